Context: an optimization exercise on an open-source flow, tuned for small area, a short achievable clock period and few clock cycles. The choices shown serve that exercise and are no tape-out recipe.
The RTL was checked by simulation tests, not by an equivalence proof against the original design.
Order is by start time. A run may have started before the one above it ended, and the first run may already hold edits.
Not every run is shown, and edits may drop behaviour that the tests do not exercise.
Power and IR drop assume default switching activity.

==> flow/design.v <==
`timescale 1ns / 1ps
module adder(S,Cout,A,B,Cin);
parameter WIDTH=31;
output	[WIDTH-1:0]	S;
output				Cout;
input	[WIDTH-1:0]	A;
input	[WIDTH-1:0]	B;
input				Cin;
assign {Cout,S}=A+B+Cin;
endmodule
`timescale 1ns / 1ps
module mux2_1(out,in0,in1,sel);
parameter WIDTH=32;
output	[WIDTH-1:0]	out;
input	[WIDTH-1:0]	in0;
input	[WIDTH-1:0]	in1;
input				sel;
assign out=sel?in1:in0;
endmodule
`timescale 1ns / 1ps
module extender(data32, data16,ext_ops);
output reg [31:0] data32;
input [15:0] data16;
input [1:0] ext_ops;
always @(*)
begin
    case(ext_ops)
    2'b01: data32 = {{16{data16[15]}},data16};
    2'b10: data32 = {data16,{16{1'b0}}};
    default: data32 = {{16{1'b0}},data16};
    endcase
end
endmodule
`timescale 1ns / 1ps
module alu(
    output reg [31:0] S,
    output wire z,
    output reg Cout,
    input wire [31:0] A,
    input wire [31:0] B,
    input wire Cin,
    input wire [2:0] alu_ops
    );
assign z=~|S;
always @(*)
begin
	case (alu_ops)
	3'b000: begin {Cout,S}=A+B+Cin; end
	3'b001: begin {Cout,S}=A-B; end
	3'b010: begin S=A|B; Cout=0; end
	3'b011: begin S=A&B; Cout=0; end
	3'b100: begin S=A^B; Cout=0; end
	3'b101: begin S=-A; Cout=0; end
	3'b110: begin S=~A; Cout=0; end
	default: begin S=~B; Cout=0; end	
	endcase
end
endmodule
`timescale 1ns / 1ps
module regfile(A, B, data, ra, rb, rw, we, clock);
output	[31:0]	A;
output	[31:0]	B;
input 	[31:0]	data;
input 	[4:0]	ra, rb, rw;
input			we;
input			clock;
reg		[31:0] regs[31:0];
assign A = regs[ra];
assign B = regs[rb];
always @(posedge clock)
begin
	if (we)
		regs[rw] <= data;
end
endmodule
`timescale 1ns / 1ps
module control(	
	sel_pc,
	sel_addpc,
	sel_wr,
	sel_b,
	sel_data,
	reg_wr,
	mem_wr,
	ext_ops,
	alu_ops,
	opcode,
	reserved,
	z_flag
	);
output reg sel_pc;
output reg sel_addpc;
output reg sel_wr;
output reg sel_b;
output reg sel_data;
output reg reg_wr;
output reg mem_wr;
output reg [1:0] ext_ops;
output reg [2:0] alu_ops;
input [5:0] opcode;
input [2:0] reserved;
input z_flag;
localparam ORI=6'b010000;
localparam ORUI=6'b010001;
localparam ADD=6'b000001;
localparam LW=6'b011000;
localparam SW=6'b011100;
localparam BEQ=6'b100100;
localparam JMP=6'b110000;
always @(*)
begin
	case (opcode)
		JMP : sel_pc=1;
		default : sel_pc=0;
	endcase
end
always @(*)
begin
	case (opcode)
		BEQ : sel_addpc=z_flag;
		default : sel_addpc=0;
	endcase
end
always @(*)
begin
	case (opcode)
		ORI : sel_wr=1;
		ORUI : sel_wr=1;
		LW : sel_wr=1;
		default : sel_wr=0;
	endcase
end
always @(*)
begin
	case (opcode)
		ORI : sel_b=1;
		ORUI : sel_b=1;
		LW : sel_b=1;
		SW : sel_b=1;
		default : sel_b=0;
	endcase
end
always @(*)
begin
	case (opcode)
		LW : sel_data=1;
		default : sel_data=0;
	endcase
end
always @(*)
begin
	case (opcode)
		ORI : reg_wr=1;
		ORUI : reg_wr=1;
		ADD : reg_wr=1;
		LW : reg_wr=1;
		default : reg_wr=0;
	endcase
end
always @(*)
begin
	case (opcode)
		SW : mem_wr=1;
		default : mem_wr=0;
	endcase
end
always @(*)
begin
	case (opcode)
		ORUI : ext_ops=2'b10;
		LW : ext_ops=2'b01;
		SW : ext_ops=2'b01;
		BEQ : ext_ops=2'b01;
		default : ext_ops=2'b00;
	endcase
end
always @(*)
begin
	case (opcode)
		ORI : alu_ops=3'b010;
		ORUI : alu_ops=3'b010;
		BEQ : alu_ops=3'b001;
		ADD : alu_ops=reserved;
		default : alu_ops=3'b000;
	endcase
end
endmodule
`timescale 1ns / 1ps
module nanocpu(p_address,p_data,d_address,d_wdata,d_rdata,mem_wr,clock,nreset);
output 	[31:0]	p_address;
input 	[31:0]	p_data;
output	[31:0]	d_address;
output			mem_wr;
output	[31:0]	d_wdata;
input	[31:0]	d_rdata;
input			clock;
input			nreset;
localparam ORI=6'b010000;
localparam ORUI=6'b010001;
localparam ADD=6'b000001;
localparam LW=6'b011000;
localparam SW=6'b011100;
localparam BEQ=6'b100100;
localparam JMP=6'b110000;
localparam R_SUM=3'd0, R_OR=3'd1, R_AND=3'd2, R_XOR=3'd3, R_Y=3'd4, R_MEM=3'd5;
reg	[29:0]	pc;
assign p_address = {pc, 2'b00};
wire	[5:0]	op = p_data[31:26];
wire	[4:0]	rs = p_data[25:21];
wire	[4:0]	rt = p_data[20:16];
wire	[4:0]	rd = p_data[15:11];
wire	[2:0]	fn = p_data[2:0];
wire	[15:0]	imm = p_data[15:0];
wire	d_ori  = (op == ORI);
wire	d_orui = (op == ORUI);
wire	d_add  = (op == ADD);
wire	d_lw   = (op == LW);
wire	d_sw   = (op == SW);
wire	d_beq  = (op == BEQ);
wire	d_jmp  = (op == JMP);
reg		v_q;
reg	[31:0]	a_q, y_q, b_q;
reg		cin_c_q, cin_k_q, c_inv_q, c_en_q;
reg	[2:0]	rsel_q;
reg		we_q, sw_q, beq_q;
reg	[4:0]	rw_q;
reg		c_q;
wire	[31:0]	ex_res;
wire		ex_we = v_q & we_q;
wire	[31:0]	rf_a, rf_b;
regfile	REGFILE(rf_a, rf_b, ex_res, rs, rt, rw_q, ex_we, clock);
wire	[31:0]	A = (ex_we && rw_q == rs) ? ex_res : rf_a;
wire	[31:0]	B = (ex_we && rw_q == rt) ? ex_res : rf_b;
reg	[31:0]	a_d, y_d;
reg		cin_c_d, cin_k_d, c_inv_d, c_en_d, we_d;
reg	[2:0]	rsel_d;
reg	[4:0]	rw_d;
always @(*)
begin
	a_d = A;
	y_d = B;
	cin_c_d = 1'b1; cin_k_d = 1'b0; c_inv_d = 1'b0; c_en_d = 1'b1;
	rsel_d = R_SUM; we_d = 1'b0; rw_d = rd;
	case (op)
	ORI:  begin y_d = {16'b0, imm}; rsel_d = R_OR; c_en_d = 1'b0; we_d = 1'b1; rw_d = rt; end
	ORUI: begin y_d = {imm, 16'b0}; rsel_d = R_OR; c_en_d = 1'b0; we_d = 1'b1; rw_d = rt; end
	LW:   begin y_d = {{16{imm[15]}}, imm}; rsel_d = R_MEM; we_d = 1'b1; rw_d = rt; end
	SW:   begin y_d = {{16{imm[15]}}, imm}; end
	BEQ:  begin y_d = ~B; cin_c_d = 1'b0; cin_k_d = 1'b1; c_inv_d = 1'b1; end
	ADD:  begin
		we_d = 1'b1;
		case (fn)
		3'b000: ;
		3'b001: begin y_d = ~B; cin_c_d = 1'b0; cin_k_d = 1'b1; c_inv_d = 1'b1; end
		3'b010: begin rsel_d = R_OR;  c_en_d = 1'b0; end
		3'b011: begin rsel_d = R_AND; c_en_d = 1'b0; end
		3'b100: begin rsel_d = R_XOR; c_en_d = 1'b0; end
		3'b101: begin a_d = 32'b0; y_d = ~A; cin_c_d = 1'b0; cin_k_d = 1'b1; c_en_d = 1'b0; end
		3'b110: begin y_d = ~A; rsel_d = R_Y; c_en_d = 1'b0; end
		default: begin y_d = ~B; rsel_d = R_Y; c_en_d = 1'b0; end
		endcase
		end
	default: ;
	endcase
end
wire	[32:0]	sum = {1'b0, a_q} + {1'b0, y_q} + {32'b0, cin_c_q ? c_q : cin_k_q};
wire		carry = sum[32];
reg	[31:0]	res;
always @(*)
begin
	case (rsel_q)
	R_SUM:	res = sum[31:0];
	R_OR:	res = a_q | y_q;
	R_AND:	res = a_q & y_q;
	R_XOR:	res = a_q ^ y_q;
	R_Y:	res = y_q;
	default: res = d_rdata;
	endcase
end
assign ex_res = res;
assign d_address = sum[31:0];
assign d_wdata = b_q;
assign mem_wr = v_q & sw_q;
wire	br_taken = v_q & beq_q & (&(a_q ^ y_q));
wire	[29:0]	pc_inc = pc + 30'd1;
wire	[29:0]	pc_br = pc + {{14{b_q[15]}}, b_q[15:0]};
wire	[29:0]	pc_jmp = {4'b0000, p_data[25:0]};
always @(posedge clock)
begin
	if (!nreset) begin
		pc <= 30'd0;
		v_q <= 1'b0;
		c_q <= 1'b0;
	end else begin
		pc <= br_taken ? pc_br : (d_jmp ? pc_jmp : pc_inc);
		v_q <= ~br_taken;
		if (v_q)
			c_q <= (carry ^ c_inv_q) & c_en_q;
	end
end
always @(posedge clock)
begin
	a_q <= a_d;
	y_q <= y_d;
	b_q <= d_beq ? {B[31:16], imm} : B;
	cin_c_q <= cin_c_d;
	cin_k_q <= cin_k_d;
	c_inv_q <= c_inv_d;
	c_en_q <= c_en_d;
	rsel_q <= rsel_d;
	we_q <= we_d;
	sw_q <= d_sw;
	beq_q <= d_beq;
	rw_q <= rw_d;
end
endmodule
==> flow/run.sh <==
#!/bin/bash
# synth_recipe.tcl (not shown) runs the flow's synth.tcl, then flattens the netlist and writes it again
# the make line also repeats each setting of config.mk as NAME=value (left out here)
make -C /OpenROAD-flow-scripts/flow DESIGN_CONFIG=/design/flow/config.mk WORK_HOME=/design/flow/orfs CLKGATE_MAP_FILE= SYNTH_SCRIPT=/design/flow/synth_recipe.tcl finish
==> flow/config.mk <==
export PLATFORM = sky130hd
export DESIGN_NAME = nanocpu
export DESIGN_NICKNAME = nanocpu
export VERILOG_FILES = /design/flow/design.v
export SDC_FILE = /design/flow/constraint.sdc
export NUM_CORES = 4
export LEC_CHECK = 0
export CAP_MARGIN = 20
export CORE_MARGIN = 2
export CORE_UTILIZATION = 40
export SLEW_MARGIN = 20
==> flow/constraint.sdc <==
create_clock -name core_clock -period 11.5 [get_ports {clock}]
set_input_delay 2.3000 -clock core_clock [delete_from_list [all_inputs] [get_ports {clock}]]
set_output_delay 2.3000 -clock core_clock [all_outputs]
set_load 0.01 [all_outputs]
==> summary.txt, run 1 <==
STA
  • Worst-case hold slack: about 460 ps
  • Max-slew violation count: 0
  • Fin Setup TNS: 0 ps
  • Clock Skew: 68.0 ps
  • Final number of hold-violating endpoints: 0
  • Post-route fraction of the period consumed by the critical path: between 50 and 60%
  • Relative slew margins: roughly 22%
  • Final Critical Period: around 6900 ps
  • Final number of setup-violating endpoints: 0
  • Fmax: around 150 MHz
  • Post-route worst setup slack: ~4600 ps
  • Pin slew with the least headroom to its limit: roughly 1200 ps
  • Unrepaired setup endpoints after global routing: false

Hold path
  • Hold Crit Endpoint: c_q
  • Hold Crit Class: reg -> reg
  • Min-delay src: c_en_q
  • Worst Hold Depth: 2

Floorplanning
  • DIE AREA: roughly 150000 um2
  • Top-Level Pins: between 150 and 200
  • Initial core utilization: 40.4%
  • Die W: slightly below 400 um
  • Core region area: about 150000 um2
  • Die extent in y: 391 um
  • Total number of placement rows: between 100 and 150

Logic synthesis
  • Leading cell type by number of instances after synthesis: edfxtp_1
  • Total of warnings raised by yosys: 2
  • Post-synthesis average cell area: roughly 16 um2
  • Top cells by area in the synthesized netlist: edfxtp_1 (51%), mux4_2 (24%), dfxtp_1 (4.8%)
  • Number of flops mapped to enable cells by yosys: 1024
  • Proportion of synthesized flip-flops having asynchronous set or reset: 0%
  • Share of the synthesized area in the top cell type: ~50%
  • Flip-flop and latch count after synthesis: 1167
  • Cells after synthesis: between 3000 and 4000
  • Number of distinct library cell variants in the gate-level netlist after synthesis: 87
  • Top cell type by total area after synthesis: edfxtp_1
  • Ys flop type: edfxtp_1
  • Post-synthesis instance area: roughly 60000 um2
  • Most frequent cells after synthesis: edfxtp_1 (1024), mux4_2 (643), nand2_1 (212)
  • Sequential fraction of the synthesis area: roughly 56%

Finish
  • Finished Cell Area: 68000 um2
  • Non-filler instance count after layout: 5908
  • Post-layout nets: between 4000 and 5000
  • Total area of multi-input combinational cells: between 20000 and 25000 um2
  • Area Overhead vs Synth: 13.7%
  • Register area: between 30000 and 40000 um2
  • Count of filler cells inserted in the layout: 12600
  • Layout cells sized above 1: between 20% and 30%
  • Final core utilization: 45.9%

CTS
  • Clock sink count: approximately 1200
  • Clock Root Buffer: clkbuf_16
  • H-Tree Level Count: 3
  • Number of gates resized after CTS: 0
  • Number of buffers inserted by hold repair at cts: 0
  • Insertion delay to the later sink of the worst-skew pair: 760 ps
  • Number of buffers inserted during clock tree synthesis: 116
  • Number of post-CTS setup repair buffers: 0
  • Clock slew seen by the registers of the worst setup and hold paths: about 60 ps
  • Clock tree buffer depth: 3
  • CTS tree: built

Worst setup path
  • Worst reg2reg setup slack: ~6800 ps
  • Crit Path Class: reg -> out
  • Critical Path Start Type: flip-flop
  • Capture instance of the worst register-to-register path: y_q[13]
  • Maximum fanout count along the critical path: 4
  • Data required time of the worst path: between 9000 and 10000 ps
  • Worst endpoint data arrival time: roughly 4600 ps
  • Worst reg2reg path depth: 13
  • Worst reg2reg startpoint: cin_c_q
  • Endpoint kind of the worst setup timing path: output port

Placement
  • Placer's final routability congestion estimate: between 0.9 and 1
  • Worst slack after detailed placement: just over 5000 ps
  • Area after detailed placement: between 60000 and 70000 um2
  • HPWL after detailed placement: between 100000 and 150000 um
  • Number of placed instances with taps included: roughly 5700
  • Port Buffer Count: 160

Routing
  • Number of detailed-route iterations in the first pass: 7
  • Routed wire length: slightly below 200000 um
  • DRT iter0 DRCs: approximately 4700
  • Number of nets still failing antenna checks after routing: 0
  • Number of design rule violations left after detail routing: 0
  • Via count: roughly 38000
  • Avg WL per Cell: about 33 um
  • Detailed-route vias per instance: 6.41

Power
  • Total power draw: about 12 mW
  • Leakage power of the design: ~23 nW
  • Power density over the cells: between 150 and 200 nW/um2
  • VDD IR max: ~0.00013 V

Global routing
  • Initial antenna violation count: 7
  • Global route total overflow: 0
  • Aggregate global-route resource usage: around 25%
  • Wire length of the first global-routing pass: between 200000 and 300000 um
  • Vias in the first global route: between 30000 and 40000
  • Pin count of the biggest net entering global routing: 120

Job
  • Count of maximum capacitance violations: 0

Status
  • Result of the run: complete, no violations
==> sequential cells by signal (all words and copies together), names as in the netlist, 3 cells and up <==
register,count
REGFILE.regs,1024
a_q,32
b_q,32
pc,30
rsel_q,3
rw_q,5
y_q,32
==> logic make-up (layout without fill, tap and decap cells) <==
family / after synthesis / count (layout) / synth area share (%)
flops: 1167 / 1167 / 56.2
mux: 755 / 755 / 26.1
simple gates: 638 / 638 / 4.88
compound gates: 624 / 624 / 6.62
buf+inv: 392 / 609 / 2.85
fa+ha+maj: 97 / 97 / 2.07
xor+xnor: 84 / 84 / 1.23
other cells: 1 / 4 / 0.00627
==> layout by cell type (no fill, tap or decap), types with 97 or more instances in the layout <==
cell type        instances
nand2_1                212
dfxtp_1                141
mux4_2                 643
clkdlybuf4s50_1        150
inv_1                  123
o21ai_0                119
clkbuf_16              118
a21oi_1                180
buf_4                   97
edfxtp_1              1024
nor2_1                 155
==> metal layers <==
metal,GRT usage (%),part of all wire [%],vias up
met1,35.0,40,19900
met4,9.10,3.6,4
met5,0,0.011,-
met3,3.71,8.9,330
li1,-,-,15500
met2,40.3,48,2049
==> critical path, stage by stage, from the launching register on <==
cell	delay, ps
dfxtp_1	310
mux2_2	230
fa_1	240
inv_1	70
fa_1	400
nand2b_1	210
a211oi_4	320
o21ai_1	180
a31o_1	290
o221a_2	290
o31a_1	360
xnor2_1	280
clkdlybuf4s50_1	620
==> report_power, final <==
part	total, mW	internal [mW]	switching (mW)
registers	5.34	5.27	0.0699
logic	2.33	0.776	1.56
clock network	4.11	2.40	1.72
==> worst max-delay path by stage <==
stage,cells past startpoint,endpoint,startpoint,slack (ps)
floorplan,11,d_address[30],cin_c_q,6380
global placement,10,y_q[6],p_data[21],5090
detailed placement,10,y_q[6],p_data[21],5080
CTS,12,d_address[30],cin_c_q,4570
global route,12,d_address[26],cin_c_q,4470
finish,12,d_address[30],cin_c_q,4630
==> layout make-up <==
class | count | share of cell area [%]
antenna | 2 | 0.00736
clock buffer | 141 | 4.55
clock inverter | 80 | 1.55
inverter | 129 | 0.712
multi-input combinational | 2200 | 36.6
sequential | 1167 | 49.5
tap | 1930 | 3.55
timing repair buffer | 259 | 3.58
Testbench counts, summed over its fixed seeds: cycles 109,667.
==> run 2, diff against run 1 <==
--- a/flow/design.v
+++ b/flow/design.v
@@ -206,10 +206,13 @@
 reg	[29:0]	pc;
 assign p_address = {pc, 2'b00};
-wire	[5:0]	op = p_data[31:26];
-wire	[4:0]	rs = p_data[25:21];
-wire	[4:0]	rt = p_data[20:16];
-wire	[4:0]	rd = p_data[15:11];
-wire	[2:0]	fn = p_data[2:0];
-wire	[15:0]	imm = p_data[15:0];
+wire	f_jmp = (p_data[31:26] == JMP);
+reg	[31:0]	ir;
+reg		vd_q;
+wire	[5:0]	op = ir[31:26];
+wire	[4:0]	rs = ir[25:21];
+wire	[4:0]	rt = ir[20:16];
+wire	[4:0]	rd = ir[15:11];
+wire	[2:0]	fn = ir[2:0];
+wire	[15:0]	imm = ir[15:0];
 wire	d_ori  = (op == ORI);
 wire	d_orui = (op == ORUI);
@@ -218,5 +221,4 @@
 wire	d_sw   = (op == SW);
 wire	d_beq  = (op == BEQ);
-wire	d_jmp  = (op == JMP);
 reg		v_q;
 reg	[31:0]	a_q, y_q, b_q;
@@ -226,10 +228,19 @@
 reg	[4:0]	rw_q;
 reg		c_q;
+reg		v3_q, we3_q, ld3_q, sw3_q;
+reg	[4:0]	rw3_q;
+reg	[31:0]	res3_q, wd3_q;
 wire	[31:0]	ex_res;
-wire		ex_we = v_q & we_q;
+wire		ex_fw = v_q & we_q & (rsel_q != R_MEM);
+wire		ld2 = v_q & (rsel_q == R_MEM);
+wire		wb_we = v3_q & we3_q;
+wire	[31:0]	wb_data = ld3_q ? d_rdata : res3_q;
 wire	[31:0]	rf_a, rf_b;
-regfile	REGFILE(rf_a, rf_b, ex_res, rs, rt, rw_q, ex_we, clock);
-wire	[31:0]	A = (ex_we && rw_q == rs) ? ex_res : rf_a;
-wire	[31:0]	B = (ex_we && rw_q == rt) ? ex_res : rf_b;
+regfile	REGFILE(rf_a, rf_b, wb_data, rs, rt, rw3_q, wb_we, clock);
+wire	[31:0]	A = (ex_fw && rw_q == rs) ? ex_res : (wb_we && rw3_q == rs) ? wb_data : rf_a;
+wire	[31:0]	B = (ex_fw && rw_q == rt) ? ex_res : (wb_we && rw3_q == rt) ? wb_data : rf_b;
+wire	uses_rt = ~(d_ori | d_orui | d_lw);
+wire	stall = ld2 & ((rw_q == rs) | (uses_rt & (rw_q == rt)));
+wire	[29:0]	pc_br = pc + {{14{imm[15]}}, imm};
 reg	[31:0]	a_d, y_d;
 reg		cin_c_d, cin_k_d, c_inv_d, c_en_d, we_d;
@@ -270,29 +281,34 @@
 begin
 	case (rsel_q)
-	R_SUM:	res = sum[31:0];
 	R_OR:	res = a_q | y_q;
 	R_AND:	res = a_q & y_q;
 	R_XOR:	res = a_q ^ y_q;
 	R_Y:	res = y_q;
-	default: res = d_rdata;
+	default: res = sum[31:0];
 	endcase
 end
 assign ex_res = res;
-assign d_address = sum[31:0];
-assign d_wdata = b_q;
-assign mem_wr = v_q & sw_q;
 wire	br_taken = v_q & beq_q & (&(a_q ^ y_q));
-wire	[29:0]	pc_inc = pc + 30'd1;
-wire	[29:0]	pc_br = pc + {{14{b_q[15]}}, b_q[15:0]};
-wire	[29:0]	pc_jmp = {4'b0000, p_data[25:0]};
+assign d_address = res3_q;
+assign d_wdata = wd3_q;
+assign mem_wr = v3_q & sw3_q;
 always @(posedge clock)
 begin
 	if (!nreset) begin
 		pc <= 30'd0;
+		vd_q <= 1'b0;
 		v_q <= 1'b0;
+		v3_q <= 1'b0;
 		c_q <= 1'b0;
 	end else begin
-		pc <= br_taken ? pc_br : (d_jmp ? pc_jmp : pc_inc);
-		v_q <= ~br_taken;
+		if (br_taken) begin
+			pc <= b_q[29:0];
+			vd_q <= 1'b0;
+		end else if (!stall) begin
+			pc <= f_jmp ? {4'b0000, p_data[25:0]} : pc + 30'd1;
+			vd_q <= 1'b1;
+		end
+		v_q <= vd_q & ~br_taken & ~stall;
+		v3_q <= v_q;
 		if (v_q)
 			c_q <= (carry ^ c_inv_q) & c_en_q;
@@ -301,7 +317,9 @@
 always @(posedge clock)
 begin
+	if (!stall)
+		ir <= p_data;
 	a_q <= a_d;
 	y_q <= y_d;
-	b_q <= d_beq ? {B[31:16], imm} : B;
+	b_q <= d_beq ? {2'b00, pc_br} : B;
 	cin_c_q <= cin_c_d;
 	cin_k_q <= cin_k_d;
@@ -313,4 +331,10 @@
 	beq_q <= d_beq;
 	rw_q <= rw_d;
+	we3_q <= we_q;
+	ld3_q <= (rsel_q == R_MEM);
+	sw3_q <= sw_q;
+	rw3_q <= rw_q;
+	res3_q <= res;
+	wd3_q <= b_q;
 end
 endmodule
==> summary.txt, run 2 <==
Logic synthesis
  • Number of flops mapped to enable cells by yosys: 1056
  • Flip-flop and latch count after synthesis: around 1300
  • Proportion of synthesized flip-flops having asynchronous set or reset: 0%
  • Ys flop type: edfxtp_1
  • Cells after synthesis: about 4000
  • Total of warnings raised by yosys: 2
  • Top cells by area in the synthesized netlist: edfxtp_1 (50%), mux4_2 (22%), dfxtp_1 (7.2%)
  • Number of distinct library cell variants in the gate-level netlist after synthesis: between 80 and 90
  • Post-synthesis instance area: 62900 um2
  • Top cell type by total area after synthesis: edfxtp_1
  • Post-synthesis average cell area: ~16 um2
  • Sequential fraction of the synthesis area: a little under 60%
  • Share of the synthesized area in the top cell type: 50.4%
  • Leading cell type by number of instances after synthesis: edfxtp_1
  • Most frequent cells after synthesis: edfxtp_1 (1056), mux4_2 (606), nor2_1 (257)

Job
  • Count of maximum capacitance violations: 0

CTS
  • Number of buffers inserted by hold repair at cts: 0
  • CTS tree: built
  • Number of gates resized after CTS: 0
  • Insertion delay to the later sink of the worst-skew pair: 790 ps
  • Number of buffers inserted during clock tree synthesis: ~140
  • H-Tree Level Count: 4
  • Clock tree buffer depth: 3
  • Clock slew seen by the registers of the worst setup and hold paths: 70 ps
  • Clock sink count: roughly 1300
  • Number of post-CTS setup repair buffers: 0
  • Clock Root Buffer: clkbuf_16

Routing
  • Detailed-route vias per instance: 6.46
  • Avg WL per Cell: approximately 33 um
  • DRT iter0 DRCs: 5242
  • Number of nets still failing antenna checks after routing: 0
  • Via count: ~40000
  • Routed wire length: ~210000 um
  • Number of design rule violations left after detail routing: 0
  • Number of detailed-route iterations in the first pass: 6

STA
  • Clock Skew: between 20 and 25 ps
  • Pin slew with the least headroom to its limit: between 1000 and 1500 ps
  • Relative slew margins: a little under a quarter
  • Post-route fraction of the period consumed by the critical path: 42.9%
  • Final number of hold-violating endpoints: 0
  • Final Critical Period: between 4000 and 5000 ps
  • Fin Setup TNS: 0 ps
  • Fmax: slightly above 200 MHz
  • Final number of setup-violating endpoints: 0
  • Max-slew violation count: 0
  • Unrepaired setup endpoints after global routing: false

Finish
  • Largest Register: REGFILE.regs
  • Most frequent cells in the layout: edfxtp_1 (1056), mux4_2 (606), a21oi_1 (241)
  • Most frequent standard cell in the layout excluding fill and tap cells: edfxtp_1
  • Post-layout nets: between 4000 and 5000
  • Final core utilization: 45.6%
  • Layout cells sized above 1: 24.7%
  • Max reg flops: around 1000
  • Area Overhead vs Synth: 13.1%
  • Finished Cell Area: between 70000 and 80000 um2

Placement
  • Area after detailed placement: 66900 um2
  • HPWL after detailed placement: 125000 um
  • Placer's final routability congestion estimate: between 0.9 and 1
  • Port Buffer Count: 160

Floorplanning
  • Top-Level Pins: between 150 and 200
  • Core region area: about 160000 um2
  • Total number of placement rows: roughly 150
  • DIE AREA: 160000 um2
  • Die extent in y: between 400 and 500 um
  • Die W: 401 um
  • Initial core utilization: 40.3%

Global routing
  • Initial antenna violation count: 7
  • Vias in the first global route: ~40000
  • Aggregate global-route resource usage: around a quarter
  • Wire length of the first global-routing pass: around 300000 um
  • Pin count of the biggest net entering global routing: 87
  • Global route total overflow: 0

Worst setup path
  • Worst reg2reg path depth: 9
  • Largest delay share family, worst path: multiplexers
  • CP max stage cell: dfxtp_4
  • Endpoint kind of the worst setup timing path: flip-flop
  • Worst endpoint data arrival time: 5630 ps
  • Peak per-stage delay on the critical path: ~870 ps
  • Capture instance of the worst register-to-register path: y_q[20]
  • Maximum fanout count along the critical path: 35
  • Sum of buffers and inverters on the critical path: 2
  • Worst reg2reg setup slack: approximately 6600 ps
  • Cells along the critical path: buf_4 > buf_4 > mux4_2 > mux4_2 > mux2i_1 > a21oi_1 > a21oi_1 > nor2_1 > a22oi_1
  • Data required time of the worst path: ~12000 ps
  • Crit Path Class: reg -> reg
  • Critical Path Start Type: flip-flop

Power
  • Power spent charging and discharging nets: approximately 3.4 mW
  • Cell internal pwr: a little under 9 mW
  • Sequential cell fraction of total power: about 48%
  • Total power draw: 12.1 mW
  • VDD IR max: about 0.00013 V
  • Leakage power of the design: around 23 nW
  • Switching Fraction: approximately 28%
  • Logic pwr share: between 10% and 20%
  • Power density over the cells: 170 nW/um2
  • Clock network power share: roughly a third

Hold path
  • Min-delay src: b_q[31]
  • Worst Hold Depth: 0
  • Hold Crit Class: reg -> reg
  • Hold Crit Endpoint: wd3_q[31]

Status
  • Result of the run: complete, no violations
-- run 2: kinds of logic after synthesis --
| group | count (synthesis) | share of synthesized area (%) |
|---|---|---|
| DFF | 1283 | 57.6 |
| AOI/OAI and AO/OA | 747 | 7.75 |
| muxes | 737 | 23.9 |
| and+or+nand+nor | 688 | 5.04 |
| buffers and inverters | 396 | 2.85 |
| adders and majority gates | 97 | 1.96 |
| xor gates and xnor gates | 59 | 0.821 |
| other | 1 | 0.00596 |
-- run 2: worst max-delay path by stage --
stage	startpoint	to	slack, ps	cells past startpoint
after CTS	flip-flop	y_q[21]	6540	9
after detailed placement	flip-flop	y_q[21]	6570	9
after floorplan	p_data[27]	pc[17]	7850	6
final	flip-flop	y_q[20]	6560	9
after global placement	d_rdata[16]	y_q[16]	6300	6
after global routing	flip-flop	y_q[21]	6390	9
-- run 2: per-layer routing --
layer	vias up	GRT usage, %	share of wire, %
met3	460	4.69	9.1
met1	21400	34.8	39
li1	16600	-	-
met5	-	0	0.013
met2	2229	41.2	47
met4	4	10.8	4.5
-- run 2: power by group through the flow --
stage / clock network [mW] / registers, mW / logic [mW]
3_3_place_gp: 0 / 5.89 / 2.00
5_1_grt: 4.51 / 5.81 / 2.18
2_1_floorplan: 0 / 5.84 / 1.17
6_report: 4.29 / 5.80 / 2.04
3_5_place_dp: 0 / 5.90 / 2.02
4_1_cts: 4.33 / 5.80 / 2.02
-- run 2: worst register-to-register path, stage by stage (launching register included) --
cell	delay (ps)
dfxtp_4	870
buf_4	590
buf_4	610
mux4_2	640
mux4_2	500
mux2i_1	350
a21oi_1	140
a21oi_1	860
nor2_1	80
a22oi_1	210
-- run 2: final cells by class --
| class | instances | area [um2] |
|---|---|---|
| fillers | 13300 | 85100 |
| flip-flops and latches | 1283 | 36300 |
| multi-input cells | 2330 | 25200 |
| clock buffers | 182 | 3710 |
| well taps | 2058 | 2570 |
| repair buffers | 264 | 2420 |
| clock inverters | 64 | 551 |
| inverters | 106 | 399 |
| diodes | 5 | 12.5 |
-- run 2: per-stage QoR --
stage,setup WS [ps],hold slack [ps],cells
finish,6560,325,6292
global placement,6300,313,6041
floorplan,7850,310,4009
detailed placement,6570,312,6041
global route,6390,330,6288
CTS,6540,326,6287
Testbench counts for the RTL of run 2, summed over its fixed seeds: cycles 119,108.
==> run 3, diff against run 2 <==
--- a/flow/design.v
+++ b/flow/design.v
@@ -58,14 +58,26 @@
 endmodule
 `timescale 1ns / 1ps
-module regfile(A, B, data, ra, rb, rw, we, clock);
+module regfile(A, B, data, sa, sb, rw, we, clock);
 output	[31:0]	A;
 output	[31:0]	B;
 input 	[31:0]	data;
-input 	[4:0]	ra, rb, rw;
+input 	[31:0]	sa, sb;
+input 	[4:0]	rw;
 input			we;
 input			clock;
 reg		[31:0] regs[31:0];
-assign A = regs[ra];
-assign B = regs[rb];
+reg	[31:0]	ra_out, rb_out;
+integer i;
+always @(*)
+begin
+	ra_out = 32'b0;
+	rb_out = 32'b0;
+	for (i = 0; i < 32; i = i + 1) begin
+		ra_out = ra_out | (regs[i] & {32{sa[i]}});
+		rb_out = rb_out | (regs[i] & {32{sb[i]}});
+	end
+end
+assign A = ra_out;
+assign B = rb_out;
 always @(posedge clock)
 begin
@@ -209,4 +221,12 @@
 reg	[31:0]	ir;
 reg		vd_q;
+reg	[31:0]	sa_q, sb_q;
+reg	[31:0]	sa_d, sb_d;
+integer k;
+always @(*)
+	for (k = 0; k < 32; k = k + 1) begin
+		sa_d[k] = (p_data[25:21] == k);
+		sb_d[k] = (p_data[20:16] == k);
+	end
 wire	[5:0]	op = ir[31:26];
 wire	[4:0]	rs = ir[25:21];
@@ -228,5 +248,5 @@
 reg	[4:0]	rw_q;
 reg		c_q;
-reg		v3_q, we3_q, ld3_q, sw3_q;
+reg		v3_q, we3_q, ld3_q, mw3_q;
 reg	[4:0]	rw3_q;
 reg	[31:0]	res3_q, wd3_q;
@@ -237,5 +257,5 @@
 wire	[31:0]	wb_data = ld3_q ? d_rdata : res3_q;
 wire	[31:0]	rf_a, rf_b;
-regfile	REGFILE(rf_a, rf_b, wb_data, rs, rt, rw3_q, wb_we, clock);
+regfile	REGFILE(rf_a, rf_b, wb_data, sa_q, sb_q, rw3_q, wb_we, clock);
 wire	[31:0]	A = (ex_fw && rw_q == rs) ? ex_res : (wb_we && rw3_q == rs) ? wb_data : rf_a;
 wire	[31:0]	B = (ex_fw && rw_q == rt) ? ex_res : (wb_we && rw3_q == rt) ? wb_data : rf_b;
@@ -292,5 +312,5 @@
 assign d_address = res3_q;
 assign d_wdata = wd3_q;
-assign mem_wr = v3_q & sw3_q;
+assign mem_wr = mw3_q;
 always @(posedge clock)
 begin
@@ -300,4 +320,5 @@
 		v_q <= 1'b0;
 		v3_q <= 1'b0;
+		mw3_q <= 1'b0;
 		c_q <= 1'b0;
 	end else begin
@@ -311,4 +332,5 @@
 		v_q <= vd_q & ~br_taken & ~stall;
 		v3_q <= v_q;
+		mw3_q <= v_q & sw_q;
 		if (v_q)
 			c_q <= (carry ^ c_inv_q) & c_en_q;
@@ -317,6 +339,9 @@
 always @(posedge clock)
 begin
-	if (!stall)
+	if (!stall) begin
 		ir <= p_data;
+		sa_q <= sa_d;
+		sb_q <= sb_d;
+	end
 	a_q <= a_d;
 	y_q <= y_d;
@@ -333,5 +358,4 @@
 	we3_q <= we_q;
 	ld3_q <= (rsel_q == R_MEM);
-	sw3_q <= sw_q;
 	rw3_q <= rw_q;
 	res3_q <= res;
==> flow/flow/run.sh (new file) <==
#!/bin/bash
# The standard layout, with timing repair aimed at a tighter setup margin.
set -euo pipefail
bash standard.sh SETUP_SLACK_MARGIN=7.5 finish > standard_flow.log 2>&1
==> flow/standard.sh (new file) <==
#!/bin/bash
# synth_recipe.tcl (not shown) runs the flow's synth.tcl, then flattens the netlist and writes it again
# the make line also repeats each setting of config.mk as NAME=value (left out here)
make -C /OpenROAD-flow-scripts/flow DESIGN_CONFIG=/design/flow/config.mk WORK_HOME=/design/flow/orfs CLKGATE_MAP_FILE= SYNTH_SCRIPT=/design/flow/synth_recipe.tcl "${@:-finish}"
removed: flow/run.sh
==> summary.txt, run 3 <==
Status
  • Result of the run: complete, no violations

Routing
  • Avg WL per Cell: roughly 43 um
  • Routed wire length: around 300000 um
  • DRT iter0 DRCs: about 11000
  • Number of nets still failing antenna checks after routing: 0
  • Number of detailed-route iterations in the first pass: 7
  • Number of design rule violations left after detail routing: 0
  • Via count: between 50000 and 60000
  • Detailed-route vias per instance: approximately 7.5

Placement
  • Area after detailed placement: 64700 um2
  • Placer's final routability congestion estimate: 0.970
  • Worst slack after detailed placement: 6800 ps
  • Port Buffer Count: 160
  • HPWL after detailed placement: roughly 170000 um

Floorplanning
  • Die extent in y: roughly 400 um
  • Top-Level Pins: 163
  • Die W: 391 um
  • Core region area: between 100000 and 150000 um2
  • Total number of placement rows: ~140
  • Initial core utilization: roughly two fifths
  • DIE AREA: ~150000 um2

Power
  • Sequential cell fraction of total power: about 48%
  • Clock network power share: between 30% and 40%
  • Switching Fraction: between 20 and 30%
  • Leakage power of the design: ~24 nW
  • Power spent charging and discharging nets: about 3.7 mW
  • Power density over the cells: roughly 190 nW/um2
  • Logic pwr share: between 15 and 20%
  • VDD IR max: 0.000180 V
  • Total power draw: 12.9 mW
  • Cell internal pwr: between 9 and 10 mW

Logic synthesis
  • Number of flops mapped to enable cells by yosys: approximately 1100
  • Flip-flop and latch count after synthesis: approximately 1300
  • Cells after synthesis: roughly 4700
  • Top cell type by total area after synthesis: edfxtp_1
  • Post-synthesis average cell area: around 13 um2
  • Post-synthesis instance area: around 60000 um2
  • Proportion of synthesized flip-flops having asynchronous set or reset: 0%
  • Leading cell type by number of instances after synthesis: edfxtp_1
  • Ys flop type: edfxtp_1
  • Sequential fraction of the synthesis area: between 60 and 70%
  • Most frequent cells after synthesis: edfxtp_1 (1120), a22oi_1 (649), nor2_1 (304)
  • Share of the synthesized area in the top cell type: approximately 56%
  • Total of warnings raised by yosys: 2
  • Number of distinct library cell variants in the gate-level netlist after synthesis: 88
  • Top cells by area in the synthesized netlist: edfxtp_1 (56%), a22oi_1 (8.1%), dfxtp_1 (7.2%)

STA
  • Max-slew violation count: 0
  • Fin Setup TNS: 0 ps
  • Clock Skew: a little over 40 ps
  • Final number of setup-violating endpoints: 0
  • Post-route worst setup slack: between 7000 and 8000 ps
  • Final number of hold-violating endpoints: 0
  • Pin slew with the least headroom to its limit: around 1300 ps
  • Final Critical Period: about 4200 ps
  • Relative slew margins: roughly an eighth
  • Fmax: 241 MHz
  • Post-route fraction of the period consumed by the critical path: around 36%
  • Unrepaired setup endpoints after global routing: true

Finish
  • Post-layout nets: between 5000 and 6000
  • Area Overhead vs Synth: 15.7%
  • Max reg flops: 1024
  • Finished Cell Area: between 60000 and 70000 um2
  • Largest Register: REGFILE.regs
  • Layout cells sized above 1: between 10% and 20%
  • Count of filler cells inserted in the layout: ~13000
  • Most frequent standard cell in the layout excluding fill and tap cells: edfxtp_1
  • Most frequent cells in the layout: edfxtp_1 (1120), a22oi_1 (649), nor2_1 (271)

Worst setup path
  • Worst reg2reg startpoint: sa_q[0]
  • Worst endpoint data arrival time: approximately 4900 ps
  • Worst reg2reg path depth: 9
  • Critical Path Start Type: flip-flop
  • Endpoint kind of the worst setup timing path: flip-flop
  • Worst reg2reg setup slack: ~7300 ps
  • Data required time of the worst path: approximately 12000 ps
  • Critical path origin: sa_q[0]
  • Capture instance of the worst register-to-register path: y_q[19]
  • Maximum fanout count along the critical path: 22
  • Crit Path Class: reg -> reg

CTS
  • Clock Root Buffer: clkbuf_16
  • Number of buffers inserted by hold repair at cts: 0
  • Clock slew seen by the registers of the worst setup and hold paths: about 60 ps
  • H-Tree Level Count: 4
  • Number of buffers inserted during clock tree synthesis: 141
  • CTS tree: built
  • Insertion delay to the later sink of the worst-skew pair: a little over 800 ps
  • Clock tree buffer depth: 3
  • Number of post-CTS setup repair buffers: 0
  • Clock sink count: 1337

Global routing
  • Vias in the first global route: just under 50000
  • Aggregate global-route resource usage: between 30% and 40%
  • Pin count of the biggest net entering global routing: between 70 and 80
  • Initial antenna violation count: 20
  • Wire length of the first global-routing pass: around 400000 um
  • Global route total overflow: 0

Hold path
  • Worst Hold Depth: 0
  • Min-delay src: b_q[31]
  • Hold Crit Endpoint: wd3_q[31]
  • Hold Crit Class: reg -> reg

Job
  • Count of maximum capacitance violations: 0
run 3: cell count changes in the layout (fill, tap and decap cells not counted), moves of 83 or more:
cell,change
mux4_2,-606
buf_4,+83
a22oi_1,+579
a221oi_1,+199
nand4_1,+161
a22o_1,+195
run 3: area by class of cell:
type | count | area, um2 | share of cell area (%)
clock buffers | 178 | 3790 | 5.46
inverters | 113 | 429 | 0.618
multi-input cells | 2938 | 20800 | 29.9
flip-flops and latches | 1337 | 38000 | 54.8
diodes | 13 | 32.5 | 0.0468
repair buffers | 350 | 3040 | 4.37
well taps | 2016 | 2520 | 3.63
clock inverters | 77 | 818 | 1.18
run 3: through the flow:
| step | hold WS [ps] | util [%] | std cells |
|---|---|---|---|
| 2_1_floorplan | 310 | - | 4718 |
| 3_3_place_gp | 311 | 43.2 | 6749 |
| 3_5_place_dp | 314 | 43.3 | 6751 |
| 4_1_cts | 328 | 46.4 | 7006 |
| 5_1_grt | 336 | 46.5 | 7009 |
| 6_report | 328 | 46.5 | 7022 |
run 3: metal layers:
metal / vias to the layer above / routed length, um / share of wire (%) / global-route usage (%)
met2: 5566 / 120000 / 40 / 53.9
met5: - / 277 / 0.093 / 0.287
met4: 30 / 32300 / 11 / 30.1
met1: 25300 / 96000 / 32 / 44.5
met3: 1856 / 49900 / 17 / 16.7
li1: 19600 / - / - / -
run 3: power by group through the flow:
stage                     clock network, mW  logic [mW]  registers, mW
after floorplan                           0        1.02           6.15
after global placement                    0        1.96           6.21
after detailed placement                  0        1.99           6.21
after CTS                              4.64        1.96           6.11
after global routing                   4.83        2.16           6.11
final                                  4.67        2.07           6.11
run 3: kinds of logic after synthesis:
| kind of cell | after synthesis | share of synthesized area [%] |
|---|---|---|
| muxes | 83 | 1.46 |
| AOI/OAI and AO/OA | 1683 | 20.9 |
| xor gates and xnor gates | 58 | 0.847 |
| other | 1 | 0.00625 |
| adders and majority gates | 97 | 2.06 |
| DFF | 1337 | 63.3 |
| buffers and inverters | 443 | 2.82 |
| and+or+nand+nor | 1015 | 8.59 |
run 3: timing repair:
item	CTS	global route
endpoints found under the setup margin	68	17
pin swaps	0	1
resized for setup	105	13
run 3: worst max-delay path, stage by stage (launching register included):
cell and delay (ps):
edfxtp_1 900, buf_4 580, a22o_1 310, a221oi_1 210, nand3_1 140, nor4_2 1000, a21oi_1 210, o31ai_1 380
o31ai_1 120, mux2i_1 190
run 3: worst max path at each step:
stage	end	slack [ps]	cells past startpoint
CTS	p_address[22]	7290	1
finish	y_q[19]	7340	9
detailed placement	y_q[17]	6800	8
global route	y_q[30]	7430	13
global placement	y_q[16]	6800	7
floorplan	y_q[17]	7720	7
Testbench counts for the RTL of run 3, summed over its fixed seeds: cycles 119,108.
==> run 4, diff against run 3 <==
==> flow/design.v (replaced) <==
`timescale 1ns / 1ps
module prefix32(gg, pp, p0, A, B);
output	[31:0]	gg;
output	[31:0]	pp;
output	[31:0]	p0;
input	[31:0]	A;
input	[31:0]	B;
localparam N = 32;
localparam L = 5;
assign p0 = A ^ B;
wire	[(L+1)*N-1:0]	g;
wire	[(L+1)*N-1:0]	p;
assign g[N-1:0] = A & B;
assign p[N-1:0] = p0;
genvar l, i;
generate
for (l = 0; l < L; l = l + 1) begin : lvl
	for (i = 0; i < N; i = i + 1) begin : pos
		if (((i >> l) & 1) == 1) begin : comb
			localparam integer J = ((i >> l) << l) - 1;
			assign g[(l+1)*N+i] = g[l*N+i] | (p[l*N+i] & g[l*N+J]);
			assign p[(l+1)*N+i] = p[l*N+i] & p[l*N+J];
		end else begin : pass
			assign g[(l+1)*N+i] = g[l*N+i];
			assign p[(l+1)*N+i] = p[l*N+i];
		end
	end
end
endgenerate
assign gg = g[L*N +: N];
assign pp = p[L*N +: N];
endmodule
module addfold32(S, Cout, gg, pp, p0, Cin);
output	[31:0]	S;
output			Cout;
input	[31:0]	gg;
input	[31:0]	pp;
input	[31:0]	p0;
input			Cin;
wire	[32:0]	c = {gg | (pp & {32{Cin}}), Cin};
assign S = p0 ^ c[31:0];
assign Cout = c[32];
endmodule
`timescale 1ns / 1ps
module mux2_1(out,in0,in1,sel);
parameter WIDTH=32;
output	[WIDTH-1:0]	out;
input	[WIDTH-1:0]	in0;
input	[WIDTH-1:0]	in1;
input				sel;
assign out=sel?in1:in0;
endmodule
`timescale 1ns / 1ps
module agu(S, A, imm, Cin);
output	[31:0]	S;
input	[31:0]	A;
input	[15:0]	imm;
input			Cin;
wire	[15:0]	gg, pp, p0;
prefix16	PRE(gg, pp, p0, A[15:0], imm);
wire	[15:0]	hi = A[31:16];
wire	[15:0]	inc, dec;
incdec16	INCDEC(inc, dec, hi);
agu_sel	SEL(S, gg, pp, p0, hi, inc, dec, imm[15], Cin);
endmodule
module incdec16(inc, dec, A);
output	[15:0]	inc;
output	[15:0]	dec;
input	[15:0]	A;
reg	[15:0]	all1, all0;
integer i;
always @(*)
begin
	all1[0] = 1'b1;
	all0[0] = 1'b1;
	for (i = 1; i < 16; i = i + 1) begin
		all1[i] = all1[i-1] & A[i-1];
		all0[i] = all0[i-1] & ~A[i-1];
	end
end
assign inc = A ^ all1;
assign dec = A ^ all0;
endmodule
module agu_sel(S, gg, pp, p0, hi, inc, dec, s, Cin);
output	[31:0]	S;
input	[15:0]	gg, pp, p0;
input	[15:0]	hi, inc, dec;
input			s;
input			Cin;
wire	[16:0]	c = {gg | (pp & {16{Cin}}), Cin};
assign S[15:0] = p0 ^ c[15:0];
assign S[31:16] = (s ^ c[16]) ? (s ? dec : inc) : hi;
endmodule
module prefix16(gg, pp, p0, A, B);
output	[15:0]	gg;
output	[15:0]	pp;
output	[15:0]	p0;
input	[15:0]	A;
input	[15:0]	B;
localparam N = 16;
localparam L = 4;
assign p0 = A ^ B;
wire	[(L+1)*N-1:0]	g;
wire	[(L+1)*N-1:0]	p;
assign g[N-1:0] = A & B;
assign p[N-1:0] = p0;
genvar l, i;
generate
for (l = 0; l < L; l = l + 1) begin : lvl
	for (i = 0; i < N; i = i + 1) begin : pos
		if (((i >> l) & 1) == 1) begin : comb
			localparam integer J = ((i >> l) << l) - 1;
			assign g[(l+1)*N+i] = g[l*N+i] | (p[l*N+i] & g[l*N+J]);
			assign p[(l+1)*N+i] = p[l*N+i] & p[l*N+J];
		end else begin : pass
			assign g[(l+1)*N+i] = g[l*N+i];
			assign p[(l+1)*N+i] = p[l*N+i];
		end
	end
end
endgenerate
assign gg = g[L*N +: N];
assign pp = p[L*N +: N];
endmodule
`timescale 1ns / 1ps
module adder32(S, Cout, A, B, Cin);
output	[31:0]	S;
output			Cout;
input	[31:0]	A;
input	[31:0]	B;
input			Cin;
wire	[31:0]	gg, pp, p0;
prefix32	PRE(gg, pp, p0, A, B);
addfold32	FOLD(S, Cout, gg, pp, p0, Cin);
endmodule
`timescale 1ns / 1ps
module regfile(A, B, data, sa, sb, rw, we, clock);
output	[31:0]	A;
output	[31:0]	B;
input 	[31:0]	data;
input 	[31:0]	sa, sb;
input 	[4:0]	rw;
input			we;
input			clock;
reg		[31:0] regs[31:0];
reg	[31:0]	ra_out, rb_out;
integer i;
always @(*)
begin
	ra_out = 32'b0;
	rb_out = 32'b0;
	for (i = 0; i < 32; i = i + 1) begin
		ra_out = ra_out | (regs[i] & {32{sa[i]}});
		rb_out = rb_out | (regs[i] & {32{sb[i]}});
	end
end
assign A = ra_out;
assign B = rb_out;
always @(posedge clock)
begin
	if (we)
		regs[rw] <= data;
end
endmodule
`timescale 1ns / 1ps
module control(	
	sel_pc,
	sel_addpc,
	sel_wr,
	sel_b,
	sel_data,
	reg_wr,
	mem_wr,
	ext_ops,
	alu_ops,
	opcode,
	reserved,
	z_flag
	);
output reg sel_pc;
output reg sel_addpc;
output reg sel_wr;
output reg sel_b;
output reg sel_data;
output reg reg_wr;
output reg mem_wr;
output reg [1:0] ext_ops;
output reg [2:0] alu_ops;
input [5:0] opcode;
input [2:0] reserved;
input z_flag;
localparam ORI=6'b010000;
localparam ORUI=6'b010001;
localparam ADD=6'b000001;
localparam LW=6'b011000;
localparam SW=6'b011100;
localparam BEQ=6'b100100;
localparam JMP=6'b110000;
always @(*)
begin
	case (opcode)
		JMP : sel_pc=1;
		default : sel_pc=0;
	endcase
end
always @(*)
begin
	case (opcode)
		BEQ : sel_addpc=z_flag;
		default : sel_addpc=0;
	endcase
end
always @(*)
begin
	case (opcode)
		ORI : sel_wr=1;
		ORUI : sel_wr=1;
		LW : sel_wr=1;
		default : sel_wr=0;
	endcase
end
always @(*)
begin
	case (opcode)
		ORI : sel_b=1;
		ORUI : sel_b=1;
		LW : sel_b=1;
		SW : sel_b=1;
		default : sel_b=0;
	endcase
end
always @(*)
begin
	case (opcode)
		LW : sel_data=1;
		default : sel_data=0;
	endcase
end
always @(*)
begin
	case (opcode)
		ORI : reg_wr=1;
		ORUI : reg_wr=1;
		ADD : reg_wr=1;
		LW : reg_wr=1;
		default : reg_wr=0;
	endcase
end
always @(*)
begin
	case (opcode)
		SW : mem_wr=1;
		default : mem_wr=0;
	endcase
end
always @(*)
begin
	case (opcode)
		ORUI : ext_ops=2'b10;
		LW : ext_ops=2'b01;
		SW : ext_ops=2'b01;
		BEQ : ext_ops=2'b01;
		default : ext_ops=2'b00;
	endcase
end
always @(*)
begin
	case (opcode)
		ORI : alu_ops=3'b010;
		ORUI : alu_ops=3'b010;
		BEQ : alu_ops=3'b001;
		ADD : alu_ops=reserved;
		default : alu_ops=3'b000;
	endcase
end
endmodule
`timescale 1ns / 1ps
module nanocpu(p_address,p_data,d_address,d_wdata,d_rdata,mem_wr,clock,nreset);
output 	[31:0]	p_address;
input 	[31:0]	p_data;
output	[31:0]	d_address;
output			mem_wr;
output	[31:0]	d_wdata;
input	[31:0]	d_rdata;
input			clock;
input			nreset;
localparam ORI=6'b010000;
localparam ORUI=6'b010001;
localparam ADD=6'b000001;
localparam LW=6'b011000;
localparam SW=6'b011100;
localparam BEQ=6'b100100;
localparam JMP=6'b110000;
localparam R_SUM=3'd0, R_OR=3'd1, R_AND=3'd2, R_XOR=3'd3, R_Y=3'd4, R_MEM=3'd5;
reg	[29:0]	pc;
assign p_address = {pc, 2'b00};
wire	[5:0]	f_op = p_data[31:26];
wire	f_jmp = (f_op == JMP);
wire	f_mem = (f_op == LW) | (f_op == SW);
reg	[31:0]	ir;
reg		vd_q;
reg	[31:0]	sa_q, sb_q;
reg	[31:0]	sa_d, sb_d;
integer k;
always @(*)
	for (k = 0; k < 32; k = k + 1) begin
		sa_d[k] = (p_data[25:21] == k);
		sb_d[k] = (p_data[20:16] == k);
	end
wire	[5:0]	op = ir[31:26];
wire	[4:0]	rs = ir[25:21];
wire	[4:0]	rt = ir[20:16];
wire	[4:0]	rd = ir[15:11];
wire	[2:0]	fn = ir[2:0];
wire	[15:0]	imm = ir[15:0];
wire	d_ori  = (op == ORI);
wire	d_orui = (op == ORUI);
wire	d_add  = (op == ADD);
wire	d_lw   = (op == LW);
wire	d_sw   = (op == SW);
wire	d_beq  = (op == BEQ);
reg		v_q;
reg	[31:0]	a_q, y_q;
reg	[29:0]	bt_q;
reg		cin_q, c_inv_q, c_en_q;
reg	[2:0]	rsel_q;
reg		we_q, beq_q;
reg	[4:0]	rw_q;
reg		c_q;
reg	[31:0]	da_q, wd_q;
reg		mw_q;
wire	[31:0]	ex_res;
wire		ex_we = v_q & we_q;
wire	[31:0]	rf_a, rf_b;
regfile	REGFILE(rf_a, rf_b, ex_res, sa_q, sb_q, rw_q, ex_we, clock);
wire	byp_a = ex_we & (rw_q == rs);
wire	byp_b = ex_we & (rw_q == rt);
wire	[31:0]	A = rf_a;
wire	[31:0]	B = rf_b;
reg	stall;
reg	we_d;
wire	stall_d = vd_q & we_d & f_mem & (rw_d == p_data[25:21]);
wire	[29:0]	pc_br = pc + {{14{imm[15]}}, imm};
reg	[31:0]	a_d, y_d;
reg		ya_d, yb_d, yinv_d, a0_d;
reg		cin_c_d, cin_k_d, c_inv_d, c_en_d;
reg	[2:0]	rsel_d;
reg	[4:0]	rw_d;
always @(*)
begin
	a_d = A;
	y_d = B;
	ya_d = 1'b0; yb_d = 1'b1; yinv_d = 1'b0; a0_d = 1'b0;
	cin_c_d = 1'b1; cin_k_d = 1'b0; c_inv_d = 1'b0; c_en_d = 1'b1;
	rsel_d = R_SUM; we_d = 1'b0; rw_d = rd;
	case (op)
	ORI:  begin y_d = {16'b0, imm}; yb_d = 1'b0; rsel_d = R_OR; c_en_d = 1'b0; we_d = 1'b1; rw_d = rt; end
	ORUI: begin y_d = {imm, 16'b0}; yb_d = 1'b0; rsel_d = R_OR; c_en_d = 1'b0; we_d = 1'b1; rw_d = rt; end
	LW:   begin y_d = {{16{imm[15]}}, imm}; yb_d = 1'b0; rsel_d = R_MEM; we_d = 1'b1; rw_d = rt; end
	SW:   begin y_d = {{16{imm[15]}}, imm}; yb_d = 1'b0; end
	BEQ:  begin y_d = ~B; yinv_d = 1'b1; cin_c_d = 1'b0; cin_k_d = 1'b1; c_inv_d = 1'b1; end
	ADD:  begin
		we_d = 1'b1;
		case (fn)
		3'b000: ;
		3'b001: begin y_d = ~B; yinv_d = 1'b1; cin_c_d = 1'b0; cin_k_d = 1'b1; c_inv_d = 1'b1; end
		3'b010: begin rsel_d = R_OR;  c_en_d = 1'b0; end
		3'b011: begin rsel_d = R_AND; c_en_d = 1'b0; end
		3'b100: begin rsel_d = R_XOR; c_en_d = 1'b0; end
		3'b101: begin a_d = 32'b0; a0_d = 1'b1; y_d = ~A; ya_d = 1'b1; yb_d = 1'b0; yinv_d = 1'b1; cin_c_d = 1'b0; cin_k_d = 1'b1; c_en_d = 1'b0; end
		3'b110: begin y_d = ~A; ya_d = 1'b1; yb_d = 1'b0; yinv_d = 1'b1; rsel_d = R_Y; c_en_d = 1'b0; end
		default: begin y_d = ~B; yinv_d = 1'b1; rsel_d = R_Y; c_en_d = 1'b0; end
		endcase
		end
	default: ;
	endcase
end
wire	use_ex_y = (ya_d & byp_a) | (yb_d & byp_b);
wire	use_ex_a = byp_a & ~a0_d;
wire	[31:0]	sum;
wire		carry;
adder32	ALUADD(sum, carry, a_q, y_q, cin_q);
wire		c_new = v_q ? ((carry ^ c_inv_q) & c_en_q) : c_q;
reg	[31:0]	res_o;
always @(*)
begin
	case (rsel_q)
	R_OR:	res_o = a_q | y_q;
	R_AND:	res_o = a_q & y_q;
	R_XOR:	res_o = a_q ^ y_q;
	R_Y:	res_o = y_q;
	default: res_o = d_rdata;
	endcase
end
assign ex_res = (rsel_q == R_SUM) ? sum : res_o;
wire	br_taken = v_q & beq_q & (&(a_q ^ y_q));
wire	[31:0]	ag_sum;
agu	AGU(ag_sum, rf_a, imm, c_new);
assign d_address = da_q;
assign d_wdata = wd_q;
assign mem_wr = mw_q;
always @(posedge clock)
begin
	if (!nreset) begin
		pc <= 30'd0;
		vd_q <= 1'b0;
		v_q <= 1'b0;
		mw_q <= 1'b0;
		c_q <= 1'b0;
		stall <= 1'b0;
	end else begin
		if (br_taken) begin
			pc <= bt_q;
			vd_q <= 1'b0;
		end else if (!stall) begin
			pc <= f_jmp ? {4'b0000, p_data[25:0]} : pc + 30'd1;
			vd_q <= 1'b1;
		end
		v_q <= vd_q & ~br_taken & ~stall;
		mw_q <= vd_q & ~br_taken & ~stall & d_sw;
		c_q <= c_new;
		stall <= ~stall & ~br_taken & stall_d;
	end
end
always @(posedge clock)
begin
	if (!stall) begin
		ir <= p_data;
		sa_q <= sa_d;
		sb_q <= sb_d;
	end
	a_q <= use_ex_a ? ex_res : a_d;
	y_q <= use_ex_y ? (ex_res ^ {32{yinv_d}}) : y_d;
	bt_q <= pc_br;
	cin_q <= cin_c_d ? c_new : cin_k_d;
	c_inv_q <= c_inv_d;
	c_en_q <= c_en_d;
	rsel_q <= rsel_d;
	we_q <= we_d;
	beq_q <= d_beq;
	rw_q <= rw_d;
	da_q <= ag_sum;
	wd_q <= byp_b ? ex_res : B;
end
endmodule
==> flow/flow/run.sh (replaced) <==
#!/bin/bash
# The standard layout, with drive-strength-2 port buffers and timing repair
# aimed at a tighter setup margin.
set -euo pipefail
bash standard.sh 'BUFFER_PORTS_ARGS=-buffer_cell sky130_fd_sc_hd__buf_2' SETUP_SLACK_MARGIN=7.8 finish > standard_flow.log 2>&1
--- a/flow/config.mk
+++ b/flow/config.mk
@@ -8,4 +8,7 @@
 export CAP_MARGIN = 20
 export CORE_MARGIN = 2
-export CORE_UTILIZATION = 40
+export CORE_UTILIZATION = 50
+export CTS_BUF_LIST = sky130_fd_sc_hd__clkbuf_8
+export CTS_CLUSTER_SIZE = 24
 export SLEW_MARGIN = 20
+export SYNTH_HIERARCHICAL = 1
==> summary.txt, run 4 <==
Status
  • Result of the run: complete, no violations

STA
  • Final Critical Period: around 4500 ps
  • Final number of setup-violating endpoints: 0
  • Pin slew with the least headroom to its limit: 1140 ps
  • Fmax: roughly 220 MHz
  • Final number of hold-violating endpoints: 0
  • Post-route fraction of the period consumed by the critical path: 39.1%
  • Relative slew margins: around a quarter
  • Max-slew violation count: 0
  • Fin Setup TNS: 0 ps
  • Unrepaired setup endpoints after global routing: true
  • Clock Skew: roughly 85 ps

Logic synthesis
  • Total of warnings raised by yosys: 9
  • Flip-flop and latch count after synthesis: 1326
  • Proportion of synthesized flip-flops having asynchronous set or reset: 0%
  • Ys flop type: edfxtp_1
  • Number of distinct library cell variants in the gate-level netlist after synthesis: 92
  • Post-synthesis instance area: around 62000 um2
  • Top cells by area in the synthesized netlist: edfxtp_1 (54%), a22oi_1 (12%), dfxtp_1 (6.6%)
  • Top cell type by total area after synthesis: edfxtp_1
  • Leading cell type by number of instances after synthesis: edfxtp_1
  • Sequential fraction of the synthesis area: between 60% and 70%
  • Post-synthesis average cell area: between 10 and 15 um2
  • Cells after synthesis: just under 5000
  • Number of flops mapped to enable cells by yosys: 1120
  • Share of the synthesized area in the top cell type: a little over half
  • Most frequent cells after synthesis: edfxtp_1 (1120), a22oi_1 (1032), nand4_1 (287)

Placement
  • HPWL after detailed placement: around 140000 um
  • Placer's final routability congestion estimate: 0.931
  • Port Buffer Count: between 150 and 200

Worst setup path
  • Endpoint kind of the worst setup timing path: flip-flop
  • Data required time of the worst path: between 10000 and 15000 ps
  • Peak per-stage delay on the critical path: slightly below 700 ps
  • Critical Path Start Type: flip-flop
  • Sum of buffers and inverters on the critical path: 1
  • Maximum fanout count along the critical path: 5
  • Worst endpoint data arrival time: approximately 5300 ps
  • CP max stage cell: or4_4
  • Cells along the critical path: buf_12 > a22oi_2 > nand4_1 > or4_4 > ha_4 > ha_4 > ha_4 > ha_4 > ha_4 > ha_4 > ha_4 > ha_4 > ha_4 > ha_4 > ha_4 > ha_4 > ha_4 > ha_4 > xor2_1 > mux2i_1 > mux2i_1
  • Most frequent cell on the critical path: ha_4
  • Crit Path Class: reg -> reg
  • Largest delay share family, worst path: adder cells

Global routing
  • Vias in the first global route: between 40000 and 50000
  • Global route total overflow: 0
  • Aggregate global-route resource usage: between 30 and 40%
  • Pin count of the biggest net entering global routing: between 70 and 80
  • Wire length of the first global-routing pass: around 330000 um
  • Initial antenna violation count: 10

Power
  • Logic pwr share: between 20% and 30%
  • VDD IR max: 0.000196 V
  • Cell internal pwr: between 9 and 10 mW
  • Total power draw: about 13 mW
  • Leakage power of the design: between 20 and 30 nW
  • Sequential cell fraction of total power: a little under half
  • Clock network power share: between 30% and 40%
  • Power spent charging and discharging nets: about 4.2 mW
  • Power density over the cells: roughly 180 nW/um2
  • Switching Fraction: between 30% and 40%

Routing
  • Uppermost layer routed: met5
  • Avg WL per Cell: between 30 and 40 um
  • Number of design rule violations left after detail routing: 0
  • Detailed-route wire length on metal 1: ~84000 um
  • Metal3 WL: around 26000 um
  • DRT iter0 DRCs: 6619
  • Routed wire length: 231000 um
  • Sum of met2 wire segment lengths after detailed routing: between 100000 and 150000 um
  • Number of nets still failing antenna checks after routing: 0
  • Detailed-route vias per instance: just under 7
  • Number of detailed-route iterations in the first pass: 8
  • Via count: roughly 50000

Floorplanning
  • Die extent in y: between 300 and 400 um
  • DIE AREA: ~130000 um2
  • Top-Level Pins: 163
  • Die W: roughly 360 um
  • Core region area: 124000 um2
  • Initial core utilization: roughly half
  • Total number of placement rows: between 100 and 150

CTS
  • Number of buffers inserted during clock tree synthesis: 215
  • CTS tree: built
  • H-Tree Level Count: 4
  • Insertion delay to the later sink of the worst-skew pair: roughly 980 ps
  • Number of buffers inserted by hold repair at cts: 0
  • Clock sink count: about 1300
  • Clock slew seen by the registers of the worst setup and hold paths: approximately 60 ps
  • Clock Root Buffer: clkbuf_8
  • Clock tree buffer depth: 3

Finish
  • Max reg flops: 1024
  • Post-layout nets: roughly 5500
  • Count of filler cells inserted in the layout: 10100
  • Most frequent cells in the layout: edfxtp_1 (1120), a22oi_1 (1012), nand4_1 (287)
  • Final core utilization: roughly three fifths
  • Layout cells sized above 1: about 22%
  • Area Overhead vs Synth: 17.3%
  • Largest Register: REGFILE.regs
  • Most frequent standard cell in the layout excluding fill and tap cells: edfxtp_1

Hold path
  • Hold Crit Class: reg -> reg

Job
  • Count of maximum capacitance violations: 0
[run 4: cells by family (layout without fill, tap and decap cells)]
| family | after synthesis | in the layout | share of synthesized area [%] |
|---|---|---|---|
| multiplexers | 148 | 148 | 2.88 |
| AO/OA/AOI/OAI | 1620 | 1623 | 19.1 |
| other | 1 | 11 | 0.00603 |
| AND/OR/NAND/NOR | 993 | 997 | 8.39 |
| buffers and inverters | 514 | 1034 | 3.69 |
| adder cells (fa/ha/maj) | 171 | 171 | 3.45 |
| XOR/XNOR | 130 | 130 | 1.83 |
| flip-flops | 1326 | 1326 | 60.7 |
[run 4: modules after synthesis, one instance, submodules excluded, excerpt]
module     flops+latches  area [um2]  times used  cells inside
agu_sel                0         766           1            87
prefix32               0        1390           1           189
prefix16               0         548           1            72
incdec16               0         484           1            60
regfile             1024       41700           1          2606
addfold32              0         694           1            68
[run 4: routing by layer]
| metal | up-vias | GRT usage [%] |
|---|---|---|
| li1 | 20600 | - |
| met2 | 3343 | 53.6 |
| met3 | 695 | 8.49 |
| met1 | 24000 | 45.7 |
| met4 | 2 | 22.6 |
| met5 | - | 0 |
[run 4: final timing paths]
path | slack, ps | cells after the start | endpoint | startpoint
max | 7000 | 21 | da_q[31] | sa_q[17]
min | 440 | 2 | pc[19] | bt_q[19]
max reg2reg | 7000 | 21 | da_q[31] | sa_q[17]
min reg2reg | 440 | 2 | pc[19] | bt_q[19]
[run 4: power by group through the flow]
stage                     Combinational (mW)  Clock [mW]  Sequential, mW
final                                   3.12        3.98            6.18
after global routing                    3.27        4.23            6.19
after CTS                               2.85        4.02            6.17
after detailed placement                2.50           0            6.27
after global placement                  2.46           0            6.27
after floorplan                         1.43           0            6.26
[run 4: final cells by class]
type                            instances  area, um2  area share [%]
Inverter                              190        736            1.01
Timing Repair Buffer                  443       4080            5.59
Tap cell                             1637       2050            2.81
Multi-Input combinational cell       3071      24000            32.9
Antenna cell                            9       22.5          0.0309
Sequential cell                      1326      37900            52.0
Timing Repair inverter                  4       30.0          0.0411
Clock buffer                          228       3140            4.30
Clock inverter                        169        992            1.36
[run 4: timing repair]
action,CTS,global route
resized for setup,327,147
pin swaps,25,35
gates cloned,19,4
setup buffers,101,26
endpoints found under the setup margin,540,577
[run 4: stage by stage]
| stage | setup WS, ps | std cells | cell area (um2) | hold slack, ps |
|---|---|---|---|---|
| 2_1_floorplan | 7500 | 4904 | 62700 | 421 |
| 3_3_place_gp | 6880 | 6519 | 65300 | 429 |
| 3_5_place_dp | 6860 | 6520 | 65300 | 445 |
| 4_1_cts | 7110 | 7037 | 72000 | 432 |
| 5_1_grt | 7010 | 7074 | 73000 | 467 |
| 6_report | 7000 | 7077 | 73000 | 440 |
[run 4: tightest hold or removal path, delay by kind of cell, from the launching register on]
family             cells  cell delay, ps
AOI/OAI and AO/OA      1              70
DFF                    1             300
and+or+nand+nor        1              40
Testbench counts for the RTL of run 4, summed over its fixed seeds: cycles 114,575.
==> run 5, diff against run 4 <==
--- a/flow/design.v
+++ b/flow/design.v
@@ -68,15 +68,27 @@
 output	[15:0]	dec;
 input	[15:0]	A;
-reg	[15:0]	all1, all0;
-integer i;
-always @(*)
-begin
-	all1[0] = 1'b1;
-	all0[0] = 1'b1;
-	for (i = 1; i < 16; i = i + 1) begin
-		all1[i] = all1[i-1] & A[i-1];
-		all0[i] = all0[i-1] & ~A[i-1];
+localparam N = 16;
+localparam L = 4;
+wire	[(L+1)*N-1:0]	p1;
+wire	[(L+1)*N-1:0]	p0;
+assign p1[N-1:0] = A;
+assign p0[N-1:0] = ~A;
+genvar l, i;
+generate
+for (l = 0; l < L; l = l + 1) begin : lvl
+	for (i = 0; i < N; i = i + 1) begin : pos
+		if (((i >> l) & 1) == 1) begin : comb
+			localparam integer J = ((i >> l) << l) - 1;
+			assign p1[(l+1)*N+i] = p1[l*N+i] & p1[l*N+J];
+			assign p0[(l+1)*N+i] = p0[l*N+i] & p0[l*N+J];
+		end else begin : pass
+			assign p1[(l+1)*N+i] = p1[l*N+i];
+			assign p0[(l+1)*N+i] = p0[l*N+i];
+		end
 	end
 end
+endgenerate
+wire	[N-1:0]	all1 = {p1[L*N +: N-1], 1'b1};
+wire	[N-1:0]	all0 = {p0[L*N +: N-1], 1'b1};
 assign inc = A ^ all1;
 assign dec = A ^ all0;
@@ -144,17 +156,4 @@
 input			clock;
 reg		[31:0] regs[31:0];
-reg	[31:0]	ra_out, rb_out;
-integer i;
-always @(*)
-begin
-	ra_out = 32'b0;
-	rb_out = 32'b0;
-	for (i = 0; i < 32; i = i + 1) begin
-		ra_out = ra_out | (regs[i] & {32{sa[i]}});
-		rb_out = rb_out | (regs[i] & {32{sb[i]}});
-	end
-end
-assign A = ra_out;
-assign B = rb_out;
 always @(posedge clock)
 begin
@@ -162,4 +161,49 @@
 		regs[rw] <= data;
 end
+genvar b, r;
+generate
+for (b = 0; b < 32; b = b + 1) begin : bits
+	wire	[31:0]	col;
+	for (r = 0; r < 32; r = r + 1) begin : rows
+		assign col[r] = regs[r][b];
+	end
+	rf_mux32	MA(A[b], col, sa);
+	rf_mux32	MB(B[b], col, sb);
+end
+endgenerate
+endmodule
+module rf_mux32(y, d, s);
+output			y;
+input	[31:0]	d;
+input	[31:0]	s;
+wire	[3:0]	u;
+wire	[1:0]	v;
+genvar i;
+generate
+for (i = 0; i < 4; i = i + 1) begin : l1
+	rf_or8	G(u[i], d[8*i +: 8], s[8*i +: 8]);
+end
+for (i = 0; i < 2; i = i + 1) begin : l2
+	rf_nor2	G(v[i], u[2*i], u[2*i+1]);
+end
+endgenerate
+rf_nand2	L3(y, v[0], v[1]);
+endmodule
+module rf_or8(y, d, s);
+output			y;
+input	[7:0]	d;
+input	[7:0]	s;
+wire	[3:0]	t = ~((d[7:4] & s[7:4]) | (d[3:0] & s[3:0]));
+assign y = ~&t;
+endmodule
+module rf_nor2(y, a, b);
+output	y;
+input	a, b;
+assign y = ~(a | b);
+endmodule
+module rf_nand2(y, a, b);
+output	y;
+input	a, b;
+assign y = ~(a & b);
 endmodule
 `timescale 1ns / 1ps
@@ -413,5 +457,8 @@
 			pc <= bt_q;
 			vd_q <= 1'b0;
-		end else if (!stall) begin
+		end else if (stall) begin
+			pc <= pc - 30'd1;
+			vd_q <= 1'b0;
+		end else begin
 			pc <= f_jmp ? {4'b0000, p_data[25:0]} : pc + 30'd1;
 			vd_q <= 1'b1;
@@ -425,9 +472,7 @@
 always @(posedge clock)
 begin
-	if (!stall) begin
-		ir <= p_data;
-		sa_q <= sa_d;
-		sb_q <= sb_d;
-	end
+	ir <= p_data;
+	sa_q <= sa_d;
+	sb_q <= sb_d;
 	a_q <= use_ex_a ? ex_res : a_d;
 	y_q <= use_ex_y ? (ex_res ^ {32{yinv_d}}) : y_d;
==> flow/flow/run.sh (replaced) <==
#!/bin/bash
# The standard layout, with drive-strength-2 port buffers, a clock tree with
# larger sink clusters and no dummy loads, and timing repair aimed at a
# tighter setup margin.
set -euo pipefail
bash standard.sh \
  'BUFFER_PORTS_ARGS=-buffer_cell sky130_fd_sc_hd__buf_2' \
  'CTS_ARGS=-sink_clustering_enable -repair_clock_nets -sink_clustering_size 28 -sink_clustering_max_diameter 80 -dont_use_dummy_load' \
  SETUP_SLACK_MARGIN=7.8 \
  finish > standard_flow.log 2>&1
--- a/flow/config.mk
+++ b/flow/config.mk
@@ -8,7 +8,6 @@
 export CAP_MARGIN = 20
 export CORE_MARGIN = 2
-export CORE_UTILIZATION = 50
-export CTS_BUF_LIST = sky130_fd_sc_hd__clkbuf_8
-export CTS_CLUSTER_SIZE = 24
+export CORE_UTILIZATION = 55
+export PLACE_DENSITY = 0.65
 export SLEW_MARGIN = 20
 export SYNTH_HIERARCHICAL = 1
==> summary.txt, run 5 <==
STA
  • Post-route worst setup slack: ~8000 ps
  • Fmax: ~270 MHz
  • Relative slew margins: 31.8%
  • Final Critical Period: about 3700 ps
  • Fin Setup TNS: 0 ps
  • Final number of hold-violating endpoints: 0
  • Pin slew with the least headroom to its limit: between 1000 and 1500 ps
  • Clock Skew: between 70 and 80 ps
  • Unrepaired setup endpoints after global routing: true
  • Max-slew violation count: 0
  • Post-route fraction of the period consumed by the critical path: around a third
  • Final number of setup-violating endpoints: 0

Worst setup path
  • Peak per-stage delay on the critical path: 680 ps
  • Most frequent cell on the critical path: mux2i_1
  • Worst reg2reg setup slack: ~7800 ps
  • Capture point of the critical path: da_q[25]
  • CP max stage cell: nor2_1
  • Endpoint kind of the worst setup timing path: flip-flop
  • Worst reg2reg path depth: 11
  • Capture instance of the worst register-to-register path: da_q[25]
  • Worst endpoint data arrival time: around 4300 ps
  • Data required time of the worst path: 12080 ps
  • Crit Path Class: reg -> reg
  • Worst reg2reg startpoint: sa_q[2]
  • Critical Path Start Type: flip-flop
  • Maximum fanout count along the critical path: 17
  • Critical path origin: sa_q[2]
  • Cells along the critical path: buf_6 > a22oi_1 > nand4_1 > nor2_1 > nand2_2 > nor4_4 > and2_1 > ha_1 > xor2_1 > mux2i_1 > mux2i_1

Routing
  • Avg WL per Cell: approximately 33 um
  • Number of design rule violations left after detail routing: 0
  • DRT iter0 DRCs: slightly above 7000
  • Number of detailed-route iterations in the first pass: 6
  • Detailed-route vias per instance: 7.14
  • Number of nets still failing antenna checks after routing: 0
  • Routed wire length: approximately 220000 um
  • Via count: between 40000 and 50000

CTS
  • CTS tree: built
  • Number of buffers inserted by hold repair at cts: 0
  • Clock sink count: around 1300
  • Clock Root Buffer: clkbuf_16
  • Number of buffers inserted during clock tree synthesis: between 60 and 70
  • Insertion delay to the later sink of the worst-skew pair: 710 ps
  • Clock tree buffer depth: 3
  • Clock slew seen by the registers of the worst setup and hold paths: 110 ps
  • H-Tree Level Count: 3

Logic synthesis
  • Top cells by area in the synthesized netlist: edfxtp_1 (50%), a22oi_1 (13%), dfxtp_1 (9.9%)
  • Leading cell type by number of instances after synthesis: a22oi_1
  • Number of distinct library cell variants in the gate-level netlist after synthesis: 100
  • Post-synthesis average cell area: 12.3 um2
  • Share of the synthesized area in the top cell type: approximately 50%
  • Flip-flop and latch count after synthesis: 1326
  • Top cell type by total area after synthesis: edfxtp_1
  • Proportion of synthesized flip-flops having asynchronous set or reset: 0%
  • Most frequent cells after synthesis: a22oi_1 (1091), edfxtp_1 (1024), nor2_1 (408)
  • Total of warnings raised by yosys: 8
  • Ys flop type: edfxtp_1
  • Cells after synthesis: about 5000
  • Number of flops mapped to enable cells by yosys: 1024
  • Post-synthesis instance area: approximately 60000 um2
  • Sequential fraction of the synthesis area: between 50% and 60%

Finish
  • Post-layout nets: ~5400
  • Area Overhead vs Synth: 10.4%
  • Count of filler cells inserted in the layout: between 8000 and 9000
  • Most frequent cells in the layout: a22oi_1 (1076), edfxtp_1 (1024), nor2_1 (348)
  • Largest Register: REGFILE.regs
  • Max reg flops: approximately 1000
  • Layout cells sized above 1: roughly 14%
  • Most frequent standard cell in the layout excluding fill and tap cells: a22oi_1

Placement
  • Worst slack after detailed placement: roughly 7000 ps
  • Port Buffer Count: 160
  • HPWL after detailed placement: 136000 um
  • Placer's final routability congestion estimate: 0.985

Floorplanning
  • Die extent in y: 338 um
  • Top-Level Pins: between 150 and 200
  • Initial core utilization: a little under three fifths
  • Die W: approximately 340 um
  • Total number of placement rows: 122
  • Core region area: between 100000 and 150000 um2
  • DIE AREA: between 100000 and 150000 um2

Global routing
  • Initial antenna violation count: 9
  • Aggregate global-route resource usage: 38.4%
  • Pin count of the biggest net entering global routing: 85
  • Vias in the first global route: 45100
  • Global route total overflow: 0
  • Wire length of the first global-routing pass: between 300000 and 400000 um

Power
  • VDD IR max: approximately 0.00014 V
  • Power density over the cells: around 170 nW/um2
  • Leakage power of the design: 23.4 nW

Hold path
  • Hold Crit Class: reg -> reg

Status
  • Result of the run: complete, no violations

Job
  • Count of maximum capacitance violations: 0
[run 5: changes by cell type after synthesis, moves of 52 or more]
cell      before   now
inv_1        185   126
clkbuf_1     200   131
or4_1         67     3
nor2_1       270   408
buf_2         74    15
o221ai_1      54     2
edfxtp_1    1120  1024
dfxtp_1      206   302
a22oi_1     1032  1091
[run 5: layout make-up]
cell class	count	area [um2]	area share [%]
Antenna cell	5	12.5	0.0185
Sequential cell	1326	36900	54.5
Clock buffer	66	1650	2.44
Tap cell	1488	1860	2.75
Inverter	127	477	0.704
Multi-Input combinational cell	3366	24300	35.9
Timing Repair Buffer	344	2480	3.67
[run 5: power by group]
group          internal [mW]  switching (mW)  total, mW
Clock                   1.03            1.48       2.51
Combinational          0.746            2.06       2.81
Sequential              5.93           0.112       6.05
[run 5: critical path: cells and delay by family (launching register included)]
kind | cells | cell delay [ps]
AND/OR/NAND/NOR | 5 | 2190
flip-flops | 1 | 420
multiplexers | 2 | 240
buffers and inverters | 1 | 200
AO/OA/AOI/OAI | 1 | 200
adder cells (fa/ha/maj) | 1 | 150
XOR/XNOR | 1 | 150
[run 5: worst min path at each step]
stage | startpoint | endpoint | slack (ps) | cells past startpoint
floorplan | bt_q[10] | pc[10] | 430 | 2
detailed placement | bt_q[3] | pc[3] | 460 | 2
global route | bt_q[3] | pc[3] | 490 | 2
global placement | bt_q[3] | pc[3] | 440 | 2
CTS | bt_q[3] | pc[3] | 450 | 2
finish | bt_q[3] | pc[3] | 450 | 2
[run 5: layer usage]
layer	global-route usage (%)	vias to the layer above	wire, um
met4	25.4	4	17600
met3	11.0	666	27600
met2	56.5	3361	97000
met5	1.06	-	192
met1	49.5	23600	81800
li1	-	20400	-
[run 5: logic make-up after synthesis]
group,share of synthesized area [%]
flip-flops,60.0
adder cells (fa/ha/maj),3.07
buffers and inverters,2.05
other,0.00611
AND/OR/NAND/NOR,9.96
multiplexers,2.49
AO/OA/AOI/OAI,19.5
XOR/XNOR,2.88
[run 5: what timing repair did]
| item | 4_1_cts | 5_1_grt |
|---|---|---|
| gates cloned | 2 | 2 |
| setup endpoints to repair | 110 | 80 |
| gates resized for setup | 145 | 114 |
| pin swaps | 30 | 38 |
| buffers inserted | 12 | 16 |
[run 5: through the flow]
stage                     util [%]  instance area [um2]  std cells  total power [mW]  hold slack (ps)
after floorplan                  -                61300       4989              7.51              429
after global placement        58.4                64700       6619              8.69              442
final                         61.2                67700       6722              11.4              451
after CTS                     60.5                67000       6699              11.2              454
after detailed placement      58.4                64700       6619              8.73              455
after global routing          61.2                67700       6717              11.7              487
[run 5: per-module statistics from Yosys (local to each module, per instance), a selection]
module / cells / copies in the design / cell area [um2]
addfold32: 68 / 1 / 694
agu_sel: 87 / 1 / 766
incdec16: 89 / 1 / 647
nanocpu: 1945 / 1 / 16300
prefix16: 72 / 1 / 563
prefix32: 181 / 1 / 1290
regfile: 1074 / 1 / 31000
rf_nand2: 1 / 64 / 3.75
rf_nor2: 1 / 128 / 3.75
rf_or8: 5 / 256 / 36.3
Testbench counts for the RTL of run 5, summed over its fixed seeds: cycles 114,647.
==> run 6, diff against run 5 <==
--- a/flow/config.mk
+++ b/flow/config.mk
@@ -8,6 +8,6 @@
 export CAP_MARGIN = 20
 export CORE_MARGIN = 2
-export CORE_UTILIZATION = 55
-export PLACE_DENSITY = 0.65
+export CORE_UTILIZATION = 62
+export PLACE_DENSITY = 0.72
 export SLEW_MARGIN = 20
 export SYNTH_HIERARCHICAL = 1
==> summary.txt, run 6 <==
Status
  • Result of the run: complete, no violations

Finish
  • Max reg flops: between 1000 and 1500
  • Antenna Diode Count: 0
  • Non-filler instance count after layout: between 6000 and 7000
  • Most frequent cells in the layout: a22oi_1 (1073), edfxtp_1 (1024), nor2_1 (351)
  • Layout cells sized above 1: between 10% and 20%
  • Area Overhead vs Synth: 10.2%
  • Register area: approximately 37000 um2
  • Most frequent standard cell in the layout excluding fill and tap cells: a22oi_1
  • Final core utilization: between 60% and 70%
  • Largest Register: REGFILE.regs
  • Post-layout nets: roughly 5500
  • Total area of multi-input combinational cells: 24200 um2
  • Count of filler cells inserted in the layout: 7141

Worst setup path
  • Endpoint kind of the worst setup timing path: flip-flop
  • Crit Path Class: reg -> reg
  • Critical Path Start Type: flip-flop
  • Data required time of the worst path: around 12000 ps
  • Maximum fanout count along the critical path: 17
  • Worst endpoint data arrival time: around 4500 ps

STA
  • Pin slew with the least headroom to its limit: between 900 and 1000 ps
  • Worst-case hold slack: about 450 ps
  • Max-slew violation count: 0
  • Final number of hold-violating endpoints: 0
  • Post-route worst setup slack: between 7000 and 8000 ps
  • Unrepaired setup endpoints after global routing: true
  • Clock Skew: 75.6 ps
  • Final number of setup-violating endpoints: 0
  • Final Critical Period: roughly 3900 ps
  • Fin Setup TNS: 0 ps
  • Fmax: 259 MHz
  • Post-route fraction of the period consumed by the critical path: 33.6%
  • Relative slew margins: about 34%

CTS
  • CTS tree: built
  • Clock Root Buffer: clkbuf_16
  • H-Tree Level Count: 2
  • Clock sink count: around 1300
  • Insertion delay to the later sink of the worst-skew pair: around 750 ps
  • Clock slew seen by the registers of the worst setup and hold paths: between 100 and 150 ps
  • Clock tree buffer depth: 3
  • Number of buffers inserted by hold repair at cts: 0
  • Number of buffers inserted during clock tree synthesis: 60

Logic synthesis
  • Proportion of synthesized flip-flops having asynchronous set or reset: 0%
  • Share of the synthesized area in the top cell type: 50.1%
  • Number of flops mapped to enable cells by yosys: between 1000 and 1500
  • Flip-flop and latch count after synthesis: 1326
  • Most frequent cells after synthesis: a22oi_1 (1091), edfxtp_1 (1024), nor2_1 (408)
  • Ys flop type: edfxtp_1
  • Cells after synthesis: roughly 5000
  • Top cell type by total area after synthesis: edfxtp_1
  • Number of distinct library cell variants in the gate-level netlist after synthesis: 100
  • Leading cell type by number of instances after synthesis: a22oi_1
  • Top cells by area in the synthesized netlist: edfxtp_1 (50%), a22oi_1 (13%), dfxtp_1 (9.9%)
  • Post-synthesis instance area: just over 60000 um2
  • Post-synthesis average cell area: between 10 and 15 um2
  • Total of warnings raised by yosys: 8
  • Sequential fraction of the synthesis area: 60.0%

Routing
  • Routed wire length: around 220000 um
  • Number of design rule violations left after detail routing: 0
  • Number of nets still failing antenna checks after routing: 0
  • Avg WL per Cell: roughly 33 um
  • Detailed-route vias per instance: 7.44
  • DRT iter0 DRCs: just over 8000
  • Via count: slightly below 50000
  • Number of detailed-route iterations in the first pass: 7

Power
  • Leakage power of the design: about 23 nW
  • VDD IR max: around 0.00015 V
  • Power density over the cells: roughly 170 nW/um2

Global routing
  • Aggregate global-route resource usage: between 40% and 50%
  • Global route total overflow: 0
  • Pin count of the biggest net entering global routing: 95
  • Wire length of the first global-routing pass: ~300000 um
  • Vias in the first global route: about 45000
  • Initial antenna violation count: 11

Placement
  • Worst slack after detailed placement: around 7000 ps
  • Number of placed instances with taps included: 6424
  • HPWL after detailed placement: 134000 um
  • Port Buffer Count: between 150 and 200
  • Placer's final routability congestion estimate: ~1.0

Floorplanning
  • Die W: roughly 320 um
  • Total number of placement rows: approximately 120
  • Die extent in y: roughly 320 um
  • DIE AREA: 101000 um2
  • Initial core utilization: between 60 and 70%
  • Core region area: roughly 100000 um2
  • Top-Level Pins: between 150 and 200

Hold path
  • Hold Crit Class: reg -> reg

Job
  • Count of maximum capacitance violations: 0
-- run 6: modules after synthesis, one instance, submodules excluded, excerpt --
module,flip-flops and latches,cells inside
prefix16,0,72
rf_nor2,0,1
rf_nand2,0,1
agu_sel,0,87
prefix32,0,181
nanocpu,302,1945
-- run 6: kinds of logic (layout without fill, tap and decap cells) --
family | Yosys count | count (layout) | share of synthesized area, %
adders and majority gates | 150 | 150 | 3.07
and+or+nand+nor | 1209 | 1210 | 9.96
DFF | 1326 | 1326 | 60.0
AOI/OAI and AO/OA | 1652 | 1652 | 19.5
buffers and inverters | 298 | 559 | 2.05
other | 1 | 2 | 0.00611
muxes | 150 | 150 | 2.49
xor gates and xnor gates | 202 | 202 | 2.88
-- run 6: layout make-up --
type,count,area share (%)
clock buffers,60,2.22
inverters,127,0.705
multi-input cells,3366,35.9
flip-flops and latches,1326,54.6
well taps,1287,2.38
repair buffers,372,4.22
-- run 6: per-stage QoR --
stage	area, um2	power (mW)
after floorplan	61300	7.51
after global placement	64400	8.64
after detailed placement	64500	8.70
after CTS	67200	11.0
after global routing	67600	11.5
final	67600	11.2
-- run 6: where the power goes --
group	internal (mW)	leakage [nW]	switching (mW)
logic	0.769	11.0	2.06
clock network	0.928	0.739	1.44
registers	5.93	11.8	0.109
total	7.63	23.5	3.61
-- run 6: routing by layer --
metal,routed length (um),global-route usage (%)
met1,74700,52.4
met2,94100,61.9
met3,28600,10.9
met4,18600,28.5
met5,71,0
-- run 6: critical path, cell delays in order (launching register included) --
cell and delay [ps]:
dfxtp_4 450, buf_4 250, a22oi_1 170, nand4_1 260, nor2_1 670, nand2_1 570
nor4_4 610, and2_1 210, ha_1 160, xor2_1 150, mux2i_1 90, mux2i_1 150
-- run 6: timing repair --
item / in CTS / in global routing
pin swaps: 43 / 36
setup buffers: 38 / 10
gates cloned: 3 / 3
gates resized for setup: 211 / 66
setup endpoints to repair: 91 / 40
-- run 6: final timing paths --
check           from       end  slack, ps  depth (start not counted)
max          sa_q[7]  da_q[25]       7630                         11
min          bt_q[3]     pc[3]        450                          2
max reg2reg  sa_q[7]  da_q[25]       7630                         11
min reg2reg  bt_q[3]     pc[3]        450                          2
==> run 7, diff against run 6 <==
--- a/flow/design.v
+++ b/flow/design.v
@@ -385,5 +385,6 @@
 reg	we_d;
 wire	stall_d = vd_q & we_d & f_mem & (rw_d == p_data[25:21]);
-wire	[29:0]	pc_br = pc + {{14{imm[15]}}, imm};
+wire	[15:0]	br_off = imm | {16{~d_beq}};
+wire	[29:0]	pc_br = pc + {{14{br_off[15]}}, br_off};
 reg	[31:0]	a_d, y_d;
 reg		ya_d, yb_d, yinv_d, a0_d;
@@ -458,5 +459,5 @@
 			vd_q <= 1'b0;
 		end else if (stall) begin
-			pc <= pc - 30'd1;
+			pc <= pc_br;
 			vd_q <= 1'b0;
 		end else begin
--- a/flow/config.mk
+++ b/flow/config.mk
@@ -8,6 +8,6 @@
 export CAP_MARGIN = 20
 export CORE_MARGIN = 2
-export CORE_UTILIZATION = 62
-export PLACE_DENSITY = 0.72
+export CORE_UTILIZATION = 55
+export PLACE_DENSITY = 0.65
 export SLEW_MARGIN = 20
 export SYNTH_HIERARCHICAL = 1
==> summary.txt, run 7 <==
Status
  • Result of the run: complete, no violations

Floorplanning
  • Die W: about 340 um
  • DIE AREA: 114000 um2
  • Core region area: between 100000 and 150000 um2
  • Top-Level Pins: ~160
  • Die extent in y: ~340 um
  • Total number of placement rows: between 100 and 150
  • Initial core utilization: between 50% and 60%

CTS
  • Number of buffers inserted during clock tree synthesis: 60
  • Clock Root Buffer: clkbuf_16
  • Clock tree buffer depth: 3
  • Insertion delay to the later sink of the worst-skew pair: 750 ps
  • CTS tree: built
  • Clock slew seen by the registers of the worst setup and hold paths: ~110 ps
  • Clock sink count: between 1000 and 1500
  • H-Tree Level Count: 2
  • Number of buffers inserted by hold repair at cts: 0

Placement
  • Area after detailed placement: around 65000 um2
  • Number of placed instances with taps included: between 6000 and 7000
  • Port Buffer Count: 160
  • Placer's final routability congestion estimate: 0.948
  • HPWL after detailed placement: ~130000 um
  • Worst slack after detailed placement: 6730 ps

Logic synthesis
  • Number of distinct library cell variants in the gate-level netlist after synthesis: just under 100
  • Cells after synthesis: between 4000 and 5000
  • Flip-flop and latch count after synthesis: about 1300
  • Sequential fraction of the synthesis area: between 60% and 70%
  • Proportion of synthesized flip-flops having asynchronous set or reset: 0%
  • Share of the synthesized area in the top cell type: 50.3%
  • Total of warnings raised by yosys: 8
  • Post-synthesis average cell area: about 12 um2
  • Top cells by area in the synthesized netlist: edfxtp_1 (50%), a22oi_1 (14%), dfxtp_1 (9.9%)
  • Most frequent cells after synthesis: a22oi_1 (1104), edfxtp_1 (1024), nor2_1 (391)
  • Top cell type by total area after synthesis: edfxtp_1
  • Leading cell type by number of instances after synthesis: a22oi_1
  • Ys flop type: edfxtp_1
  • Number of flops mapped to enable cells by yosys: between 1000 and 1500
  • Post-synthesis instance area: between 60000 and 70000 um2

Worst setup path
  • Maximum fanout count along the critical path: 32
  • Critical Path Start Type: flip-flop
  • Data required time of the worst path: around 12000 ps
  • Crit Path Class: reg -> reg
  • Worst endpoint data arrival time: 4320 ps
  • Endpoint kind of the worst setup timing path: flip-flop

STA
  • Final number of setup-violating endpoints: 0
  • Pin slew with the least headroom to its limit: approximately 1100 ps
  • Relative slew margins: 27.3%
  • Fmax: around 270 MHz
  • Max-slew violation count: 0
  • Worst-case hold slack: 466 ps
  • Final Critical Period: roughly 3800 ps
  • Fin Setup TNS: 0 ps
  • Unrepaired setup endpoints after global routing: true
  • Post-route fraction of the period consumed by the critical path: 32.6%
  • Final number of hold-violating endpoints: 0
  • Post-route worst setup slack: 7750 ps
  • Clock Skew: roughly 77 ps

Finish
  • Non-filler instance count after layout: approximately 6700
  • Count of filler cells inserted in the layout: 8756
  • Register area: about 37000 um2
  • Area Overhead vs Synth: 11.0%
  • Post-layout nets: 5389
  • Finished Cell Area: 67900 um2
  • Largest Register: REGFILE.regs
  • Layout cells sized above 1: between 15 and 20%
  • Final core utilization: around three fifths
  • Total area of multi-input combinational cells: between 20000 and 25000 um2
  • Most frequent standard cell in the layout excluding fill and tap cells: a22oi_1
  • Max reg flops: 1024
  • Most frequent cells in the layout: a22oi_1 (1084), edfxtp_1 (1024), nor2_1 (331)

Power
  • Clock network power share: about a fifth
  • Sequential cell fraction of total power: 53.6%
  • Power spent charging and discharging nets: between 3 and 4 mW
  • Cell internal pwr: 7.68 mW
  • Leakage power of the design: ~23 nW
  • VDD IR max: approximately 0.00016 V
  • Power density over the cells: between 150 and 200 nW/um2
  • Switching Fraction: between 30% and 40%
  • Total power draw: roughly 11 mW
  • Logic pwr share: approximately a quarter

Global routing
  • Wire length of the first global-routing pass: 309000 um
  • Aggregate global-route resource usage: between 30% and 40%
  • Vias in the first global route: about 44000
  • Initial antenna violation count: 15
  • Global route total overflow: 0
  • Pin count of the biggest net entering global routing: 84

Routing
  • Routed wire length: ~220000 um
  • Detailed-route wire length on metal 1: roughly 80000 um
  • Metal3 WL: 27300 um
  • Sum of met2 wire segment lengths after detailed routing: just under 100000 um
  • Number of nets still failing antenna checks after routing: 0
  • Uppermost layer routed: met5
  • Number of detailed-route iterations in the first pass: 6
  • Via count: roughly 48000
  • DRT iter0 DRCs: 7760
  • Avg WL per Cell: approximately 33 um
  • Number of design rule violations left after detail routing: 0
  • Detailed-route vias per instance: approximately 7.2

Job
  • Count of maximum capacitance violations: 0

Hold path
  • Hold Crit Class: reg -> reg
==> run 7: final timing paths <==
check,slack (ps),cells after the start,end,startpoint
worst max-delay path,7750,13,da_q[24],sa_q[4]
worst min-delay path,470,2,pc[11],bt_q[11]
worst max register to register,7750,13,da_q[24],sa_q[4]
worst min register to register,470,2,pc[11],bt_q[11]
==> run 7: worst max-delay path, cell delays in order (launching register included) <==
cell	delay (ps)
dfxtp_1	330
buf_8	210
a22oi_1	210
nand4_1	400
nor2_2	390
nand2_2	260
ha_1	430
and2b_1	180
a311o_1	350
a21oi_4	150
buf_12	170
buf_16	160
mux2i_1	210
mux2i_1	100
==> run 7: final cells by class <==
class | instances | area share, %
Antenna cell | 4 | 0.0147
Clock buffer | 60 | 2.21
Inverter | 104 | 0.579
Multi-Input combinational cell | 3317 | 36.2
Sequential cell | 1326 | 54.3
Tap cell | 1488 | 2.74
Timing Repair Buffer | 361 | 4.00
==> run 7: cells by family after synthesis <==
group,Yosys count,synth area share (%)
AND/OR/NAND/NOR,1168,9.83
multiplexers,185,3.11
adder cells (fa/ha/maj),153,3.14
other,1,0.00613
XOR/XNOR,173,2.48
AO/OA/AOI/OAI,1634,19.4
flip-flops,1326,60.2
buffers and inverters,263,1.82
==> run 7: power groups by stage <==
| stage | sequential [mW] | clock (mW) | combinational, mW |
|---|---|---|---|
| after CTS | 6.06 | 2.39 | 2.70 |
| final | 6.07 | 2.38 | 2.87 |
| after floorplan | 6.20 | 0 | 1.36 |
| after global placement | 6.17 | 0 | 2.57 |
| after detailed placement | 6.17 | 0 | 2.61 |
| after global routing | 6.08 | 2.55 | 2.98 |
==> run 7: what timing repair did <==
action                                  CTS  global route
endpoints found under the setup margin  103            97
pin swaps                                49            57
resized for setup                       157           149
buffers inserted                         21            18
gates cloned                              4             4
==> run 7: modules after synthesis (local to each module, per instance), excerpt <==
module,flops+latches,times used
agu_sel,0,1
rf_nand2,0,64
rf_or8,0,256
prefix32,0,1
addfold32,0,1
nanocpu,302,1
prefix16,0,1
regfile,1024,1
rf_nor2,0,128
incdec16,0,1
==> run 7: metal layers <==
metal / GRT usage, % / up-vias
met5: 1.66 / -
met4: 25.2 / 10
met3: 9.00 / 618
met2: 56.1 / 3303
met1: 49.8 / 23500
li1: - / 20200
Testbench counts for the RTL of run 7, summed over its fixed seeds: cycles 114,647.
==> run 8, diff against run 7 <==
--- a/flow/design.v
+++ b/flow/design.v
@@ -385,6 +385,5 @@
 reg	we_d;
 wire	stall_d = vd_q & we_d & f_mem & (rw_d == p_data[25:21]);
-wire	[15:0]	br_off = imm | {16{~d_beq}};
-wire	[29:0]	pc_br = pc + {{14{br_off[15]}}, br_off};
+wire	[29:0]	pc_br = pc + {{14{imm[15]}}, imm};
 reg	[31:0]	a_d, y_d;
 reg		ya_d, yb_d, yinv_d, a0_d;
@@ -459,5 +458,5 @@
 			vd_q <= 1'b0;
 		end else if (stall) begin
-			pc <= pc_br;
+			pc <= pc - 30'd1;
 			vd_q <= 1'b0;
 		end else begin
--- a/flow/flow/run.sh
+++ b/flow/flow/run.sh
@@ -7,4 +7,4 @@
   'BUFFER_PORTS_ARGS=-buffer_cell sky130_fd_sc_hd__buf_2' \
   'CTS_ARGS=-sink_clustering_enable -repair_clock_nets -sink_clustering_size 28 -sink_clustering_max_diameter 80 -dont_use_dummy_load' \
-  SETUP_SLACK_MARGIN=7.8 \
+  SETUP_SLACK_MARGIN=8.0 \
   finish > standard_flow.log 2>&1
==> summary.txt, run 8 <==
Logic synthesis
  • Total of warnings raised by yosys: 8
  • Number of distinct library cell variants in the gate-level netlist after synthesis: 100
  • Top cells by area in the synthesized netlist: edfxtp_1 (50%), a22oi_1 (13%), dfxtp_1 (9.9%)
  • Xor and xnor fraction of the mapped netlist area: under 10%
  • Proportion of synthesized flip-flops having asynchronous set or reset: 0%
  • Compound-gate portion of the synthesized area: approximately 20%
  • Mux contribution to synthesized area: roughly 2.5%
  • Post-synthesis average cell area: roughly 12 um2
  • Most frequent cells after synthesis: a22oi_1 (1091), edfxtp_1 (1024), nor2_1 (408)
  • Number of flops mapped to enable cells by yosys: between 1000 and 1500
  • Share of synthesized cell area in and, or, nand and nor gates: under 10%
  • Sequential fraction of the synthesis area: 60.0%
  • Leading cell type by number of instances after synthesis: a22oi_1
  • Flip-flop and latch count after synthesis: between 1000 and 1500
  • Combinational family with the most area after synthesis: compound AO/OA/AOI/OAI gates
  • Top cell type by total area after synthesis: edfxtp_1
  • Ys flop type: edfxtp_1
  • Share of the synthesized area in the top cell type: around half
  • Cells after synthesis: 4988
  • Post-synthesis instance area: approximately 60000 um2
  • Arithmetic-cell share of the synthesized area counting full adders, half adders and majority gates: 3.07%

CTS
  • Number of buffers inserted during clock tree synthesis: 60
  • Clock slew seen by the registers of the worst setup and hold paths: between 100 and 150 ps
  • Clock tree buffer depth: 3
  • Insertion delay to the later sink of the worst-skew pair: roughly 750 ps
  • Clock sink count: around 1300
  • H-Tree Level Count: 2
  • CTS tree: built
  • Clock Root Buffer: clkbuf_16
  • Number of buffers inserted by hold repair at cts: 0

Power
  • Clock network power share: around a fifth
  • Power density over the cells: 167 nW/um2
  • Logic pwr share: 26.6%
  • Cell internal pwr: approximately 7.8 mW
  • VDD IR max: between 0.0001 and 0.00015 V
  • Leakage power of the design: between 20 and 25 nW
  • Power spent charging and discharging nets: about 3.8 mW
  • Total power draw: between 10 and 15 mW
  • Switching Fraction: 32.6%
  • Sequential cell fraction of total power: 52.6%

Floorplanning
  • Die extent in y: roughly 340 um
  • Total number of placement rows: roughly 120
  • Top-Level Pins: between 150 and 200
  • Die W: 338 um
  • Core region area: ~110000 um2
  • DIE AREA: 114000 um2
  • Initial core utilization: a little under three fifths

Worst setup path
  • Largest delay share family, worst path: compound AO/OA/AOI/OAI gates
  • Worst endpoint data arrival time: a little over 4000 ps
  • Cells along the critical path: buf_2 > a22oi_1 > nand3_2
  • Critical Path Start Type: input port
  • Maximum fanout count along the critical path: 17
  • Worst reg2reg startpoint: sa_q[22]
  • Endpoint kind of the worst setup timing path: flip-flop
  • Sum of buffers and inverters on the critical path: 1
  • CP max stage cell: a22oi_1
  • Capture instance of the worst register-to-register path: da_q[30]
  • Data required time of the worst path: around 12000 ps
  • Worst reg2reg setup slack: 7720 ps
  • Worst reg2reg path depth: 16
  • Peak per-stage delay on the critical path: roughly 870 ps
  • Crit Path Class: in -> reg

STA
  • Post-route fraction of the period consumed by the critical path: 33.3%
  • Relative slew margins: roughly 9.9%
  • Fin Setup TNS: 0 ps
  • Worst-case hold slack: about 460 ps
  • Final Critical Period: between 3000 and 4000 ps
  • Pin slew with the least headroom to its limit: approximately 1400 ps
  • Clock Skew: just under 80 ps
  • Fmax: approximately 260 MHz
  • Final number of setup-violating endpoints: 0
  • Final number of hold-violating endpoints: 0
  • Max-slew violation count: 0
  • Unrepaired setup endpoints after global routing: true

Hold path
  • Hold Crit Endpoint: pc[10]
  • Hold Crit Class: reg -> reg
  • Min-delay src: bt_q[10]
  • Worst Hold Depth: 2

Routing
  • Avg WL per Cell: 34.6 um
  • Number of nets still failing antenna checks after routing: 0
  • DRT iter0 DRCs: 7630
  • Detailed-route vias per instance: between 7 and 8
  • Number of design rule violations left after detail routing: 0
  • Via count: 49000
  • Routed wire length: ~230000 um
  • Number of detailed-route iterations in the first pass: 6

Global routing
  • Global route total overflow: 0
  • Aggregate global-route resource usage: roughly two fifths
  • Initial antenna violation count: 10
  • Vias in the first global route: about 45000
  • Pin count of the biggest net entering global routing: 73
  • Wire length of the first global-routing pass: around 320000 um

Finish
  • Most frequent standard cell in the layout excluding fill and tap cells: a22oi_1
  • Max reg flops: 1024
  • Post-layout nets: approximately 5500
  • Non-filler instance count after layout: ~6800
  • Largest Register: REGFILE.regs
  • Most frequent cells in the layout: a22oi_1 (1060), edfxtp_1 (1024), nor2_1 (348)
  • Register area: approximately 37000 um2
  • Total area of multi-input combinational cells: about 25000 um2
  • Count of filler cells inserted in the layout: around 8600
  • Area Overhead vs Synth: 12.7%
  • Layout cells sized above 1: 15.8%

Placement
  • HPWL after detailed placement: around 140000 um
  • Placer's final routability congestion estimate: between 0.9 and 1
  • Number of placed instances with taps included: between 6000 and 7000
  • Port Buffer Count: 160

Job
  • Count of maximum capacitance violations: 0

Status
  • Result of the run: complete, no violations
## run 8: modules after synthesis, one instance, submodules excluded, excerpt
module	cells inside	flip-flops and latches	times used
prefix32	181	0	1
agu_sel	87	0	1
rf_nor2	1	0	128
nanocpu	1945	302	1
prefix16	72	0	1
addfold32	68	0	1
regfile	1074	1024	1
rf_or8	5	0	256
incdec16	89	0	1
rf_nand2	1	0	64
## run 8: tightest hold or removal path, delay by kind of cell, from the launching register on
family,cells,cell delay (ps)
and+or+nand+nor,1,50
AOI/OAI and AO/OA,1,60
DFF,1,320
## run 8: cells by family after synthesis
group,count (synthesis)
AO/OA/AOI/OAI,1652
flip-flops,1326
AND/OR/NAND/NOR,1209
buffers and inverters,298
XOR/XNOR,202
adder cells (fa/ha/maj),150
multiplexers,150
other,1
## run 8: worst max path at each step
stage | start | to | slack (ps) | cells past startpoint
2_1_floorplan | d_rdata[18] | y_q[18] | 8010 | 4
3_3_place_gp | d_rdata[8] | a_q[8] | 7150 | 5
3_5_place_dp | sa_q[18] | da_q[26] | 7180 | 15
4_1_cts | pc[29] | p_address[31] | 7920 | 1
5_1_grt | sa_q[14] | da_q[20] | 7730 | 17
6_report | d_rdata[13] | REGFILE.regs[29][13] | 7670 | 3
## run 8: timing repair
item / in CTS / in global routing
cloned: 10 / 7
pin swaps: 64 / 20
resized for setup: 360 / 82
endpoints found under the setup margin: 395 / 210
setup buffers: 59 / 22
## run 8: layer usage
layer	vias up	GRT usage [%]	part of all wire [%]	wire length, um
met5	-	0	0.039	91
met4	12	22.3	7.4	17400
met3	727	11.5	14	31700
met2	3694	58.3	43	101000
met1	24000	51.0	36	84100
li1	20600	-	-	-
## run 8: final cells by class
cell class | count | share of cell area (%)
diodes | 2 | 0.00724
flip-flops and latches | 1326 | 53.5
well taps | 1488 | 2.69
multi-input cells | 3373 | 36.0
clock buffers | 60 | 2.17
repair buffers | 392 | 4.91
inverters | 127 | 0.689
## run 8: power by group through the flow
stage	Sequential [mW]	Clock, mW	Combinational (mW)
3_5_place_dp	6.18	0	2.52
5_1_grt	6.07	2.53	3.19
6_report	6.06	2.40	3.07
3_3_place_gp	6.18	0	2.48
4_1_cts	6.06	2.39	2.73
2_1_floorplan	6.17	0	1.34
## run 8: through the flow
stage          area, um2  worst slack (ps)  util, %
2_1_floorplan      61500              8010        -
3_3_place_gp       64700              7150     58.5
3_5_place_dp       64700              7180     58.5
4_1_cts            68400              7920     61.8
5_1_grt            69100              7730     62.5
6_report           69100              7670     62.5
Testbench counts for the RTL of run 8, summed over its fixed seeds: cycles 114,647.
==> run 9, diff against run 8 <==
--- a/flow/design.v
+++ b/flow/design.v
@@ -385,5 +385,6 @@
 reg	we_d;
 wire	stall_d = vd_q & we_d & f_mem & (rw_d == p_data[25:21]);
-wire	[29:0]	pc_br = pc + {{14{imm[15]}}, imm};
+wire	[15:0]	br_off = imm | {16{~d_beq}};
+wire	[29:0]	pc_br = pc + {{14{br_off[15]}}, br_off};
 reg	[31:0]	a_d, y_d;
 reg		ya_d, yb_d, yinv_d, a0_d;
@@ -458,5 +459,5 @@
 			vd_q <= 1'b0;
 		end else if (stall) begin
-			pc <= pc - 30'd1;
+			pc <= pc_br;
 			vd_q <= 1'b0;
 		end else begin
--- a/flow/flow/run.sh
+++ b/flow/flow/run.sh
@@ -7,4 +7,4 @@
   'BUFFER_PORTS_ARGS=-buffer_cell sky130_fd_sc_hd__buf_2' \
   'CTS_ARGS=-sink_clustering_enable -repair_clock_nets -sink_clustering_size 28 -sink_clustering_max_diameter 80 -dont_use_dummy_load' \
-  SETUP_SLACK_MARGIN=8.0 \
+  SETUP_SLACK_MARGIN=7.6 \
   finish > standard_flow.log 2>&1
==> summary.txt, run 9 <==
Hold path
  • Hold Crit Class: reg -> reg
  • Worst Hold Depth: 1

Worst setup path
  • Worst reg2reg path depth: 16
  • Maximum fanout count along the critical path: 32
  • Endpoint kind of the worst setup timing path: flip-flop
  • Critical Path Start Type: flip-flop
  • Crit Path Class: reg -> reg
  • Data required time of the worst path: around 12000 ps
  • Worst endpoint data arrival time: roughly 4500 ps

STA
  • Relative slew margins: -12.9%
  • Unrepaired setup endpoints after global routing: true
  • Fin Setup TNS: 0 ps
  • Final number of hold-violating endpoints: 0
  • Final number of setup-violating endpoints: 0
  • Post-route fraction of the period consumed by the critical path: roughly 34%
  • Max-slew violation count: 6
  • Clock Skew: about 75 ps
  • Final Critical Period: a little under 4000 ps
  • Pin slew with the least headroom to its limit: ~1700 ps
  • Worst-case hold slack: between 400 and 500 ps
  • Fmax: between 200 and 300 MHz

Floorplanning
  • DIE AREA: approximately 110000 um2
  • Die W: around 340 um
  • Top-Level Pins: about 160
  • Core region area: about 110000 um2
  • Die extent in y: 337 um
  • Total number of placement rows: between 100 and 150
  • Initial core utilization: 55.3%

Logic synthesis
  • Leading cell type by number of instances after synthesis: a22oi_1
  • Sequential fraction of the synthesis area: 60.2%
  • Proportion of synthesized flip-flops having asynchronous set or reset: 0%
  • Share of the synthesized area in the top cell type: about half
  • Flip-flop and latch count after synthesis: between 1000 and 1500
  • Most frequent cells after synthesis: a22oi_1 (1104), edfxtp_1 (1024), nor2_1 (391)
  • Ys flop type: edfxtp_1
  • Number of distinct library cell variants in the gate-level netlist after synthesis: 97
  • Post-synthesis average cell area: 12.5 um2
  • Post-synthesis instance area: ~61000 um2
  • Top cell type by total area after synthesis: edfxtp_1
  • Number of flops mapped to enable cells by yosys: about 1000
  • Cells after synthesis: 4903
  • Total of warnings raised by yosys: 8
  • Top cells by area in the synthesized netlist: edfxtp_1 (50%), a22oi_1 (14%), dfxtp_1 (9.9%)

Global routing
  • Global route total overflow: 0
  • Vias in the first global route: about 44000
  • Wire length of the first global-routing pass: 309000 um
  • Aggregate global-route resource usage: between 30% and 40%
  • Initial antenna violation count: 12
  • Pin count of the biggest net entering global routing: 96

Placement
  • Placer's final routability congestion estimate: 0.953
  • Port Buffer Count: 160
  • HPWL after detailed placement: ~140000 um

Status
  • Result of the run: failed layout checks
  • Fail Reasons: max-capacitance violations, max-slew violations

Power
  • Logic pwr share: about 25%
  • Sequential cell fraction of total power: between 50% and 60%
  • VDD IR max: roughly 0.00013 V
  • Power spent charging and discharging nets: 3.61 mW
  • Leakage power of the design: approximately 23 nW
  • Switching Fraction: ~32%
  • Power density over the cells: roughly 170 nW/um2
  • Clock network power share: 21.1%
  • Cell internal pwr: 7.65 mW

CTS
  • Clock tree buffer depth: 3
  • Clock Root Buffer: clkbuf_16
  • CTS tree: built
  • Insertion delay to the later sink of the worst-skew pair: between 700 and 800 ps
  • Number of buffers inserted during clock tree synthesis: 60
  • Clock slew seen by the registers of the worst setup and hold paths: about 110 ps
  • H-Tree Level Count: 2
  • Number of buffers inserted by hold repair at cts: 0
  • Clock sink count: around 1300

Routing
  • Detailed-route vias per instance: around 7
  • Avg WL per Cell: 33.4 um
  • Number of detailed-route iterations in the first pass: 9
  • Number of design rule violations left after detail routing: 0
  • Routed wire length: ~220000 um
  • DRT iter0 DRCs: ~7400
  • Via count: 47500
  • Number of nets still failing antenna checks after routing: 0

Finish
  • Max reg flops: just over 1000
  • Layout cells sized above 1: about 14%
  • Post-layout nets: between 5000 and 6000
  • Count of filler cells inserted in the layout: a little under 9000
  • Most frequent standard cell in the layout excluding fill and tap cells: a22oi_1
  • Most frequent cells in the layout: a22oi_1 (1090), edfxtp_1 (1024), nor2_1 (333)
  • Area Overhead vs Synth: 10.2%
  • Largest Register: REGFILE.regs

Job
  • Count of maximum capacitance violations: 1
[run 9: routing by layer]
metal / up-vias / GRT usage, % / wire (um)
met2: 3200 / 56.2 / 97900
met3: 610 / 9.80 / 27400
li1: 20200 / - / -
met5: - / 0 / 185
met1: 23500 / 49.8 / 81200
met4: 8 / 22.9 / 15300
[run 9: what timing repair did]
action,CTS,global route
endpoints found under the setup margin,102,34
gates cloned,3,2
buffers inserted,5,27
pin swaps,19,46
resized for setup,102,105
[run 9: logic make-up (layout without fill, tap and decap cells)]
logic type / after synthesis / count (layout) / share of synthesized area (%)
buffers and inverters: 263 / 519 / 1.82
multiplexers: 185 / 185 / 3.11
XOR/XNOR: 173 / 173 / 2.48
AO/OA/AOI/OAI: 1634 / 1634 / 19.4
flip-flops: 1326 / 1326 / 60.2
adder cells (fa/ha/maj): 153 / 153 / 3.14
AND/OR/NAND/NOR: 1168 / 1170 / 9.83
other: 1 / 5 / 0.00613
[run 9: Yosys stat by module, one instance, submodules excluded, excerpt]
module,copies in the design,cells
rf_nor2,128,1
incdec16,1,89
regfile,1,1074
rf_nand2,64,1
rf_or8,256,5
addfold32,1,68
agu_sel,1,87
nanocpu,1,1860
prefix16,1,72
prefix32,1,181
[run 9: area by class of cell]
cell class | count | area [um2] | area share [%]
Tap cell | 1488 | 1860 | 2.76
Inverter | 104 | 390 | 0.579
Multi-Input combinational cell | 3317 | 24200 | 35.9
Timing Repair Buffer | 355 | 2570 | 3.81
Antenna cell | 3 | 7.51 | 0.0111
Sequential cell | 1326 | 36800 | 54.7
Clock buffer | 60 | 1500 | 2.23
[run 9: path summary, 6_finish.rpt]
kind	slack (ps)	start	to
setup / recovery	7640	sa_q[21]	da_q[30]
hold / removal	450	bt_q[12]	pc[12]
setup reg to reg	7640	sa_q[21]	da_q[30]
hold reg to reg	450	bt_q[12]	pc[12]
[run 9: through the flow]
| stage | instance area [um2] | power [mW] | instances | utilization, % | setup slack [ps] |
|---|---|---|---|---|---|
| 6_report | 67400 | 11.3 | 6653 | 61.0 | 7640 |
| 5_1_grt | 67400 | 11.6 | 6651 | 61.0 | 7570 |
| 4_1_cts | 66600 | 11.1 | 6621 | 60.3 | 7600 |
| 3_5_place_dp | 64600 | 8.77 | 6553 | 58.5 | 6790 |
| 3_3_place_gp | 64600 | 8.72 | 6553 | 58.5 | 6830 |
| 2_1_floorplan | 61200 | 7.56 | 4904 | - | 7620 |
[run 9: power groups by stage]
| stage | logic [mW] | registers, mW | clock network [mW] |
|---|---|---|---|
| after CTS | 2.63 | 6.07 | 2.39 |
| after global placement | 2.55 | 6.18 | 0 |
| final | 2.81 | 6.07 | 2.38 |
| after global routing | 2.94 | 6.08 | 2.55 |
| after floorplan | 1.36 | 6.20 | 0 |
| after detailed placement | 2.59 | 6.18 | 0 |
[run 9: worst max-delay path: stages, from the launching register on]
cell       delay, ps
dfxtp_1          330
buf_8            210
a22oi_1          240
nand4_1          300
nor2_2           320
nand2_2          200
ha_4             300
nand2_2          110
nor2_1            60
a211oi_2         220
nand3_2          120
a311o_1          360
a21oi_4          150
buf_12           150
bufbuf_16        310
mux2i_1          210
mux2i_1           90
Testbench counts for the RTL of run 9, summed over its fixed seeds: cycles 114,647.
==> run 10, diff against run 9 <==
==> flow/flow/run.sh (replaced) <==
#!/bin/bash
# The standard layout, with drive-strength-1 port buffers, a clock tree with
# larger sink clusters and no dummy loads, and timing repair aimed at a
# tighter setup margin.
set -euo pipefail
bash standard.sh \
  'BUFFER_PORTS_ARGS=-buffer_cell sky130_fd_sc_hd__buf_1' \
  'CTS_ARGS=-sink_clustering_enable -repair_clock_nets -sink_clustering_size 28 -sink_clustering_max_diameter 80 -dont_use_dummy_load' \
  SETUP_SLACK_MARGIN=7.8 \
  finish > standard_flow.log 2>&1
==> summary.txt, run 10 <==
CTS
  • Clock sink count: ~1300
  • H-Tree Level Count: 2
  • Insertion delay to the later sink of the worst-skew pair: 750 ps
  • Clock Root Buffer: clkbuf_16
  • CTS tree: built
  • Number of buffers inserted during clock tree synthesis: slightly above 60
  • Clock slew seen by the registers of the worst setup and hold paths: ~110 ps
  • Number of buffers inserted by hold repair at cts: 0
  • Clock tree buffer depth: 3

Finish
  • Most frequent standard cell in the layout excluding fill and tap cells: a22oi_1
  • Largest Register: REGFILE.regs
  • Layout cells sized above 1: 12.5%
  • Most frequent cells in the layout: a22oi_1 (1088), edfxtp_1 (1024), nor2_1 (328)
  • Finished Cell Area: roughly 68000 um2
  • Final core utilization: 61.5%
  • Max reg flops: 1024
  • Post-layout nets: between 5000 and 6000
  • Area Overhead vs Synth: 11.2%

STA
  • Post-route worst setup slack: around 7500 ps
  • Final number of setup-violating endpoints: 0
  • Final number of hold-violating endpoints: 0
  • Unrepaired setup endpoints after global routing: true
  • Fmax: between 200 and 250 MHz
  • Max-slew violation count: 0
  • Final Critical Period: 4010 ps
  • Clock Skew: 68.4 ps
  • Post-route fraction of the period consumed by the critical path: a little over a third
  • Fin Setup TNS: 0 ps
  • Pin slew with the least headroom to its limit: roughly 1400 ps
  • Relative slew margins: 7.91%

Logic synthesis
  • Compound-gate portion of the synthesized area: 19.4%
  • Mux contribution to synthesized area: 3.11%
  • Sequential fraction of the synthesis area: ~60%
  • Xor and xnor fraction of the mapped netlist area: under 10%
  • Leading cell type by number of instances after synthesis: a22oi_1
  • Proportion of synthesized flip-flops having asynchronous set or reset: 0%
  • Number of flops mapped to enable cells by yosys: approximately 1000
  • Combinational family with the most area after synthesis: compound AO/OA/AOI/OAI gates
  • Number of distinct library cell variants in the gate-level netlist after synthesis: 97
  • Total of warnings raised by yosys: 8
  • Top cells by area in the synthesized netlist: edfxtp_1 (50%), a22oi_1 (14%), dfxtp_1 (9.9%)
  • Arithmetic-cell share of the synthesized area counting full adders, half adders and majority gates: 3.14%
  • Flip-flop and latch count after synthesis: approximately 1300
  • Post-synthesis average cell area: ~12 um2
  • Most frequent cells after synthesis: a22oi_1 (1104), edfxtp_1 (1024), nor2_1 (391)
  • Share of the synthesized area in the top cell type: between 50 and 60%
  • Top cell type by total area after synthesis: edfxtp_1
  • Post-synthesis instance area: 61200 um2
  • Share of synthesized cell area in and, or, nand and nor gates: 9.83%
  • Cells after synthesis: a little under 5000
  • Ys flop type: edfxtp_1

Worst setup path
  • Capture point of the critical path: REGFILE.regs[31][22]
  • Critical path origin: d_rdata[22]
  • Crit Path Class: in -> reg
  • Data required time of the worst path: between 10000 and 15000 ps
  • Critical Path Start Type: input port
  • Maximum fanout count along the critical path: 17
  • Worst endpoint data arrival time: between 4000 and 5000 ps
  • Capture instance of the worst register-to-register path: da_q[29]
  • Worst reg2reg path depth: 17
  • Worst reg2reg setup slack: 7680 ps
  • Endpoint kind of the worst setup timing path: flip-flop
  • Worst reg2reg startpoint: sa_q[18]

Power
  • Total power draw: between 10 and 15 mW
  • Sequential cell fraction of total power: between 50% and 60%
  • Power spent charging and discharging nets: ~3.7 mW
  • Leakage power of the design: ~23 nW
  • Power density over the cells: roughly 170 nW/um2
  • Clock network power share: 21.1%
  • Cell internal pwr: approximately 7.7 mW
  • Logic pwr share: roughly 25%
  • VDD IR max: between 0.00015 and 0.0002 V
  • Switching Fraction: roughly a third

Floorplanning
  • Total number of placement rows: 122
  • Top-Level Pins: around 160
  • Core region area: between 100000 and 150000 um2
  • Initial core utilization: a little under three fifths
  • Die extent in y: about 340 um
  • DIE AREA: between 100000 and 150000 um2
  • Die W: ~340 um

Global routing
  • Global route total overflow: 0
  • Pin count of the biggest net entering global routing: 90
  • Aggregate global-route resource usage: ~38%
  • Vias in the first global route: around 44000
  • Wire length of the first global-routing pass: between 300000 and 400000 um
  • Initial antenna violation count: 11

Placement
  • Area after detailed placement: 64400 um2
  • HPWL after detailed placement: 134000 um
  • Placer's final routability congestion estimate: about 0.96
  • Worst slack after detailed placement: 6800 ps
  • Port Buffer Count: 160

Hold path
  • Hold Crit Class: reg -> reg

Routing
  • Via count: around 48000
  • Avg WL per Cell: 33.4 um
  • Number of nets still failing antenna checks after routing: 0
  • Number of design rule violations left after detail routing: 0
  • Number of detailed-route iterations in the first pass: 7
  • Detailed-route vias per instance: between 7 and 8
  • Routed wire length: 223000 um
  • DRT iter0 DRCs: about 6800

Job
  • Count of maximum capacitance violations: 0

Status
  • Result of the run: complete, no violations
==> run 10: cell types whose count changed in the layout (fill, tap and decap cells not counted), sizes merged <==
cell	delta
diode	+2
bufbuf	+2
clkbuf	+4
buf	+16
==> run 10: area by class of cell <==
type,instances,area (um2)
Fill cell,8759,42500
Clock buffer,61,1530
Antenna cell,5,12.5
Multi-Input combinational cell,3317,24500
Inverter,104,390
Sequential cell,1326,36900
Tap cell,1488,1860
Timing Repair Buffer,376,2790
==> run 10: worst min path at each step <==
| stage | from | endpoint | slack [ps] | cells after the start |
|---|---|---|---|---|
| after floorplan | bt_q[11] | pc[11] | 440 | 2 |
| after global placement | bt_q[11] | pc[11] | 450 | 2 |
| after detailed placement | bt_q[2] | pc[2] | 460 | 1 |
| after CTS | bt_q[11] | pc[11] | 450 | 2 |
| after global routing | bt_q[4] | pc[4] | 460 | 1 |
| final | bt_q[11] | pc[11] | 430 | 2 |
==> run 10: power by group through the flow <==
| stage | combinational (mW) | sequential [mW] | clock [mW] |
|---|---|---|---|
| after floorplan | 1.36 | 6.20 | 0 |
| after global placement | 2.57 | 6.17 | 0 |
| after detailed placement | 2.60 | 6.17 | 0 |
| after CTS | 2.68 | 6.06 | 2.40 |
| after global routing | 3.00 | 6.08 | 2.55 |
| final | 2.89 | 6.07 | 2.40 |
==> run 10: repair_timing <==
item,4_1_cts,5_1_grt
endpoints found under the setup margin,107,77
gates cloned,7,4
pin swaps,43,67
resized for setup,173,144
buffers inserted,24,22
==> run 10: per-module statistics from Yosys (local to each module, per instance), excerpt <==
module / flip-flops and latches / cell area [um2] / times used / cells
nanocpu: 302 / 16200 / 1 / 1860
rf_nand2: 0 / 3.75 / 64 / 1
agu_sel: 0 / 766 / 1 / 87
addfold32: 0 / 694 / 1 / 68
prefix16: 0 / 563 / 1 / 72
regfile: 1024 / 31000 / 1 / 1074
==> run 10: routing by layer <==
layer,track usage (%),vias up,part of all wire [%]
li1,-,20300,-
met1,49.1,23500,36
met2,56.8,3313,44
met3,9.67,619,13
met4,23.9,4,7.8
met5,0,-,0.011
==> run 10: logic make-up (layout without fill, tap and decap cells) <==
family	Yosys count	in the layout
compound gates	1634	1634
xor+xnor	173	173
fa+ha+maj	153	153
buf+inv	263	541
flops	1326	1326
mux	185	185
other cells	1	7
simple gates	1168	1170
==> run 10: worst max-delay path, stage by stage <==
cell and delay [ps]:
buf_1 80, a22oi_1 1030, nand3_2 850
==> run 10: metrics by stage <==
stage | instances | hold slack (ps)
2_1_floorplan | 4904 | 443
3_5_place_dp | 6554 | 458
5_1_grt | 6672 | 457
4_1_cts | 6646 | 445
6_report | 6677 | 434
3_3_place_gp | 6554 | 449

## afterwards: timing with drivers on the ports
The flow's constraints put no driver on any port. The routed layouts listed below were extracted and timed again, unchanged, in two steps. Step 1 sets driving cells, clkbuf_16 on the clock port and buf_2 on the other inputs (assumed; they add their load-dependent delay and slew). Step 2 also shifts input and output timing later by t, the mid clock arrival at the registers, as if the neighbouring blocks saw the same clock. Three values: ideal ports, drivers, drivers and shift; two values: the first two.
| run | t, ns | setup slack, ns | hold slack, ns |
|---|---|---|---|
| run 1 | 0.812 | 4.630 / 4.546 / 5.052 | 0.459 / 0.459 / 0.459 |
| run 2 | 0.845 | 6.564 / 6.564 / 6.493 | 0.325 / 0.325 / 0.325 |
| run 3 | 0.893 | 7.343 / 7.343 / 6.712 | 0.328 / 0.328 / 0.328 |
| run 4 | 1.022 | 6.999 / 6.999 / 6.999 | 0.440 / 0.440 / 0.440 |
| run 5 | 0.756 | 7.793 / 7.757 / 7.237 | 0.451 / 0.451 / 0.451 |
| run 6 | 0.788 | 7.633 / 7.633 / 7.303 | 0.445 / 0.445 / 0.445 |
| run 7 | 0.787 | 7.750 / 7.719 / 7.204 | 0.466 / 0.466 / 0.466 |
| run 8 | 0.796 | 7.672 / 7.724 / 6.939 | 0.457 / 0.457 / 0.457 |
| run 9 | 0.791 | 7.644 / 7.644 / 7.102 | 0.448 / 0.448 / 0.448 |
| run 10 | 0.801 | 7.487 / 7.548 / 6.747 | 0.434 / 0.434 / 0.434 |
For run 10, which loses most, drivers alone change the setup slack by +0.061 ns; drivers and shift together by -0.740 ns.
